From an optimization exercise on the open Yosys and OpenROAD flow, aimed at small area and a short achievable clock period; shortcuts taken in it are not production practice. In this exercise RTL edits were held to simulation tests only and were not proved equivalent to the original. The runs stand in the order in which they began. Some may have run side by side, so a run need not build on the results above it, and the first need not be the original design. The series may have gaps, and a smaller design here may also do less where the tests do not look. No activity file was given, so power comes from the tool's default toggle rates.

--- flow/design.v ---
module DFlipFlop
(input clk, input rst, input D, output reg Q);
always @ (posedge clk or posedge rst)
if (rst) begin
Q <= 1'b0;
end else begin
Q <= D;
end
endmodule
 module mux2x1( input s, input in1, input in2, output out);
assign out = (s? in2 : in1);
endmodule
module nreg #(parameter n = 8) (input [n-1:0] D, output [n-1:0] Q, input load, input rst, input clk);
wire [n-1:0] out; 
genvar i;
generate
for (i=0; i<n; i=i+1) begin: mygenloop
mux2x1 minst( .s(load),  .in1(Q[i]), .in2(D[i]), .out(out[i]));
DFlipFlop dinst( .clk(clk),  .rst(rst),  .D(out[i]), .Q(Q[i]));
end
endgenerate
endmodule
module nmux2x1#(parameter n=8)(input s, input [n-1:0] in1, input [n-1:0] in2, output [n-1:0] out);
genvar i;
generate
for (i=0; i<n; i=i+1) begin: mygenloop
mux2x1 minst( .s(s),  .in1(in1[i]), .in2(in2[i]), .out(out[i]));
end
endgenerate
endmodule
module mux4x1 #(parameter n = 8) (
    input [1:0] s,                 
    input [n-1:0] in0, in1, in2, in3, 
    output reg [n-1:0] out         
);
    always @(*) begin
        case (s)
            2'b00: out = in0;
            2'b01: out = in1;
            2'b10: out = in2;
            2'b11: out = in3;
            default: out = {n{1'b0}};
        endcase
    end
endmodule
module fulladder(input A, input B, input cin, output cout, output sum );
assign {cout, sum} = A + B + cin;
endmodule
module rca(
    A, B,
    sum,
    overflow
);
    parameter n=32;
    input [n-1:0] A, B;
    output [n:0] sum;
    output overflow; 
    wire [n:0] c;
    wire [31:0] sum_temp;
    genvar i;
    assign c[0] = 0;
    generate
        for (i=0; i<=31; i=i+1) begin: mygenloop
            fulladder fa(.A(A[i]), .B(B[i]), .cin(c[i]), .sum(sum_temp[i]), .cout(c[i+1]));
        end
    endgenerate
    assign overflow = (A[31] == B[31]) && (sum_temp[31] != A[31]);
    assign sum = sum_temp;
endmodule
module alu #(parameter n = 32)(
    input [n-1:0] A,
    input [n-1:0] B,
    input [3:0] sel,
    output reg [n-1:0] result,
    output wire cf, zf, vf, sf,
    input [4:0] shamt,
    input [2:0] funct3,
    output reg branch_taken 
);
    wire [n-1:0] AND = A & B;
    wire [n-1:0] OR = A | B;
    wire [n-1:0] XOR = A ^ B;
    wire [n-1:0] SLL = A << shamt;
    wire [n-1:0] SRL = A >> shamt;
    wire [n-1:0] SRA = A >>> shamt;
    wire [n-1:0] add, sub;
    wire [n-1:0] SLT = ($signed(A) < $signed(B)) ? 32'b1 : 32'b0;     
    wire [n-1:0] SLTU = (A < B) ? 32'b1 : 32'b0;                       
    rca adder( A, B, add, cf);
    wire cf_sub;
    rca subber( A, B, sub, cf_sub);
    assign zf = (result == 0);
    assign sf = result[n-1];
    assign vf = (A[n-1] ^ B[n-1]) ^ result[n-1] ^ cf;
    always @(*) begin
        branch_taken = 1'b0; 
        result = {n{1'b0}};
        case(sel)
            4'b0000: result = AND;
            4'b0001: result = OR;
            4'b0010: result = add;
            4'b0100: result = sub;
            4'b0011: result = XOR;
            4'b0100: result = A - B;
            4'b0101: result = SLL;
            4'b0110: result = SRL;
            4'b0111: result = SRA;
            4'b1000: result = SLT;
            4'b1001: result = SLTU;
            4'b1010: begin  
                case (funct3)
                    3'b000: branch_taken = (A == B);                 
                    3'b001: branch_taken = (A != B);                 
                    3'b100: branch_taken = ($signed(A) < $signed(B));  
                    3'b101: branch_taken = ($signed(A) >= $signed(B));  
                    3'b110: branch_taken = (A < B);                  
                    3'b111: branch_taken = (A >= B);                 
                    default: branch_taken = 1'b0;
                endcase
            end
            default: result = 32'b0;
        endcase
    end
endmodule
module aluctrl(input [1:0] aluop, input [2:0] inst, input in, output reg [3:0] alusel);
    always @(*) begin
        casez ({aluop, inst, in})
            6'b00????: alusel = 4'b0010;  
            6'b01????: alusel = 4'b1010;  
            6'b100000: alusel = 4'b0010;  
            6'b100001: alusel = 4'b0100;  
            6'b10010?: alusel = 4'b1000;  
            6'b10011?: alusel = 4'b1001;  
            6'b10111?: alusel = 4'b0000;  
            6'b10100?: alusel = 4'b0011;  
            6'b101101: alusel = 4'b0001;
            6'b101100: alusel = 4'b0001;  
            6'b101110: alusel = 4'b0000;  
            6'b100010: alusel = 4'b0101;  
            6'b101010: alusel = 4'b0110;  
            6'b101011: alusel = 4'b0111;  
            default: alusel = 4'b0000;    
        endcase
    end
endmodule
module control(input rst, input [4:0] in, output reg branch, mr, mwrite, alusrc, regwr, output reg [1:0] aluop, output reg [1:0] mtoreg, output reg jal, jalr);
    always @ (*) begin
    if (rst) {branch, mr, mtoreg, aluop, mwrite, alusrc, regwr, jal, jalr} = 11'd0;
    else
        case (in)
            5'b01100: begin  
                branch = 0; mr = 0; mtoreg = 2'b01; aluop = 2'b10; mwrite = 0; alusrc = 0; regwr = 1; jal = 0; jalr =0 ;
            end
            5'b00000: begin  
                branch = 0; mr = 1; mtoreg = 2'b10; aluop = 2'b00; mwrite = 0; alusrc = 1; regwr = 1; jal = 0; jalr =0 ;
            end
            5'b01000: begin  
                branch = 0; mr = 0; mtoreg = 2'b00; aluop = 2'b00; mwrite = 1; alusrc = 1; regwr = 0; jal = 0; jalr =0 ;
            end
            5'b11000: begin  
                branch = 1; mr = 0; mtoreg = 2'b00; aluop = 2'b01; mwrite = 0; alusrc = 0;  regwr = 0; jal = 0; jalr =0 ;
            end
            5'b11011: begin  
                branch = 0; mr = 0; mtoreg = 2'b01; aluop = 2'b00; mwrite = 0; alusrc = 1;  regwr = 1; jal = 1; jalr = 0;
            end
            5'b11001: begin  
                branch = 0; mr = 0; mtoreg = 2'b00; aluop = 2'b00; mwrite = 0; alusrc = 1; regwr = 1; jalr = 1; jal = 0;
            end
            5'b00101: begin  
                branch = 0; mr = 0; mtoreg = 2'b11; aluop = 2'b10; mwrite = 0; alusrc = 1; regwr = 1; jal = 0; jalr =0 ;
            end
            5'b01101: begin  
                branch = 0; mr = 0; mtoreg = 2'b11; aluop = 2'b00; mwrite = 0; alusrc = 1;  regwr = 1; jal = 0; jalr =0 ;
            end
            5'b00100: begin  
                branch = 0; mr = 0; mtoreg = 2'b01 ; aluop = 2'b10 ; mwrite = 0; alusrc = 1;  regwr = 1; jal = 0; jalr =0 ;
            end
            5'b00011: begin  
                branch = 0; mr = 0; mtoreg = 2'b00 ; aluop = 2'b00 ; mwrite = 0; alusrc = 0;  regwr = 0; jal = 0; jalr = 0 ;
                end
            5'b11100: begin  
                branch = 0; mr = 0; mtoreg = 2'b00 ; aluop = 2'b00 ; mwrite = 0; alusrc = 0;  regwr = 0; jal = 0; jalr = 0 ;
                end
            default: begin 
                branch = 0; mr = 0; mtoreg = 2'b00; aluop = 2'b00; mwrite = 0; alusrc = 0;  regwr = 0; jal = 0; jalr =0 ;
            end
        endcase
    end
endmodule
module ImmGen (output reg [31:0] gen_out, input [31:0] inst);
always @ (*) begin
gen_out = 32'b0;
if(inst[6] == 1)
 gen_out = {{21{inst[31]}}, inst[7], inst[30:25], inst[11:8]};
else
if(inst[5] == 1) 
gen_out = {{20{inst[31]}}, inst[31:25], inst[11:7]};
if(inst[5] == 0)
     gen_out = (inst[31]? {20'b1 ,inst[31:20]}: {20'b0 ,inst[31:20]});
end
endmodule
module regfile(
input wsig, input clk, input rst, input [4:0] radd1 , input [4:0] radd2, input [4:0] wadd, 
 input [31:0] wdata,  output  [31:0] rdata1 , output  [31:0] rdata2 
    );
    integer i;
    reg [31:0] register [31:0];
  wire wr = wsig == 1 & wadd != 0;
  assign    rdata1 = (wr && wadd == radd1) ? wdata : register[radd1];
  assign  rdata2 = (wr && wadd == radd2) ? wdata : register[radd2];
    always @ (posedge clk) begin
    if(rst == 0) begin
    if(wr) 
    register[wadd] <= wdata;
    end
   else  
   begin
    for(i = 0; i<32; i=i+1) 
    register[i] <= 0;
    end
    end
endmodule
module forward(
input [4:0] ID_EX_rs1, 
input [4:0] ID_EX_rs2, 
input [4:0] EX_MEM_rd, 
input [4:0] MEM_WB_rd,
 input EX_MEM_regwr, 
 input MEM_WB_regwr,
 output reg [1:0] forwardA,
 output reg [1:0] forwardB);
 always @ (*) begin
 if( (EX_MEM_regwr && EX_MEM_rd != 0) && EX_MEM_rd == ID_EX_rs1) begin
 forwardA = 2'b10;
 end
 else 
 if((( MEM_WB_regwr && MEM_WB_rd != 0) && ( MEM_WB_rd == ID_EX_rs1)) 
&& !(EX_MEM_regwr && (EX_MEM_rd != 0) && (EX_MEM_rd == ID_EX_rs1)))
 forwardA = 2'b01;
 else 
 forwardA = 2'b00;
 if( (EX_MEM_regwr && EX_MEM_rd != 0) && EX_MEM_rd == ID_EX_rs2)
 forwardB = 2'b10;
 else 
  if((MEM_WB_regwr && (MEM_WB_rd != 0)
 && (MEM_WB_rd == ID_EX_rs2))
 && !(EX_MEM_regwr && EX_MEM_rd != 0 && EX_MEM_rd == ID_EX_rs2))
    forwardB = 2'b01;
  else 
 forwardB = 2'b00;
 end
endmodule
module StallUnit(input [4:0] IF_ID_rs1_addr, IF_ID_rs2_addr, ID_EX_rd_addr, input ID_EX_MemRead, output reg stall);
always @* begin
    if((IF_ID_rs1_addr == ID_EX_rd_addr | IF_ID_rs2_addr == ID_EX_rd_addr) & ID_EX_MemRead & (ID_EX_rd_addr != 0 ))
        stall = 1;
    else
        stall = 0; 
end
endmodule
module DataMem(
    input MemRead, 
    input [2:0] funct3,
    input [31:0] word,
    output reg [31:0] data_out
);
    always @(*) begin
        if (MemRead) begin
            case (funct3)
                3'b000: data_out = {{24{word[7]}}, word[7:0]};      
                3'b001: data_out = {{16{word[15]}}, word[15:0]};    
                3'b010: data_out = word;                            
                3'b100: data_out = {24'b0, word[7:0]};              
                3'b101: data_out = {16'b0, word[15:0]};             
                default: data_out = word;
            endcase
        end else begin
            data_out = 32'b0;
        end
    end
endmodule
module RISCV_pipeline ( input rst, input clk,
    output [5:0] mem_addr, output mem_we, output [31:0] mem_wdata, input [31:0] mem_rdata );
wire [31:0] instr;
wire [31:0] pc_out;
wire [31:0] imm_out;
wire branch, mr, mwrite, alusrc, regwr, jal, jalr; 
wire [1:0] mtoreg;       
wire [1:0] aluop; 
wire [31:0] rdata1  , rdata2;
reg flusher;
wire [31:0] B;    
wire [3:0] alusel;
wire [31:0] alures; 
wire zero;  
wire [31:0] data_mem_out;    
wire [31:0] data_mux_out; 
wire [31:0] shift_out; 
wire [31:0] temp_pc; 
wire [31:0] temp_pc2;
wire overflow;           
wire pcsrc;               
reg [31:0] result_pc;
wire load = 1;  
wire cf, zf, vf, sf;
wire [4:0] shamt;
wire branch_taken;
wire [31:0] IF_ID_PC, IF_ID_Inst;
wire [31:0] ID_EX_PC, ID_EX_RegR1, ID_EX_RegR2, ID_EX_Imm;
wire [10:0] ID_EX_Ctrl;
wire [3:0] ID_EX_Func;
wire [4:0] ID_EX_Rs1, ID_EX_Rs2, ID_EX_Rd;
wire [31:0] EX_MEM_BranchAddOut, EX_MEM_ALU_out, EX_MEM_RegR2;
wire [7:0] EX_MEM_Ctrl;
wire [4:0] EX_MEM_Rd;
wire EX_MEM_Zero;
wire [31:0] EX_MEM_PC;
wire [31:0] EX_MEM_temp_pc;
wire [31:0] MEM_WB_Mem_out, MEM_WB_ALU_out;
wire [4:0] MEM_WB_Ctrl;
wire [4:0] MEM_WB_Rd;
wire [31:0] MEM_WB_PC;
wire [31:0] MEM_WB_temp_pc; 
wire [1:0] forwardA, forwardB;
wire [31:0] fmux_out, smux_out;
wire [31:0] auipc;
wire [31:0] up_imm;      
wire [31:0] EX_MEM_Jal_tar, EX_MEM_Jalr_tar;         
wire stall;
wire [5:0] choose_mem;
wire [10:0] ctrl_to_ID_EX;
wire ender;
wire [31:0] dummyval;
assign ender = !dummyval[20] && dummyval[6:0] == 7'b1110011;
nreg #(32) PC(result_pc, pc_out, !stall && !EX_MEM_Ctrl[3] && !ender, rst, clk);
assign dummyval = EX_MEM_Ctrl[3] | flusher ? 32'b00000000000000000000000000110011 : data_mem_out[31:0];
nreg #(64) IF_ID (
    .D({pc_out, dummyval}),     
    .Q({IF_ID_PC, IF_ID_Inst}), 
    .load(!stall), 
    .rst(rst), 
    .clk(clk));         
control ctrl(rst,  IF_ID_Inst[6:2], branch, mr, mwrite, alusrc, regwr, aluop, mtoreg, jal, jalr);
 regfile regs( .wsig(MEM_WB_Ctrl[4]) ,  .clk(clk),  .rst(rst), .radd1(IF_ID_Inst[19:15]) , .radd2(IF_ID_Inst[24:20]), .wadd(MEM_WB_Rd), 
  .wdata(data_mux_out),  .rdata1(rdata1) , .rdata2(rdata2));
  ImmGen immgen(.gen_out(imm_out), .inst(IF_ID_Inst));
 nreg #(158) ID_EX(
    .D({ctrl_to_ID_EX, IF_ID_PC, rdata1, rdata2, imm_out, {IF_ID_Inst[14:12], IF_ID_Inst[30]}, IF_ID_Inst[19:15], IF_ID_Inst[24:20], IF_ID_Inst[11:7]}),
    .Q({ID_EX_Ctrl,ID_EX_PC,ID_EX_RegR1,ID_EX_RegR2, ID_EX_Imm, ID_EX_Func,ID_EX_Rs1,ID_EX_Rs2,ID_EX_Rd}),    
    .load(load), 
    .rst(rst), 
    .clk(clk));
  StallUnit staller(.IF_ID_rs1_addr(IF_ID_Inst[19:15]), .IF_ID_rs2_addr(IF_ID_Inst[24:20]), .ID_EX_rd_addr(ID_EX_Rd),  .ID_EX_MemRead(ID_EX_Ctrl[9]), .stall(stall)); 
 nmux2x1#(11) hazard_mux(stall | flusher, {branch, mr, mtoreg, mwrite, alusrc, regwr, aluop, jal, jalr}, 11'd0, ctrl_to_ID_EX);      
rca rca_inst( ID_EX_PC, ID_EX_Imm, temp_pc2, overflow);
  forward forward(
        ID_EX_Rs1, 
        ID_EX_Rs2, 
        EX_MEM_Rd, 
        MEM_WB_Rd,
         EX_MEM_Ctrl[7],         
         MEM_WB_Ctrl[4],         
        forwardA,
        forwardB);
    mux4x1 #(32) first_mux4x1(
    forwardA,                 
   ID_EX_RegR1, data_mux_out, EX_MEM_ALU_out, 32'b0, 
    fmux_out        
);
   mux4x1 #(32) second_mux4x1(
    forwardB,                 
    ID_EX_RegR2, EX_MEM_ALU_out, data_mux_out, 32'b0,              
    smux_out        
);
  nmux2x1#(32) mux_reg(ID_EX_Ctrl[5], smux_out, ID_EX_Imm, B);
  aluctrl aluctrl(ID_EX_Ctrl[3:2], ID_EX_Func[3:1], ID_EX_Func[0] , alusel );
  alu #(32) aluinst(fmux_out,  B, alusel, alures, cf, zf, vf, sf, ID_EX_Rs2, ID_EX_Func[3:1], branch_taken );
   wire [31:0] jal_target = ID_EX_PC + ID_EX_Imm;
   wire [31:0] jalr_target = (ID_EX_RegR1 + ID_EX_Imm) & ~1;
 wire [2:0] EXMEMfunc;
 wire [7:0] ID_EX_Ctrl_In;
 assign ID_EX_Ctrl_In = flusher ? 8'd0 : {ID_EX_Ctrl[4], ID_EX_Ctrl[8:7], ID_EX_Ctrl[10], ID_EX_Ctrl[9], ID_EX_Ctrl[6], ID_EX_Ctrl[1], ID_EX_Ctrl[0]};
  nreg #(209) EX_MEM(
  .D({{ID_EX_Func[3:1], ID_EX_Ctrl_In}, ID_EX_PC, temp_pc2, branch_taken, alures, ID_EX_RegR2, ID_EX_Rd, jal_target, jalr_target}),
  .Q({EXMEMfunc, EX_MEM_Ctrl, EX_MEM_PC, EX_MEM_BranchAddOut, EX_MEM_Zero, EX_MEM_ALU_out, EX_MEM_RegR2, EX_MEM_Rd, EX_MEM_Jal_tar, EX_MEM_Jalr_tar}), 
  .load(load), 
  .rst(rst), 
  .clk(clk));       
 nmux2x1#(6) mem_choose(EX_MEM_Ctrl[3], pc_out[7:2], EX_MEM_ALU_out, choose_mem);
 wire [2:0] funct_in;
 assign funct_in = EX_MEM_Ctrl[3] ? EXMEMfunc : 3'b010;
  DataMem data_mem( .MemRead(1'b1), .funct3(funct_in), .word(mem_rdata), .data_out(data_mem_out));
  assign mem_addr = choose_mem[5:0];
  assign mem_we = EX_MEM_Ctrl[2];
  assign mem_wdata = EX_MEM_RegR2;
  assign pcsrc = (EX_MEM_Ctrl[4] & EX_MEM_Zero);
  nreg #(106) MEM_WB(
  .D({{EX_MEM_Ctrl[7], EX_MEM_Ctrl[6:5], EX_MEM_Ctrl[1], EX_MEM_Ctrl[0]}, EX_MEM_PC, data_mem_out, EX_MEM_ALU_out, EX_MEM_Rd}),
  .Q({MEM_WB_Ctrl, MEM_WB_PC, MEM_WB_Mem_out, MEM_WB_ALU_out, MEM_WB_Rd}),     
  .load(load), 
  .rst(rst), 
  .clk(clk));
   mux4x1 #(32) data_mux ( MEM_WB_Ctrl[3:2], pc_out+4, MEM_WB_ALU_out, MEM_WB_Mem_out,    32'd0,  data_mux_out);
always @* begin
if (EX_MEM_Ctrl[1]) begin flusher = 1; result_pc = jal_target; end
else if (EX_MEM_Ctrl[0]) begin flusher = 1; result_pc = jalr_target; end
else if (EX_MEM_Ctrl[4]) begin flusher = 1; result_pc = EX_MEM_BranchAddOut; end
else begin
flusher = 0;
result_pc = pc_out + 4;
end
end
endmodule
--- flow/run.sh ---
#!/bin/bash
# synth_recipe.tcl (not shown) runs the flow's synth.tcl, then flattens the netlist and writes it again
# the make line also repeats each setting of config.mk as NAME=value (left out here)
make -C /OpenROAD-flow-scripts/flow DESIGN_CONFIG=/design/flow/config.mk WORK_HOME=/design/flow/orfs CLKGATE_MAP_FILE= SYNTH_SCRIPT=/design/flow/synth_recipe.tcl finish
--- flow/config.mk ---
export PLATFORM = sky130hd
export DESIGN_NAME = RISCV_pipeline
export DESIGN_NICKNAME = RISCV_pipeline
export VERILOG_FILES = /design/flow/design.v
export SDC_FILE = /design/flow/constraint.sdc
export NUM_CORES = 4
export LEC_CHECK = 0
export CAP_MARGIN = 20
export CORE_MARGIN = 2
export CORE_UTILIZATION = 40
export SLEW_MARGIN = 20
--- flow/constraint.sdc ---
create_clock -name core_clock -period 16.0 [get_ports {clk}]
set_input_delay 3.2000 -clock core_clock [delete_from_list [all_inputs] [get_ports {clk}]]
set_output_delay 3.2000 -clock core_clock [all_outputs]
set_load 0.01 [all_outputs]
==> impl_metrics.py, run 1 <==
metrics = {
    "critical_path": {
        "startpoint_type": "register",
        "cp-endpoint": "EX_MEM.mygenloop[131].dinst.Q",
        "crit_arrival_ns": 16.08,
        "critPathKind": "register to register",
        "r2r.worst_path.cells": 45,
        "path_common_cell": "fa_1",
        "critPathSlowestCell": "fa_1",
        "endpoint_kind": "register",
        "max_stage_delay_ns": 0.45,
        "rrSetupSlack_ns": 0.61,
        "cp_max_fo": 6,
        "required_ns": 16.69,
        "setup.worst_path.start": "MEM_WB.mygenloop[2].dinst.Q",
        "reg2reg_to": "EX_MEM.mygenloop[131].dinst.Q",
        "r2r-start": "MEM_WB.mygenloop[2].dinst.Q",
    },
    "cts": {
        "cts_buffer_depth": 3,
        "cts.reportedPaths.clkPinSlew_ns": 0.07,
        "ctsRootBufferMaster": "clkbuf_16",
        "clk_latency_ns": 0.85,
        "numCtsBuffers": 164,
        "hold_buffers": 0,
        "htreeDepth": 4,
        "cts.sinks": 1440,
        "cts_tree": "built",
    },
    "yosys": {
        "synth.distinct_cells": 92,
        "ys_seq_elements": 1440,
        "synthArstFlopShare_pct": 28.9,
        "syn_area_um2": 78100,
        "synthCells": 7443,
        "seq_area_frac_synth_pct": 39.6,
        "synth_edf_count": 0,
        "ys.warnings.count": 15,
        "synth.avg_cell_area_um2": 10.5,
        "synth_top_flop_cell": "dfxtp_1",
    },
    "power_and_ir_drop": {
        "ir_drop_mv": 0.122,
        "powerDensity_nw_per_um2": 120,
        "leakage_nw": 29.9,
    },
    "detailed_routing": {
        "num_vias": 62800,
        "wire_per_inst_um": 31.0,
        "routed_via_density": 6.41,
        "dr.pass1.iters": 6,
        "drc": 0,
        "drt-initial-drc-count": 7584,
        "routed_wl_mm": 304,
        "ant_nets": 0,
    },
    "grt": {
        "track_usage_pct": 30.1,
        "grt_pass1_vias": 60900,
        "overflow": 0,
        "grt_pass1_wl_mm": 438,
        "antenna_found_initial": 28,
        "grt_max_degree": 130,
    },
    "place": {
        "place_ws_ns": -0.310,
        "dp_hpwl_mm": 203,
        "port_buffers": 72,
        "gp_congestion": 1.02,
        "place_area_um2": 81200,
    },
    "sta": {
        "fin_skew_ns": 0.0442,
        "rsz0062_at_grt": "no",
        "finalCriticalPeriod_ns": 15.39,
        "fin_ws_ns": 0.609,
        "maxSlewViolCount": 0,
        "tns_ns": 0,
        "clock.fmax_mhz": 65.0,
        "setup_viol": 0,
        "max_slew_margin_pct": 18.6,
        "worst-slew-pin-transition_ns": 1.21,
        "hold_viol": 0,
        "finalCritPeriodShare_pct": 96.2,
    },
    "worst_hold_path": {
        "hp-class": "register to register",
    },
    "floorplanning": {
        "ios": 73,
        "initial_core_util_pct": 40.1,
        "die_w_um": 446,
        "dieArea_um2": 199000,
        "core_area_um2": 195000,
        "die_h_um": 446,
        "fp-row-count": 162,
    },
    "cells_and_area": {
        "final_area_um2": 86900,
        "layout_commonest_cell": "nor2_1",
        "area_growth_pct": 11.3,
        "drive_gt1_share_pct": 19.1,
        "nNetsFinal": 7367,
        "layout_common_cells": "nor2_1, a211oi_1, dfxtp_1",
    },
    "flow_run": {
        "maxCapViolCount": 0,
    },
    "run_status": {
        "outcome": "complete, no violations",
    },
}
==> worst max-delay path: cells and delay by family, from the launching register on <==
family | cells | cell delay, ns
buffers and inverters | 3 | 0.32
adders and majority gates | 31 | 12.38
AOI/OAI and AO/OA | 8 | 1.55
and+or+nand+nor | 3 | 0.62
DFF | 1 | 0.38
==> repair_timing <==
item	4_1_cts	5_1_grt
gates resized for setup	6	11
pin swaps	3	2
endpoints found under the setup margin	1	2
buffers inserted	0	0
==> worst min-delay path by stage <==
stage | startpoint | to | slack (ns) | cells after the start
finish | ID_EX.mygenloop[51].dinst.Q | EX_MEM.mygenloop[69].dinst.Q | 0.35 | 0
global route | IF_ID.mygenloop[61].dinst.Q | ID_EX.mygenloop[144].dinst.Q | 0.37 | 0
CTS | IF_ID.mygenloop[35].dinst.Q | ID_EX.mygenloop[118].dinst.Q | 0.36 | 0
detailed placement | IF_ID.mygenloop[61].dinst.Q | ID_EX.mygenloop[144].dinst.Q | 0.35 | 0
global placement | IF_ID.mygenloop[60].dinst.Q | ID_EX.mygenloop[143].dinst.Q | 0.35 | 0
floorplan | EX_MEM.mygenloop[203].dinst.Q | MEM_WB.mygenloop[103].dinst.Q | 0.33 | 0
==> cell usage after synthesis (20+ instances only) <==
master    count  area [um^2]
o31ai_1      26          195
a21oi_1     226         1130
buf_1        67          251
nand2_1     285         1070
a31oi_1      44          275
and3_1       26          163
mux2_2       71          800
nand3_1      66          330
nand2b_1     28          175
ha_1        158         1980
mux4_2      680        15300
nand4_1      29          181
dfrtp_1     416        10400
o21a_1       26          195
or3_1        22          138
fa_1         61         1220
nor2_1     1195         4490
nor2b_1     119          744
nor3_1       60          300
o221ai_1     40          350
xnor2_1      67          587
and2_1       32          200
o21ai_0     177          886
o211ai_1     32          240
buf_4        38          285
xor2_1       45          394
dfxtp_1    1024        20500
nor4_1       30          188
mux2i_1      85          851
inv_1       118          443
clkbuf_1    690         2590
a21o_1       47          353
a211oi_1   1097         8240
a22oi_1      20          150
==> logic make-up (layout without fill, tap and decap cells) <==
family / Yosys count / after routing / synth area share [%]
mux: 838 / 838 / 21.8
simple gates: 1958 / 1958 / 10.9
buf+inv: 929 / 737 / 4.68
fa+ha+maj: 219 / 219 / 4.09
xor+xnor: 112 / 112 / 1.26
compound gates: 1947 / 1947 / 17.8
flops: 1440 / 1440 / 39.6
other cells: 0 / 11 / 0
==> metal layers <==
metal,part of all wire (%),routed length (um),vias to the layer above,global-route usage [%]
met5,0.020,62,-,0
met3,9.0,27500,820,6.46
met4,6.0,18100,12,15.8
met1,40,122000,31400,39.9
li1,-,-,27400,-
met2,45,137000,3162,46.3
==> registers in the layout, indices dropped and copies added, names as in the netlist <==
name,count
EX_MEM.mygenloop.dinst.Q,112
ID_EX.mygenloop.dinst.Q,138
IF_ID.mygenloop.dinst.Q,62
MEM_WB.mygenloop.dinst.Q,72
PC.mygenloop.dinst.Q,32
regs.register,1024
==> layout make-up <==
class	count	area, um^2
clock inverters	66	922
multi-input cells	5074	44000
fillers	18100	108000
clock buffers	237	4750
repair buffers	311	2590
flip-flops and latches	1440	31000
well taps	2542	3180
diodes	11	27.5
inverters	123	472
==> power breakdown <==
| group | leakage, nW | total, mW | switching [mW] | internal, mW |
|---|---|---|---|---|
| Combinational | 13.6 | 2.40 | 1.65 | 0.744 |
| Sequential | 13.5 | 4.08 | 0.269 | 3.81 |
| Clock | 2.79 | 3.99 | 1.65 | 2.34 |
==> per-stage QoR <==
step	util [%]	total power, mW	cells	hold slack [ns]
final	44.7	10.5	9804	0.353
after global routing	44.7	10.8	9793	0.371
after CTS	44.6	10.5	9792	0.356
after detailed placement	41.7	6.48	9489	0.355
after global placement	41.7	6.45	9489	0.352
after floorplan	-	5.56	7443	0.331
==> run 2, diff against run 1 <==
==> flow/design.v (replaced) <==
module RISCV_pipeline ( input rst, input clk,
    output [5:0] mem_addr, output mem_we, output [31:0] mem_wdata, input [31:0] mem_rdata );
reg  [31:0] pc;
reg  [5:0]  addr_q;
reg  [31:0] d_pc, d_inst;                  
reg         x_br, x_mr, x_mw, x_regwr, x_jal, x_jalr;    
reg  [1:0]  x_mtoreg;
reg         x_useimm, x_op10;
reg  [31:0] x_pc, x_r1, x_r2;
reg  [10:0] x_imm_lo;                      
reg         x_imm_s;                       
reg         x_imm_hi;                      
reg  [2:0]  x_f3;
reg         x_in30;
reg  [4:0]  x_shamt, x_rd;
reg         x_fa_m, x_fa_w, x_fb_m, x_fb_w;
reg         m_br, m_mr, m_mw, m_regwr, m_jal, m_jalr;    
reg  [1:0]  m_mtoreg;
reg  [2:0]  m_f3;
reg  [31:0] m_alu, m_r2;
reg  [4:0]  m_rd;
reg         w_regwr;                       
reg  [4:0]  w_rd;
reg  [31:0] w_val;
reg         rst_q;
wire flush    = m_jal | m_jalr | m_br;
wire bubble_f = m_mr | flush;
wire ecall    = ~bubble_f & ~mem_rdata[20] & (mem_rdata[6:0] == 7'b1110011);
wire stall;
wire pc_en    = ~stall & ~m_mr & ~ecall;
wire [31:0] sum;
wire [31:0] pc_seq = pc + 32'd4;
wire [31:0] pc_tgt = m_jal  ? sum :
                     m_jalr ? {sum[31:1], 1'b0} :
                     m_br   ? m_alu : pc_seq;
wire [31:0] pc_nx  = pc_en ? pc_tgt : pc;
always @(posedge clk or posedge rst)
  if (rst) pc <= 32'd0; else pc <= pc_nx;
always @(posedge clk or posedge rst)
  if (rst) d_inst <= 32'd0;
  else if (!stall) d_inst <= bubble_f ? 32'h00000033 : mem_rdata;
always @(posedge clk)
  if (!stall) d_pc <= pc;
wire [4:0] op  = d_inst[6:2];
wire [4:0] rs1 = d_inst[19:15];
wire [4:0] rs2 = d_inst[24:20];
wire [4:0] rd  = d_inst[11:7];
reg c_br, c_mr, c_mw, c_alusrc, c_regwr, c_jal, c_jalr, c_op10;
reg [1:0] c_mtoreg;
always @* begin
  {c_br, c_mr, c_mw, c_alusrc, c_regwr, c_jal, c_jalr, c_op10} = 8'd0;
  c_mtoreg = 2'b00;
  case (op)
    5'b01100: begin c_mtoreg = 2'b01; c_op10 = 1; c_regwr = 1; end                  
    5'b00000: begin c_mr = 1; c_mtoreg = 2'b10; c_alusrc = 1; c_regwr = 1; end      
    5'b01000: begin c_mw = 1; c_alusrc = 1; end                                     
    5'b11000: begin c_br = 1; end                                                   
    5'b11011: begin c_mtoreg = 2'b01; c_alusrc = 1; c_regwr = 1; c_jal = 1; end     
    5'b11001: begin c_alusrc = 1; c_regwr = 1; c_jalr = 1; end                      
    5'b00101: begin c_mtoreg = 2'b11; c_op10 = 1; c_alusrc = 1; c_regwr = 1; end    
    5'b01101: begin c_mtoreg = 2'b11; c_alusrc = 1; c_regwr = 1; end                
    5'b00100: begin c_mtoreg = 2'b01; c_op10 = 1; c_alusrc = 1; c_regwr = 1; end    
    default: ;
  endcase
end
assign stall = x_mr & (x_rd != 5'd0) & ((rs1 == x_rd) | (rs2 == x_rd));
wire kill = stall | flush;
wire        w_we = w_regwr & (w_rd != 5'd0);
reg  [31:0] rf [1:31];
integer i;
always @(posedge clk)
  if (rst_q) begin
    for (i = 1; i < 32; i = i + 1) rf[i] <= 32'd0;
  end else if (w_we)
    rf[w_rd] <= w_val;
always @(posedge clk) rst_q <= rst;
wire [31:0] rf1 = (rs1 == 5'd0) ? 32'd0 : rf[rs1];
wire [31:0] rf2 = (rs2 == 5'd0) ? 32'd0 : rf[rs2];
wire [31:0] r1  = (w_we && w_rd == rs1) ? w_val : rf1;
wire [31:0] r2  = (w_we && w_rd == rs2) ? w_val : rf2;
wire ex_regwr_nx = x_regwr & ~flush;
wire fa_m = ex_regwr_nx & (x_rd != 5'd0) & (x_rd == rs1);
wire fa_w = ~fa_m & m_regwr & (m_rd != 5'd0) & (m_rd == rs1);
wire fb_m = ex_regwr_nx & (x_rd != 5'd0) & (x_rd == rs2);
wire fb_w = ~fb_m & m_regwr & (m_rd != 5'd0) & (m_rd == rs2);
always @(posedge clk or posedge rst)
  if (rst) begin
    {x_br, x_mr, x_mw, x_regwr, x_jal, x_jalr, x_useimm, x_op10} <= 8'd0;
    x_mtoreg <= 2'b00;
  end else if (kill) begin
    {x_br, x_mr, x_mw, x_regwr, x_jal, x_jalr, x_useimm, x_op10} <= 8'd0;
    x_mtoreg <= 2'b00;
  end else begin
    {x_br, x_mr, x_mw, x_regwr, x_jal, x_jalr, x_useimm, x_op10} <=
      {c_br, c_mr, c_mw, c_regwr, c_jal, c_jalr, c_alusrc | c_br, c_op10};
    x_mtoreg <= c_mtoreg;
  end
always @(posedge clk) begin
  x_pc     <= d_pc;
  x_r1     <= r1;
  x_r2     <= r2;
  x_imm_lo <= ~d_inst[5] ? d_inst[30:20] :                            
              d_inst[6] ? {d_inst[7], d_inst[30:25], d_inst[11:8]} :    
                          {d_inst[30:25], d_inst[11:7]};                
  x_imm_s  <= d_inst[31];
  x_imm_hi <= d_inst[5] & d_inst[31];
  x_f3     <= d_inst[14:12];
  x_in30   <= d_inst[30];
  x_shamt  <= rs2;
  x_rd     <= rd;
  x_fa_m   <= fa_m;
  x_fa_w   <= fa_w;
  x_fb_m   <= fb_m;
  x_fb_w   <= fb_w;
end
wire [31:0] imm = {{19{x_imm_hi}}, x_imm_s, x_imm_s, x_imm_lo};
wire a_pc = ~m_jalr & (m_jal | x_br);
wire a_m  = ~m_jalr & ~a_pc & x_fa_m;
wire a_w  = ~m_jalr & ~a_pc & ~x_fa_m & x_fa_w;
wire a_r  = ~a_pc & ~a_m & ~a_w;
wire [31:0] A = ({32{a_pc}} & x_pc) | ({32{a_m}} & m_alu) |
                ({32{a_w}} & w_val) | ({32{a_r}} & x_r1);
wire b_i  = x_useimm | m_jal | m_jalr;
wire b_w  = ~b_i & x_fb_m;                 
wire b_m  = ~b_i & ~x_fb_m & x_fb_w;
wire b_r  = ~b_i & ~x_fb_m & ~x_fb_w;
wire [31:0] B = ({32{b_i}} & imm) | ({32{b_w}} & w_val) |
                ({32{b_m}} & m_alu) | ({32{b_r}} & x_r2);
assign sum = A + B;
wire        slt  = $signed(A) < $signed(B);
wire        sltu = A < B;
wire [31:0] sll  = A << x_shamt;
wire [31:0] srl  = A >> x_shamt;
reg [31:0] res;
always @* begin
  res = sum;
  if (x_op10)
    case (x_f3)
      3'b000: res = sum;
      3'b001: res = x_in30 ? (A & B) : sll;
      3'b010: res = {31'd0, slt};
      3'b011: res = {31'd0, sltu};
      3'b100: res = A ^ B;
      3'b101: res = srl;
      3'b110: res = A | B;
      3'b111: res = A & B;
    endcase
end
always @(posedge clk or posedge rst)
  if (rst) begin
    {m_br, m_mr, m_mw, m_regwr, m_jal, m_jalr} <= 6'd0;
    m_mtoreg <= 2'b00;
    addr_q   <= 6'd0;
  end else begin
    if (flush) begin
      {m_br, m_mr, m_mw, m_regwr, m_jal, m_jalr} <= 6'd0;
      m_mtoreg <= 2'b00;
    end else begin
      {m_br, m_mr, m_mw, m_regwr, m_jal, m_jalr} <= {x_br, x_mr, x_mw, x_regwr, x_jal, x_jalr};
      m_mtoreg <= x_mtoreg;
    end
    addr_q <= (x_mr & ~flush) ? sum[5:0] : pc_nx[7:2];
  end
always @(posedge clk) begin
  m_f3  <= x_f3;
  m_alu <= res;
  m_r2  <= x_r2;
  m_rd  <= x_rd;
end
reg [31:0] ld;
always @* begin
  case (m_f3)
    3'b000: ld = {{24{mem_rdata[7]}}, mem_rdata[7:0]};
    3'b001: ld = {{16{mem_rdata[15]}}, mem_rdata[15:0]};
    3'b100: ld = {24'd0, mem_rdata[7:0]};
    3'b101: ld = {16'd0, mem_rdata[15:0]};
    default: ld = mem_rdata;
  endcase
end
wire [31:0] tgt4 = {pc_tgt[31:2] + 30'd1, pc_tgt[1:0]};
wire [31:0] link = pc_en ? tgt4 : pc_seq;
reg [31:0] wb_nx;
always @* begin
  case (m_mtoreg)
    2'b00: wb_nx = link;
    2'b01: wb_nx = m_alu;
    2'b10: wb_nx = ld;
    default: wb_nx = 32'd0;
  endcase
end
always @(posedge clk or posedge rst)
  if (rst) w_regwr <= 1'b0; else w_regwr <= m_regwr;
always @(posedge clk) begin
  w_rd  <= m_rd;
  w_val <= wb_nx;
end
assign mem_addr  = addr_q;
assign mem_we    = m_mw;
assign mem_wdata = m_r2;
endmodule
==> impl_metrics.py, run 2 <==
metrics = {
    "cts": {
        "cts.reportedPaths.clkPinSlew_ns": 0.06,
        "post_cts_resized": 0,
        "htreeDepth": 4,
        "cts_buffer_depth": 3,
        "post-cts-setup-buffers": 0,
        "ctsRootBufferMaster": "clkbuf_16",
        "cts.sinks": 1380,
        "cts_tree": "built",
        "numCtsBuffers": 153,
        "clk_latency_ns": 0.82,
        "hold_buffers": 0,
    },
    "floorplanning": {
        "die_h_um": 441,
        "initial_core_util_pct": 40.3,
        "die_w_um": 441,
        "dieArea_um2": 195000,
        "core_area_um2": 190000,
        "ios": 73,
        "fp-row-count": 160,
    },
    "place": {
        "port_buffers": 72,
        "dp.cells": 8329,
        "gp_congestion": 0.994,
        "place_ws_ns": 9.31,
        "dp_hpwl_mm": 191,
    },
    "detailed_routing": {
        "routed_wl_mm": 296,
        "dr.pass1.iters": 6,
        "drt-initial-drc-count": 7410,
        "drc": 0,
        "wire_per_inst_um": 34.4,
        "ant_nets": 0,
        "num_vias": 54800,
        "routed_via_density": 6.36,
    },
    "power_and_ir_drop": {
        "powerDensity_nw_per_um2": 145,
        "combinationalPowerShare_pct": 31.0,
        "ir_drop_mv": 0.113,
        "switching_share_pct": 37.8,
        "leakage_nw": 31.2,
        "total_power_mw": 12.4,
        "power_frac_seq_pct": 40.0,
        "p_clk_share_pct": 29.1,
        "intPower_mw": 7.68,
        "p_sw_mw": 4.67,
    },
    "critical_path": {
        "r2r.worst_path.cells": 17,
        "crit_arrival_ns": 7.47,
        "critPathKind": "register to register",
        "required_ns": 16.67,
        "r2r-start": "m_jal",
        "reg2reg_to": "w_val[31]",
        "cp_max_fo": 64,
        "endpoint_kind": "register",
        "startpoint_type": "register",
        "rrSetupSlack_ns": 9.20,
    },
    "sta": {
        "worst-slew-pin-transition_ns": 1.30,
        "finalCriticalPeriod_ns": 6.80,
        "max_slew_margin_pct": 13.4,
        "tns_ns": 0,
        "hold_viol": 0,
        "maxSlewViolCount": 0,
        "fin_skew_ns": 0.0351,
        "finalCritPeriodShare_pct": 42.5,
        "setup_viol": 0,
        "rsz0062_at_grt": "no",
        "fin_ws_ns": 9.20,
        "clock.fmax_mhz": 147,
    },
    "yosys": {
        "syn_area_um2": 76500,
        "synth.distinct_cells": 94,
        "synthTopCellsByArea": "edfxtp_1, mux4_2, and2_1",
        "synth_top_family_by_area": "multiplexers",
        "ys_seq_elements": 1380,
        "synth_common_cells": "edfxtp_1, and2_1, mux4_2, clkbuf_1, nand2_1",
        "yosysMostFrequentCell": "edfxtp_1",
        "synthMuxAreaShare_pct": 19.9,
        "synthAdderAreaFrac_pct": 1.63,
        "synth_edf_count": 1056,
        "synthXorXnorAreaFrac_pct": 1.10,
        "synth-compound-area-share_pct": 9.28,
        "synthArstFlopShare_pct": 6.30,
        "synthCells": 6110,
        "synth_top_flop_cell": "edfxtp_1",
        "seq_area_frac_synth_pct": 50.5,
        "synth_simple_gate_area_share_pct": 14.2,
        "ys.warnings.count": 1,
        "synth_top_area_share_pct": 41.4,
        "synth_top_cell_by_area": "edfxtp_1",
        "synth.avg_cell_area_um2": 12.5,
    },
    "cells_and_area": {
        "drive_gt1_share_pct": 19.0,
        "largest_register_ffs": 1024,
        "layout_commonest_cell": "edfxtp_1",
        "area_growth_pct": 11.2,
        "largest_register": "rf",
        "fin_util_pct": 44.8,
        "finalNonFillerCells": 8620,
        "nFillCells": 17000,
        "layout_common_cells": "edfxtp_1, and2_1, mux4_2",
        "nNetsFinal": 6109,
    },
    "worst_hold_path": {
        "hp-class": "register to register",
        "hold_end": "x_pc[18]",
        "hold_depth": 0,
        "hold_start": "d_pc[18]",
    },
    "run_status": {
        "outcome": "complete, no violations",
    },
    "grt": {
        "grt_max_degree": 95,
        "track_usage_pct": 30.2,
        "overflow": 0,
        "grt_pass1_vias": 53500,
        "antenna_found_initial": 32,
        "grt_pass1_wl_mm": 413,
    },
    "flow_run": {
        "maxCapViolCount": 0,
    },
}
[run 2: cell types whose count changed after synthesis, sizes merged, moves of 162 or more]
cell    change
a211oi   -1056
edfxtp   +1056
and2      +973
nor2      -955
dfxtp     -787
dfrtp     -329
clkbuf    -234
mux4      -162
[run 2: worst max path at each step]
stage                     cells past startpoint   from         to  slack [ns]
after floorplan                              21  m_jal  w_val[24]       10.44
after global placement                       17  m_jal  w_val[31]        9.36
after CTS                                    17  m_jal  w_val[31]        9.27
after global routing                         17  m_jal  w_val[31]        8.90
final                                        17  m_jal  w_val[31]        9.20
after detailed placement                     17  m_jal  w_val[31]        9.31
[run 2: power by group through the flow]
stage	combinational [mW]	clock, mW	sequential (mW)
floorplan	2.35	0	4.61
global placement	3.70	0	4.96
detailed placement	3.70	0	4.97
CTS	3.72	3.62	4.90
global route	3.99	3.75	4.95
finish	3.82	3.59	4.94
[run 2: kinds of logic (layout without fill, tap and decap cells)]
| kind of cell | after synthesis | after routing |
|---|---|---|
| AOI/OAI and AO/OA | 1029 | 1029 |
| xor gates and xnor gates | 96 | 96 |
| adders and majority gates | 99 | 99 |
| buffers and inverters | 682 | 642 |
| DFF | 1380 | 1380 |
| muxes | 859 | 859 |
| other | 1 | 40 |
| and+or+nand+nor | 1964 | 1964 |
[run 2: cell type report]
class	instances	area [um^2]	share of cell area, %
Antenna cell	8	20.0	0.0235
Clock buffer	199	4250	4.99
Clock inverter	81	774	0.910
Inverter	104	393	0.461
Multi-Input combinational cell	4079	35700	42.0
Sequential cell	1380	38700	45.4
Tap cell	2511	3140	3.69
Timing Repair Buffer	258	2160	2.54
[run 2: worst max-delay path, stage by stage (launching register included)]
cell      delay (ns)
dfrtp_1         0.32
buf_4           0.49
or3_1           0.84
nor3_2          0.05
buf_4           0.26
a221o_1         0.38
ha_1            0.30
fa_1            0.49
a21o_1          0.19
a221oi_1        0.55
o21ai_0         0.22
xor2_1          0.35
a22oi_1         0.24
or4_4           0.62
nor4_1          0.63
and3_1          0.41
and4_1          0.22
o31ai_1         0.07
[run 2: metal layers]
layer	global-route usage, %	part of all wire (%)	vias to the layer above
met4	16.9	6.4	4
li1	-	-	22800
met3	6.90	10	693
met5	0	0.010	-
met1	39.9	38	28100
met2	45.8	45	3279
[run 2: through the flow]
| step | cell area (um^2) | hold WS [ns] |
|---|---|---|
| after floorplan | 76700 | 0.323 |
| after global placement | 80100 | 0.324 |
| after detailed placement | 80100 | 0.327 |
| after CTS | 85100 | 0.326 |
| after global routing | 85100 | 0.340 |
| final | 85100 | 0.322 |
==> run 3, diff against run 2 <==
==> flow/design.v (replaced) <==
module RISCV_pipeline ( input rst, input clk,
    output [5:0] mem_addr, output mem_we, output [31:0] mem_wdata, input [31:0] mem_rdata );
reg  [31:0] pc;
reg  [5:0]  addr_q;
reg  [31:0] d_pc, d_inst;                  
reg         x_br, x_mr, x_mw, x_regwr, x_jal, x_jalr;    
reg  [1:0]  x_mtoreg;
reg         x_op10;
reg         x_a_pc, x_a_m, x_a_wv, x_a_wp, x_a_r;        
reg         x_b_i, x_b_wv, x_b_wp, x_b_m, x_b_r;         
reg  [31:0] x_pc, x_r1, x_r2;
reg  [10:0] x_imm_lo;                      
reg         x_imm_s;                       
reg         x_imm_hi;                      
reg  [2:0]  x_f3;
reg         x_in30;
reg  [4:0]  x_shamt, x_rd;
reg         m_br, m_mr, m_mw, m_regwr, m_jal, m_jalr;    
reg  [1:0]  m_mtoreg;
reg  [2:0]  m_f3;
reg  [31:0] m_alu, m_r2;
reg  [4:0]  m_rd;
reg         w_regwr, w_00;                 
reg  [4:0]  w_rd;
reg  [31:0] w_val;
reg         rst_q;
wire flush    = m_jal | m_jalr | m_br;
wire bubble_f = m_mr | flush;
wire ecall    = ~bubble_f & ~mem_rdata[20] & (mem_rdata[6:0] == 7'b1110011);
wire stall;
wire pc_en    = ~stall & ~m_mr & ~ecall;
wire [31:0] sum;
wire [31:0] pc_seq = pc + 32'd4;
wire [31:0] pc_tgt = m_jal  ? sum :
                     m_jalr ? {sum[31:1], 1'b0} :
                     m_br   ? m_alu : pc_seq;
wire [31:0] pc_nx  = pc_en ? pc_tgt : pc;
always @(posedge clk or posedge rst)
  if (rst) pc <= 32'd0; else pc <= pc_nx;
always @(posedge clk or posedge rst)
  if (rst) d_inst <= 32'd0;
  else if (!stall) d_inst <= bubble_f ? 32'h00000033 : mem_rdata;
always @(posedge clk)
  if (!stall) d_pc <= pc;
wire [31:0] wb = w_00 ? pc_seq : w_val;
reg  [31:2] s_q;
always @(posedge clk) s_q <= pc_en ? pc[31:2] + 30'd2 : pc_seq[31:2];
wire [31:0] pc4_f = {s_q, pc[1:0]};
wire [4:0] op  = d_inst[6:2];
wire [4:0] rs1 = d_inst[19:15];
wire [4:0] rs2 = d_inst[24:20];
wire [4:0] rd  = d_inst[11:7];
reg c_br, c_mr, c_mw, c_alusrc, c_regwr, c_jal, c_jalr, c_op10;
reg [1:0] c_mtoreg;
always @* begin
  {c_br, c_mr, c_mw, c_alusrc, c_regwr, c_jal, c_jalr, c_op10} = 8'd0;
  c_mtoreg = 2'b00;
  case (op)
    5'b01100: begin c_mtoreg = 2'b01; c_op10 = 1; c_regwr = 1; end                  
    5'b00000: begin c_mr = 1; c_mtoreg = 2'b10; c_alusrc = 1; c_regwr = 1; end      
    5'b01000: begin c_mw = 1; c_alusrc = 1; end                                     
    5'b11000: begin c_br = 1; end                                                   
    5'b11011: begin c_mtoreg = 2'b01; c_alusrc = 1; c_regwr = 1; c_jal = 1; end     
    5'b11001: begin c_alusrc = 1; c_regwr = 1; c_jalr = 1; end                      
    5'b00101: begin c_mtoreg = 2'b11; c_op10 = 1; c_alusrc = 1; c_regwr = 1; end    
    5'b01101: begin c_mtoreg = 2'b11; c_alusrc = 1; c_regwr = 1; end                
    5'b00100: begin c_mtoreg = 2'b01; c_op10 = 1; c_alusrc = 1; c_regwr = 1; end    
    default: ;
  endcase
end
assign stall = x_mr & (x_rd != 5'd0) & ((rs1 == x_rd) | (rs2 == x_rd));
wire kill = stall | flush;
wire        w_we = w_regwr & (w_rd != 5'd0);
wire [31:0] w_d  = rst_q ? 32'd0 : wb;
reg  [31:0] rf [1:31];
genvar g;
generate
  for (g = 1; g < 32; g = g + 1) begin : regs
    wire we_g = rst_q | (w_we & (w_rd == g));
    always @(posedge clk)
      if (we_g) rf[g] <= w_d;
  end
endgenerate
always @(posedge clk) rst_q <= rst;
wire byp1 = w_we & (w_rd == rs1);
wire byp2 = w_we & (w_rd == rs2);
reg [31:0] r1, r2;
integer k;
always @* begin
  r1 = {32{byp1}} & wb;
  r2 = {32{byp2}} & wb;
  for (k = 1; k < 32; k = k + 1) begin
    r1 = r1 | ({32{~byp1 & (rs1 == k)}} & rf[k]);
    r2 = r2 | ({32{~byp2 & (rs2 == k)}} & rf[k]);
  end
end
wire n_jal    = x_jal & ~flush;              
wire n_jalr   = x_jalr & ~flush;             
wire n_br     = c_br & ~kill;                
wire n_00     = (m_mtoreg == 2'b00);         
wire fa_m = x_regwr & ~flush & (x_rd != 5'd0) & (x_rd == rs1);
wire fa_w = m_regwr & (m_rd != 5'd0) & (m_rd == rs1);
wire fb_m = x_regwr & ~flush & (x_rd != 5'd0) & (x_rd == rs2);
wire fb_w = m_regwr & (m_rd != 5'd0) & (m_rd == rs2);
wire na_pc = ~n_jalr & (n_jal | n_br);
wire na_m  = ~n_jalr & ~na_pc & fa_m;
wire na_w  = ~n_jalr & ~na_pc & ~fa_m & fa_w;
wire nb_i  = ((c_alusrc | c_br) & ~kill) | n_jal | n_jalr;
wire nb_w  = ~nb_i & fb_m;                   
wire nb_m  = ~nb_i & ~fb_m & fb_w;
always @(posedge clk or posedge rst)
  if (rst) begin
    {x_br, x_mr, x_mw, x_regwr, x_jal, x_jalr, x_op10} <= 7'd0;
    x_mtoreg <= 2'b00;
    {x_a_pc, x_a_m, x_a_wv, x_a_wp, x_a_r} <= 5'd0;
    {x_b_i, x_b_wv, x_b_wp, x_b_m, x_b_r} <= 5'd0;
  end else begin
    if (kill) begin
      {x_br, x_mr, x_mw, x_regwr, x_jal, x_jalr, x_op10} <= 7'd0;
      x_mtoreg <= 2'b00;
    end else begin
      {x_br, x_mr, x_mw, x_regwr, x_jal, x_jalr, x_op10} <=
        {c_br, c_mr, c_mw, c_regwr, c_jal, c_jalr, c_op10};
      x_mtoreg <= c_mtoreg;
    end
    x_a_pc <= na_pc;
    x_a_m  <= na_m;
    x_a_wv <= na_w & ~n_00;
    x_a_wp <= na_w & n_00;
    x_a_r  <= ~na_pc & ~na_m & ~na_w;
    x_b_i  <= nb_i;
    x_b_wv <= nb_w & ~n_00;
    x_b_wp <= nb_w & n_00;
    x_b_m  <= nb_m;
    x_b_r  <= ~nb_i & ~nb_w & ~nb_m;
  end
always @(posedge clk) begin
  x_pc     <= d_pc;
  x_r1     <= r1;
  x_r2     <= r2;
  x_imm_lo <= ~d_inst[5] ? d_inst[30:20] :                            
              d_inst[6] ? {d_inst[7], d_inst[30:25], d_inst[11:8]} :    
                          {d_inst[30:25], d_inst[11:7]};                
  x_imm_s  <= d_inst[31];
  x_imm_hi <= d_inst[5] & d_inst[31];
  x_f3     <= d_inst[14:12];
  x_in30   <= d_inst[30];
  x_shamt  <= rs2;
  x_rd     <= rd;
end
wire [31:0] imm = {{19{x_imm_hi}}, x_imm_s, x_imm_s, x_imm_lo};
wire [31:0] A = ({32{x_a_pc}} & x_pc)  | ({32{x_a_m}}  & m_alu) |
                ({32{x_a_wv}} & w_val) | ({32{x_a_wp}} & pc4_f) |
                ({32{x_a_r}}  & x_r1);
wire [31:0] B = ({32{x_b_i}}  & imm)   | ({32{x_b_wv}} & w_val) |
                ({32{x_b_wp}} & pc4_f) | ({32{x_b_m}} & m_alu) |
                ({32{x_b_r}}  & x_r2);
assign sum = A + B;
wire [32:0] dif  = {1'b0, A} - {1'b0, B};
wire        sltu = dif[32];
wire        slt  = (A[31] ^ B[31]) ? A[31] : sltu;
wire        s_f001 = (x_f3 == 3'b001);
wire        left   = s_f001 & ~x_in30;
reg  [31:0] a_rev, sh_rev;
integer j;
always @* for (j = 0; j < 32; j = j + 1) a_rev[j] = A[31 - j];
wire [31:0] sh_in = left ? a_rev : A;
wire [31:0] sh    = sh_in >> x_shamt;
always @* for (j = 0; j < 32; j = j + 1) sh_rev[j] = sh[31 - j];
wire o_sum  = ~x_op10 | (x_f3 == 3'b000);
wire o_and  = x_op10 & ((x_f3 == 3'b111) | (s_f001 & x_in30));
wire o_or   = x_op10 & (x_f3 == 3'b110);
wire o_xor  = x_op10 & (x_f3 == 3'b100);
wire o_sll  = x_op10 & left;
wire o_srl  = x_op10 & (x_f3 == 3'b101);
wire o_slt  = x_op10 & (x_f3 == 3'b010);
wire o_sltu = x_op10 & (x_f3 == 3'b011);
wire [31:0] res = ({32{o_sum}} & sum)    | ({32{o_and}} & (A & B)) |
                  ({32{o_or}}  & (A | B)) | ({32{o_xor}} & (A ^ B)) |
                  ({32{o_sll}} & sh_rev) | ({32{o_srl}} & sh) |
                  {31'd0, (o_slt & slt) | (o_sltu & sltu)};
always @(posedge clk or posedge rst)
  if (rst) begin
    {m_br, m_mr, m_mw, m_regwr, m_jal, m_jalr} <= 6'd0;
    m_mtoreg <= 2'b00;
    addr_q   <= 6'd0;
  end else begin
    if (flush) begin
      {m_br, m_mr, m_mw, m_regwr, m_jal, m_jalr} <= 6'd0;
      m_mtoreg <= 2'b00;
    end else begin
      {m_br, m_mr, m_mw, m_regwr, m_jal, m_jalr} <= {x_br, x_mr, x_mw, x_regwr, x_jal, x_jalr};
      m_mtoreg <= x_mtoreg;
    end
    addr_q <= (x_mr & ~flush) ? sum[5:0] : pc_nx[7:2];
  end
always @(posedge clk) begin
  m_f3  <= x_f3;
  m_alu <= res;
  m_r2  <= x_r2;
  m_rd  <= x_rd;
end
reg [31:0] ld;
always @* begin
  case (m_f3)
    3'b000: ld = {{24{mem_rdata[7]}}, mem_rdata[7:0]};
    3'b001: ld = {{16{mem_rdata[15]}}, mem_rdata[15:0]};
    3'b100: ld = {24'd0, mem_rdata[7:0]};
    3'b101: ld = {16'd0, mem_rdata[15:0]};
    default: ld = mem_rdata;
  endcase
end
always @(posedge clk or posedge rst)
  if (rst) begin
    w_regwr <= 1'b0;
    w_00    <= 1'b1;
  end else begin
    w_regwr <= m_regwr;
    w_00    <= (m_mtoreg == 2'b00);
  end
always @(posedge clk) begin
  w_rd  <= m_rd;
  w_val <= m_mtoreg[1] ? (m_mtoreg[0] ? 32'd0 : ld) : m_alu;
end
assign mem_addr  = addr_q;
assign mem_we    = m_mw;
assign mem_wdata = m_r2;
endmodule
==> impl_metrics.py, run 3 <==
metrics = {
    "place": {
        "port_buffers": 72,
        "gp_congestion": 1.02,
        "place_area_um2": 66500,
        "place_ws_ns": 9.68,
        "dp_hpwl_mm": 171,
    },
    "detailed_routing": {
        "dr.pass1.iters": 14,
        "ant_nets": 0,
        "routed_wl_mm": 307,
        "num_vias": 53900,
        "routed_via_density": 7.45,
        "wire_per_inst_um": 42.4,
        "drc": 0,
        "drt-initial-drc-count": 12200,
    },
    "power_and_ir_drop": {
        "combinationalPowerShare_pct": 26.2,
        "switching_share_pct": 36.6,
        "intPower_mw": 8.04,
        "total_power_mw": 12.7,
        "leakage_nw": 25.4,
        "p_sw_mw": 4.65,
        "p_clk_share_pct": 27.1,
        "powerDensity_nw_per_um2": 178,
        "power_frac_seq_pct": 46.7,
        "ir_drop_mv": 0.0998,
    },
    "sta": {
        "hold_viol": 0,
        "max_slew_margin_pct": 16.9,
        "maxSlewViolCount": 0,
        "setup_viol": 0,
        "clock.fmax_mhz": 180,
        "tns_ns": 0,
        "worst-slew-pin-transition_ns": 1.25,
        "rsz0062_at_grt": "no",
        "fin_skew_ns": 0.0500,
        "finalCriticalPeriod_ns": 5.57,
        "finalCritPeriodShare_pct": 34.8,
        "fin_ws_ns": 10.43,
    },
    "cts": {
        "hold_buffers": 0,
        "ctsRootBufferMaster": "clkbuf_16",
        "numCtsBuffers": 144,
        "post_cts_resized": 0,
        "clk_latency_ns": 0.81,
        "htreeDepth": 4,
        "post-cts-setup-buffers": 0,
        "cts.sinks": 1384,
        "cts.reportedPaths.clkPinSlew_ns": 0.06,
        "cts_tree": "built",
        "cts_buffer_depth": 3,
    },
    "yosys": {
        "synth_top_cell_by_area": "edfxtp_1",
        "synthCells": 5010,
        "synth.distinct_cells": 94,
        "synthArstFlopShare_pct": 7.01,
        "syn_area_um2": 62700,
        "synth_common_cells": "edfxtp_1, a22oi_1, nand2_1, dfxtp_1, a221oi_1",
        "synth_edf_count": 1024,
        "synth_top_area_share_pct": 49.0,
        "yosysMostFrequentCell": "edfxtp_1",
        "seq_area_frac_synth_pct": 61.3,
        "synth_top_flop_cell": "edfxtp_1",
        "ys.warnings.count": 2,
        "ys_seq_elements": 1384,
        "synth.avg_cell_area_um2": 12.5,
        "synthTopCellsByArea": "edfxtp_1, dfxtp_1, a22oi_1",
    },
    "floorplanning": {
        "initial_core_util_pct": 40.2,
        "dieArea_um2": 160000,
        "ios": 73,
        "core_area_um2": 156000,
        "fp-row-count": 145,
        "die_w_um": 400,
        "die_h_um": 400,
    },
    "grt": {
        "track_usage_pct": 37.4,
        "grt_max_degree": 65,
        "antenna_found_initial": 10,
        "overflow": 0,
        "grt_pass1_vias": 49900,
        "grt_pass1_wl_mm": 411,
    },
    "critical_path": {
        "cp-endpoint": "s_q[22]",
        "endpoint_kind": "register",
        "setup.worst_path.start": "mem_rdata[20]",
        "startpoint_type": "primary input",
        "crit_arrival_ns": 6.25,
        "critPathTopFamily": "simple AND/OR/NAND/NOR gates",
        "worst-path-buf-inv": 2,
        "max_stage_delay_ns": 0.74,
        "r2r-start": "x_a_wv",
        "cp_max_fo": 28,
        "critPathKind": "primary input to register",
        "rrSetupSlack_ns": 10.97,
        "path_cells": "clkdlybuf4s50_1 -> nor2_1 -> nand3_1 -> nor4_1 -> a31oi_1 -> and2_1 -> buf_4 -> mux2i_1 -> nor2b_1 -> nand4_1 -> xnor2_1",
        "r2r.worst_path.cells": 13,
        "reg2reg_to": "pc[23]",
        "cp_num_cells": 11,
        "required_ns": 16.69,
        "critPathSlowestCell": "nor2b_1",
    },
    "cells_and_area": {
        "layout_commonest_cell": "edfxtp_1",
        "largest_register_ffs": 992,
        "largest_register": "rf",
        "regArea_um2": 38400,
        "nNetsFinal": 5178,
        "multi_input_area_um2": 22800,
        "final_area_um2": 71300,
        "layout_common_cells": "edfxtp_1, a22oi_1, nand2_1",
        "drive_gt1_share_pct": 11.4,
        "nFillCells": 14000,
        "fin_util_pct": 45.7,
        "area_growth_pct": 13.6,
    },
    "worst_hold_path": {
        "hp-class": "register to register",
    },
    "run_status": {
        "outcome": "complete, no violations",
    },
    "flow_run": {
        "maxCapViolCount": 0,
    },
}
[run 3: changes by cell type after synthesis, moves of 187 or more]
cell      change
clkbuf_1    -259
and2_1      -991
mux4_2      -491
mux2i_1     -188
a22oi_1     +516
a221oi_1    +187
[run 3: area by class of cell]
cell class              count  share of cell area [%]
diodes                     13                  0.0457
clock buffers             200                    5.70
clock inverters            64                   0.982
inverters                 136                   0.720
multi-input cells        3119                    32.0
flip-flops and latches   1384                    54.0
well taps                2058                    3.61
repair buffers            260                    2.99
[run 3: how the worst min path moves through the flow]
stage / startpoint / endpoint / slack (ns) / cells after the start
finish: d_pc[13] / x_pc[13] / 0.34 / 0
global route: d_pc[20] / x_pc[20] / 0.34 / 0
CTS: d_pc[13] / x_pc[13] / 0.34 / 0
detailed placement: d_pc[13] / x_pc[13] / 0.33 / 0
global placement: d_pc[3] / x_pc[3] / 0.32 / 0
floorplan: d_pc[0] / x_pc[0] / 0.32 / 0
[run 3: cell families (layout without fill, tap and decap cells)]
| group | after synthesis | after routing | synth area share, % |
|---|---|---|---|
| AND/OR/NAND/NOR | 1219 | 1219 | 9.83 |
| AO/OA/AOI/OAI | 1577 | 1577 | 19.3 |
| other | 0 | 13 | 0 |
| XOR/XNOR | 114 | 114 | 1.59 |
| buffers and inverters | 507 | 660 | 3.50 |
| flip-flops | 1384 | 1384 | 61.3 |
| adder cells (fa/ha/maj) | 99 | 99 | 1.99 |
| multiplexers | 110 | 110 | 2.49 |
[run 3: through the flow]
stage               std cells  hold slack (ns)
global route             7223            0.344
detailed placement       6957            0.327
global placement         6957            0.325
CTS                      7221            0.340
finish                   7234            0.337
floorplan                5010            0.323
[run 3: worst reg2reg max path, delay by kind of cell, from the launching register on]
kind | cells | cell delay (ns)
DFF | 1 | 0.35
AOI/OAI and AO/OA | 8 | 3.22
buffers and inverters | 1 | 0.28
and+or+nand+nor | 2 | 0.28
adders and majority gates | 1 | 0.28
xor gates and xnor gates | 1 | 0.55
[run 3: power by group through the flow]
| stage | clock, mW | sequential, mW | combinational (mW) |
|---|---|---|---|
| after floorplan | 0 | 5.45 | 1.85 |
| final | 3.44 | 5.93 | 3.32 |
| after global routing | 3.57 | 5.95 | 3.43 |
| after global placement | 0 | 5.89 | 3.13 |
| after CTS | 3.44 | 5.83 | 3.16 |
| after detailed placement | 0 | 5.90 | 3.14 |
[run 3: layer usage]
metal / global-route usage [%] / wire, um / part of all wire [%] / up-vias
met1: 44.9 / 101000 / 33 / 26100
met5: 1.63 / 373 / 0.12 / -
met2: 53.0 / 125000 / 41 / 5878
met3: 14.3 / 49100 / 16 / 1720
met4: 30.4 / 31700 / 10 / 16
li1: - / - / - / 20200
==> run 4, diff against run 3 <==
--- a/flow/design.v
+++ b/flow/design.v
@@ -183,7 +183,6 @@
   if (rst) begin
     {m_br, m_mr, m_mw, m_regwr, m_jal, m_jalr} <= 6'd0;
     m_mtoreg <= 2'b00;
-    addr_q   <= 6'd0;
   end else begin
     if (flush) begin
       {m_br, m_mr, m_mw, m_regwr, m_jal, m_jalr} <= 6'd0;
@@ -192,8 +191,9 @@
       {m_br, m_mr, m_mw, m_regwr, m_jal, m_jalr} <= {x_br, x_mr, x_mw, x_regwr, x_jal, x_jalr};
       m_mtoreg <= x_mtoreg;
     end
-    addr_q <= (x_mr & ~flush) ? sum[5:0] : pc_nx[7:2];
-  end
+  end
+always @(posedge clk)
+  addr_q <= rst ? 6'd0 : (x_mr & ~flush) ? sum[5:0] : pc_nx[7:2];
 always @(posedge clk) begin
   m_f3  <= x_f3;
   m_alu <= res;
==> flow/flow/run.sh (new file) <==
#!/bin/bash
# The standard layout (standard.sh), with three changes to how it is made:
#  - the port buffers are buf_4 (buffer_ports otherwise picks a slow delay cell);
#  - timing repair may change a cell's footprint when it upsizes;
#  - timing repair aims for more setup slack than the clock period needs.
# The design, its synthesis, the clock and the constraints are the standard flow's own.
# make's full output goes to standard.log in this folder.
set -euo pipefail
bash standard.sh \
  MATCH_CELL_FOOTPRINT=0 \
  SETUP_SLACK_MARGIN=11.5 \
  "BUFFER_PORTS_ARGS=-buffer_cell sky130_fd_sc_hd__buf_4" \
  finish > standard.log 2>&1
==> flow/standard.sh (new file) <==
#!/bin/bash
# synth_recipe.tcl (not shown) runs the flow's synth.tcl, then flattens the netlist and writes it again
# the make line also repeats each setting of config.mk as NAME=value (left out here)
make -C /OpenROAD-flow-scripts/flow DESIGN_CONFIG=/design/flow/config.mk WORK_HOME=/design/flow/orfs CLKGATE_MAP_FILE= SYNTH_SCRIPT=/design/flow/synth_recipe.tcl "${@:-finish}"
--- a/flow/config.mk
+++ b/flow/config.mk
@@ -7,5 +7,7 @@
 export LEC_CHECK = 0
 export CAP_MARGIN = 20
 export CORE_MARGIN = 2
-export CORE_UTILIZATION = 40
+export CORE_UTILIZATION = 55
+export CTS_CLUSTER_DIAMETER = 70
+export CTS_CLUSTER_SIZE = 30
 export SLEW_MARGIN = 20
removed: flow/run.sh
==> impl_metrics.py, run 4 <==
metrics = {
    "detailed_routing": {
        "num_vias": 55700,
        "drt-initial-drc-count": 13600,
        "dr.pass1.iters": 15,
        "wire_per_inst_um": 45.5,
        "routed_wl_mm": 309,
        "drt-met1-wl_mm": 96.9,
        "routed_via_density": 8.20,
        "drc": 0,
        "ant_nets": 0,
        "wl_met2_mm": 126,
        "highest_layer": "met5",
        "routed-wl-met3_mm": 55.1,
    },
    "sta": {
        "max_slew_margin_pct": 12.8,
        "holdWs_ns": 0.331,
        "finalCriticalPeriod_ns": 4.57,
        "setup_viol": 0,
        "worst-slew-pin-transition_ns": 1.31,
        "clock.fmax_mhz": 219,
        "maxSlewViolCount": 0,
        "finalCritPeriodShare_pct": 28.6,
        "tns_ns": 0,
        "fin_ws_ns": 11.43,
        "hold_viol": 0,
        "rsz0062_at_grt": "yes",
        "fin_skew_ns": 0.0594,
    },
    "yosys": {
        "synth_top_flop_cell": "edfxtp_1",
        "ys_seq_elements": 1384,
        "synth.avg_cell_area_um2": 12.1,
        "synth_edf_count": 1024,
        "synthArstFlopShare_pct": 6.58,
        "synth_top_area_share_pct": 48.8,
        "seq_area_frac_synth_pct": 61.0,
        "synth.distinct_cells": 81,
        "syn_area_um2": 63000,
        "synth_common_cells": "edfxtp_1, a22oi_1, nand2_1, clkbuf_1, dfxtp_1",
        "ys.warnings.count": 2,
        "synth_top_cell_by_area": "edfxtp_1",
        "synthTopCellsByArea": "edfxtp_1, dfxtp_1, a22oi_1",
        "synthCells": 5209,
        "yosysMostFrequentCell": "edfxtp_1",
    },
    "cells_and_area": {
        "final_area_um2": 70300,
        "nNetsFinal": 5323,
        "largest_register": "rf",
        "area_growth_pct": 11.6,
        "drive_gt1_share_pct": 13.1,
        "largest_register_ffs": 992,
        "layout_commonest_cell": "edfxtp_1",
        "finalNonFillerCells": 6790,
        "layout_common_cells": "edfxtp_1, a22oi_1, nand2_1",
        "fin_util_pct": 61.7,
    },
    "power_and_ir_drop": {
        "leakage_nw": 25.3,
        "switching_share_pct": 39.8,
        "p_sw_mw": 4.80,
        "intPower_mw": 7.28,
        "p_clk_share_pct": 22.8,
        "total_power_mw": 12.1,
        "ir_drop_mv": 0.148,
        "power_frac_seq_pct": 48.4,
        "combinationalPowerShare_pct": 28.9,
        "powerDensity_nw_per_um2": 172,
    },
    "run_status": {
        "outcome": "complete, no violations",
    },
    "floorplanning": {
        "ios": 73,
        "die_h_um": 342,
        "initial_core_util_pct": 55.3,
        "die_w_um": 342,
        "dieArea_um2": 117000,
        "fp-row-count": 124,
        "core_area_um2": 114000,
    },
    "cts": {
        "cts.reportedPaths.clkPinSlew_ns": 0.11,
        "cts.sinks": 1384,
        "numCtsBuffers": 89,
        "cts_buffer_depth": 3,
        "ctsRootBufferMaster": "clkbuf_16",
        "cts_tree": "built",
        "clk_latency_ns": 0.75,
        "htreeDepth": 3,
    },
    "place": {
        "place_area_um2": 66400,
        "port_buffers": 72,
        "place_ws_ns": 10.32,
        "gp_congestion": 1.04,
        "dp.cells": 6597,
        "dp_hpwl_mm": 180,
    },
    "grt": {
        "grt_max_degree": 66,
        "track_usage_pct": 51.6,
        "grt_pass1_vias": 50300,
        "antenna_found_initial": 14,
        "grt_pass1_wl_mm": 415,
        "overflow": 0,
    },
    "worst_hold_path": {
        "hp-class": "register to register",
    },
    "critical_path": {
        "crit_arrival_ns": 5.11,
        "endpoint_kind": "register",
        "required_ns": 16.53,
        "critPathKind": "register to register",
        "cp_max_fo": 20,
        "startpoint_type": "register",
    },
    "flow_run": {
        "maxCapViolCount": 0,
    },
}
==> run 4: kinds of logic after synthesis <==
kind of cell / after synthesis / synth area share [%]
AOI/OAI and AO/OA: 1594 / 19.4
adders and majority gates: 99 / 1.98
and+or+nand+nor: 1386 / 10.6
buffers and inverters: 533 / 3.28
DFF: 1384 / 61.0
muxes: 97 / 2.14
xor gates and xnor gates: 116 / 1.61
==> run 4: timing repair <==
item                                   CTS  global route
resized for setup                       16            27
cloned                                   0             2
endpoints found under the hold margin    0             0
pin swaps                                5             5
hold buffers                             0             0
buffers inserted                         4             7
setup endpoints to repair               44            45
==> run 4: cell type report <==
type,instances,area (um^2)
Clock inverter,75,1200
Antenna cell,12,30.0
Clock buffer,92,2280
Tap cell,1512,1890
Multi-Input combinational cell,3292,23600
Timing Repair Buffer,291,2340
Inverter,132,499
Sequential cell,1384,38400
Fill cell,8888,43600
==> run 4: worst max-delay path, cell delays in order, from the launching register on <==
cell	delay, ns
dfrtp_2	0.54
xor2_1	0.22
a2111oi_2	0.40
clkbuf_8	0.41
and2_1	0.22
buf_6	0.33
nor3_2	0.09
buf_4	0.30
buf_4	0.38
a221oi_1	0.32
nand3_1	0.13
nor4_1	0.67
o21ai_0	0.29
==> run 4: worst paths after layout <==
check,slack (ns),endpoint,cells after the start,from
max,11.43,x_r2[17],12,d_inst[23]
min,0.33,x_pc[3],0,d_pc[3]
max reg2reg,11.43,x_r2[17],12,d_inst[23]
min reg2reg,0.33,x_pc[3],0,d_pc[3]
max in group asynchronous,11.92,m_br,3,rst
min in group asynchronous,2.68,pc[4],2,rst
==> run 4: power groups by stage <==
stage               registers [mW]  logic, mW  clock network (mW)
finish                        5.84       3.49                2.75
global placement              5.83       3.22                   0
detailed placement            5.83       3.22                   0
global route                  5.87       3.58                2.86
floorplan                     5.45       1.89                   0
CTS                           5.76       3.25                2.73
==> run 4: metal layers <==
metal	up-vias	GRT usage, %
met5	-	1.63
met4	20	36.9
met3	1881	22.6
met2	6579	73.5
met1	26500	62.3
li1	20700	-
==> run 5, diff against run 4 <==
--- a/flow/design.v
+++ b/flow/design.v
@@ -6,8 +6,8 @@
 reg         x_br, x_mr, x_mw, x_regwr, x_jal, x_jalr;    
 reg  [1:0]  x_mtoreg;
 reg         x_op10;
-reg         x_a_pc, x_a_m, x_a_wv, x_a_wp, x_a_r;        
-reg         x_b_i, x_b_wv, x_b_wp, x_b_m, x_b_r;         
+reg         x_a_pc, x_a_m, x_a_w, x_a_r;        
+reg         x_b_i, x_b_w, x_b_m, x_b_r;         
 reg  [31:0] x_pc, x_r1, x_r2;
 reg  [10:0] x_imm_lo;                      
 reg         x_imm_s;                       
@@ -43,9 +43,7 @@
 always @(posedge clk)
   if (!stall) d_pc <= pc;
 wire [31:0] wb = w_00 ? pc_seq : w_val;
-reg  [31:2] s_q;
-always @(posedge clk) s_q <= pc_en ? pc[31:2] + 30'd2 : pc_seq[31:2];
-wire [31:0] pc4_f = {s_q, pc[1:0]};
+wire [31:0] pc4_nx = pc_en ? {pc[31:2] + 30'd2, pc[1:0]} : pc_seq;
 wire [4:0] op  = d_inst[6:2];
 wire [4:0] rs1 = d_inst[19:15];
 wire [4:0] rs2 = d_inst[24:20];
@@ -97,7 +95,6 @@
 wire n_jal    = x_jal & ~flush;              
 wire n_jalr   = x_jalr & ~flush;             
 wire n_br     = c_br & ~kill;                
-wire n_00     = (m_mtoreg == 2'b00);         
 wire fa_m = x_regwr & ~flush & (x_rd != 5'd0) & (x_rd == rs1);
 wire fa_w = m_regwr & (m_rd != 5'd0) & (m_rd == rs1);
 wire fb_m = x_regwr & ~flush & (x_rd != 5'd0) & (x_rd == rs2);
@@ -112,8 +109,8 @@
   if (rst) begin
     {x_br, x_mr, x_mw, x_regwr, x_jal, x_jalr, x_op10} <= 7'd0;
     x_mtoreg <= 2'b00;
-    {x_a_pc, x_a_m, x_a_wv, x_a_wp, x_a_r} <= 5'd0;
-    {x_b_i, x_b_wv, x_b_wp, x_b_m, x_b_r} <= 5'd0;
+    {x_a_pc, x_a_m, x_a_w, x_a_r} <= 4'd0;
+    {x_b_i, x_b_w, x_b_m, x_b_r} <= 4'd0;
   end else begin
     if (kill) begin
       {x_br, x_mr, x_mw, x_regwr, x_jal, x_jalr, x_op10} <= 7'd0;
@@ -125,12 +122,10 @@
     end
     x_a_pc <= na_pc;
     x_a_m  <= na_m;
-    x_a_wv <= na_w & ~n_00;
-    x_a_wp <= na_w & n_00;
+    x_a_w  <= na_w;
     x_a_r  <= ~na_pc & ~na_m & ~na_w;
     x_b_i  <= nb_i;
-    x_b_wv <= nb_w & ~n_00;
-    x_b_wp <= nb_w & n_00;
+    x_b_w  <= nb_w;
     x_b_m  <= nb_m;
     x_b_r  <= ~nb_i & ~nb_w & ~nb_m;
   end
@@ -149,12 +144,10 @@
   x_rd     <= rd;
 end
 wire [31:0] imm = {{19{x_imm_hi}}, x_imm_s, x_imm_s, x_imm_lo};
-wire [31:0] A = ({32{x_a_pc}} & x_pc)  | ({32{x_a_m}}  & m_alu) |
-                ({32{x_a_wv}} & w_val) | ({32{x_a_wp}} & pc4_f) |
-                ({32{x_a_r}}  & x_r1);
-wire [31:0] B = ({32{x_b_i}}  & imm)   | ({32{x_b_wv}} & w_val) |
-                ({32{x_b_wp}} & pc4_f) | ({32{x_b_m}} & m_alu) |
-                ({32{x_b_r}}  & x_r2);
+wire [31:0] A = ({32{x_a_pc}} & x_pc) | ({32{x_a_m}} & m_alu) |
+                ({32{x_a_w}}  & w_val) | ({32{x_a_r}} & x_r1);
+wire [31:0] B = ({32{x_b_i}}  & imm)   | ({32{x_b_w}} & w_val) |
+                ({32{x_b_m}}  & m_alu) | ({32{x_b_r}} & x_r2);
 assign sum = A + B;
 wire [32:0] dif  = {1'b0, A} - {1'b0, B};
 wire        sltu = dif[32];
@@ -220,7 +213,7 @@
   end
 always @(posedge clk) begin
   w_rd  <= m_rd;
-  w_val <= m_mtoreg[1] ? (m_mtoreg[0] ? 32'd0 : ld) : m_alu;
+  w_val <= m_mtoreg[1] ? (m_mtoreg[0] ? 32'd0 : ld) : (m_mtoreg[0] ? m_alu : pc4_nx);
 end
 assign mem_addr  = addr_q;
 assign mem_we    = m_mw;
==> impl_metrics.py, run 5 <==
metrics = {
    "cts": {
        "htreeDepth": 3,
        "numCtsBuffers": 87,
        "cts_buffer_depth": 3,
        "hold_buffers": 0,
        "cts.sinks": 1352,
        "cts.reportedPaths.clkPinSlew_ns": 0.10,
        "cts_tree": "built",
        "post-cts-setup-buffers": 0,
        "clk_latency_ns": 0.76,
        "ctsRootBufferMaster": "clkbuf_16",
    },
    "grt": {
        "grt_pass1_wl_mm": 412,
        "grt_pass1_vias": 50400,
        "track_usage_pct": 51.5,
        "antenna_found_initial": 16,
        "overflow": 0,
        "grt_max_degree": 68,
    },
    "power_and_ir_drop": {
        "leakage_nw": 24.7,
        "powerDensity_nw_per_um2": 174,
        "total_power_mw": 12.0,
        "ir_drop_mv": 0.136,
    },
    "floorplanning": {
        "ios": 73,
        "die_h_um": 341,
        "dieArea_um2": 116000,
        "die_w_um": 341,
        "initial_core_util_pct": 55.5,
        "core_area_um2": 113000,
        "fp-row-count": 123,
    },
    "cells_and_area": {
        "area_growth_pct": 10.6,
        "multi_input_area_um2": 23600,
        "nFillCells": 8906,
        "layout_commonest_cell": "edfxtp_1",
        "nNetsFinal": 5163,
        "fin_util_pct": 61.4,
        "largest_register": "rf",
        "layout_common_cells": "edfxtp_1, a22oi_1, nand2_1",
        "drive_gt1_share_pct": 12.7,
        "largest_register_ffs": 992,
        "regArea_um2": 37800,
    },
    "detailed_routing": {
        "wire_per_inst_um": 46.2,
        "routed_wl_mm": 306,
        "drc": 0,
        "ant_nets": 0,
        "dr.pass1.iters": 12,
        "drt-initial-drc-count": 12300,
        "routed_via_density": 8.33,
        "num_vias": 55200,
    },
    "sta": {
        "fin_skew_ns": 0.0514,
        "fin_ws_ns": 11.25,
        "max_slew_margin_pct": 4.61,
        "worst-slew-pin-transition_ns": 1.42,
        "finalCriticalPeriod_ns": 4.75,
        "maxSlewViolCount": 0,
        "setup_viol": 0,
        "tns_ns": 0,
        "finalCritPeriodShare_pct": 29.7,
        "hold_viol": 0,
        "rsz0062_at_grt": "yes",
        "clock.fmax_mhz": 211,
    },
    "critical_path": {
        "rrSetupSlack_ns": 11.25,
        "endpoint_kind": "register",
        "critPathSlowestCell": "nor3_4",
        "path_cells": "or2_4 -> o41a_1 -> buf_4 -> and3_2 -> buf_6 -> nor3_4 -> buf_4 -> a22oi_1 -> nand4_1 -> nor2_1 -> o211ai_1",
        "max_stage_delay_ns": 1.11,
        "critPathKind": "register to register",
        "path_common_cell": "buf_4",
        "cp_max_fo": 25,
        "startpoint_type": "register",
        "required_ns": 16.59,
        "crit_arrival_ns": 5.34,
    },
    "yosys": {
        "synthTopCellsByArea": "edfxtp_1, dfxtp_1, a22oi_1",
        "synth.avg_cell_area_um2": 12.3,
        "synthCells": 5069,
        "syn_area_um2": 62600,
        "seq_area_frac_synth_pct": 60.4,
        "synth.distinct_cells": 86,
        "yosysMostFrequentCell": "edfxtp_1",
        "ys.warnings.count": 2,
        "synth_top_flop_cell": "edfxtp_1",
        "synthArstFlopShare_pct": 6.58,
        "ys_seq_elements": 1352,
        "synth_edf_count": 1024,
        "synth_top_area_share_pct": 49.1,
        "synth_top_cell_by_area": "edfxtp_1",
        "synth_common_cells": "edfxtp_1, a22oi_1, nand2_1, dfxtp_1, clkbuf_1",
    },
    "run_status": {
        "outcome": "complete, no violations",
    },
    "place": {
        "port_buffers": 72,
        "gp_congestion": 1.00,
        "dp_hpwl_mm": 180,
        "place_ws_ns": 10.88,
    },
    "flow_run": {
        "maxCapViolCount": 0,
    },
    "worst_hold_path": {
        "hp-class": "register to register",
    },
}
==> run 5: cell types whose count changed in the layout (fill, tap and decap cells not counted), moves of 17 or more <==
cell | previous run | this run
nand2_1 | 488 | 393
a211oi_4 | 18 | 0
a21oi_1 | 94 | 130
a22o_1 | 145 | 180
mux4_2 | 28 | 52
a222oi_1 | 136 | 63
nor2_1 | 232 | 201
a221oi_1 | 167 | 219
dfxtp_1 | 264 | 237
nand3_1 | 161 | 120
a22oi_1 | 568 | 602
buf_4 | 278 | 261
==> run 5: routing by layer <==
layer | track usage, % | wire (um)
met1 | 61.4 | 95500
met2 | 72.4 | 124000
met3 | 23.1 | 54100
met4 | 39.8 | 32300
met5 | 2.17 | 267
==> run 5: power by group <==
group	switching, mW	leakage, nW	total [mW]	internal, mW
clock network	1.47	1.62	2.69	1.22
registers	0.889	13.6	5.80	4.91
logic	2.48	9.46	3.55	1.08
total	4.84	24.7	12.0	7.21
==> run 5: kinds of logic after synthesis <==
group	after synthesis	share of synthesized area, %
adders and majority gates	99	1.99
AOI/OAI and AO/OA	1670	20.3
buffers and inverters	521	3.40
and+or+nand+nor	1192	9.37
xor gates and xnor gates	106	1.48
DFF	1352	60.4
muxes	129	3.14
==> run 5: repair_timing <==
action,4_1_cts,5_1_grt
endpoints found under the hold margin,0,0
setup endpoints to repair,63,53
pin swaps,0,2
resized for setup,9,15
==> run 5: final timing paths <==
kind                          start        to  depth (start not counted)
setup / recovery            w_rd[3]  x_r1[31]                         11
hold / removal             d_pc[27]  x_pc[27]                          0
setup reg to reg            w_rd[3]  x_r1[31]                         11
hold reg to reg            d_pc[27]  x_pc[27]                          0
max in group asynchronous       rst   w_regwr                          4
min in group asynchronous       rst     pc[3]                          3
==> run 5: through the flow <==
step	instances	hold WS, ns	area (um^2)
3_3_place_gp	6440	0.324	65600
2_1_floorplan	5069	0.323	62700
5_1_grt	6608	0.334	69100
3_5_place_dp	6440	0.327	65600
6_report	6622	0.337	69200
4_1_cts	6603	0.337	69000
==> run 5: worst max-delay path, delay by kind of cell (launching register included) <==
kind | cells | cell delay (ns)
DFF | 1 | 0.48
and+or+nand+nor | 5 | 1.95
buffers and inverters | 3 | 1.20
AOI/OAI and AO/OA | 3 | 0.89
==> run 5: final cells by class <==
cell class | instances | share of cell area (%)
clock inverter | 66 | 1.48
antenna | 18 | 0.0651
clock buffer | 97 | 3.36
multi-input combinational | 3196 | 34.1
inverter | 126 | 0.707
tap | 1500 | 2.71
timing repair buffer | 267 | 2.95
sequential | 1352 | 54.6
==> run 6, diff against run 5 <==
--- a/flow/design.v
+++ b/flow/design.v
@@ -80,8 +80,18 @@
   end
 endgenerate
 always @(posedge clk) rst_q <= rst;
-wire byp1 = w_we & (w_rd == rs1);
-wire byp2 = w_we & (w_rd == rs2);
+reg  byp1, byp2;
+wire [4:0] rs1_nx = stall ? rs1 : bubble_f ? 5'd0 : mem_rdata[19:15];
+wire [4:0] rs2_nx = stall ? rs2 : bubble_f ? 5'd0 : mem_rdata[24:20];
+wire       wwe_nx = m_regwr & (m_rd != 5'd0);
+always @(posedge clk or posedge rst)
+  if (rst) begin
+    byp1 <= 1'b0;
+    byp2 <= 1'b0;
+  end else begin
+    byp1 <= wwe_nx & (m_rd == rs1_nx);
+    byp2 <= wwe_nx & (m_rd == rs2_nx);
+  end
 reg [31:0] r1, r2;
 integer k;
 always @* begin
--- a/flow/flow/run.sh
+++ b/flow/flow/run.sh
@@ -8,6 +8,6 @@
 set -euo pipefail
 bash standard.sh \
   MATCH_CELL_FOOTPRINT=0 \
-  SETUP_SLACK_MARGIN=11.5 \
+  SETUP_SLACK_MARGIN=11.6 \
   "BUFFER_PORTS_ARGS=-buffer_cell sky130_fd_sc_hd__buf_4" \
   finish > standard.log 2>&1
--- a/flow/config.mk
+++ b/flow/config.mk
@@ -8,6 +8,6 @@
 export CAP_MARGIN = 20
 export CORE_MARGIN = 2
 export CORE_UTILIZATION = 55
-export CTS_CLUSTER_DIAMETER = 70
+export CTS_CLUSTER_DIAMETER = 60
 export CTS_CLUSTER_SIZE = 30
 export SLEW_MARGIN = 20
==> impl_metrics.py, run 6 <==
metrics = {
    "detailed_routing": {
        "routed_wl_mm": 300,
        "drc": 0,
        "drt-initial-drc-count": 13000,
        "wire_per_inst_um": 46.0,
        "routed_via_density": 8.26,
        "dr.pass1.iters": 13,
        "ant_nets": 0,
        "num_vias": 53900,
    },
    "power_and_ir_drop": {
        "total_power_mw": 12.4,
        "leakage_nw": 25.0,
        "ir_drop_mv": 0.136,
        "powerDensity_nw_per_um2": 178,
    },
    "sta": {
        "finalCritPeriodShare_pct": 28.3,
        "hold_viol": 0,
        "fin_skew_ns": 0.101,
        "setup_viol": 0,
        "worst-slew-pin-transition_ns": 1.33,
        "rsz0062_at_grt": "yes",
        "clock.fmax_mhz": 221,
        "max_slew_margin_pct": 10.8,
        "tns_ns": 0,
        "maxSlewViolCount": 0,
        "finalCriticalPeriod_ns": 4.53,
    },
    "yosys": {
        "synth.distinct_cells": 79,
        "synthMuxAreaShare_pct": 2.21,
        "synth_top_area_share_pct": 50.2,
        "ys.warnings.count": 2,
        "synth_edf_count": 1024,
        "seq_area_frac_synth_pct": 61.7,
        "synthAdderAreaFrac_pct": 2.03,
        "synthXorXnorAreaFrac_pct": 1.60,
        "synth-compound-area-share_pct": 20.9,
        "synthCells": 4909,
        "synth_top_cell_by_area": "edfxtp_1",
        "synthTopCellsByArea": "edfxtp_1, dfxtp_1, a221oi_1",
        "synth_simple_gate_area_share_pct": 8.50,
        "yosysMostFrequentCell": "edfxtp_1",
        "synth.avg_cell_area_um2": 12.5,
        "ys_seq_elements": 1354,
        "synth_common_cells": "edfxtp_1, a221oi_1, nand2_1, a22o_1, clkbuf_1",
        "synth_top_flop_cell": "edfxtp_1",
        "synth_top_family_by_area": "compound AO/OA/AOI/OAI gates",
        "synthArstFlopShare_pct": 6.72,
        "syn_area_um2": 61300,
    },
    "critical_path": {
        "critPathKind": "register to register",
        "endpoint_kind": "register",
        "cp_max_fo": 29,
        "crit_arrival_ns": 5.11,
        "startpoint_type": "register",
        "r2r.worst_path.cells": 9,
        "required_ns": 16.59,
    },
    "run_status": {
        "outcome": "complete, no violations",
    },
    "cells_and_area": {
        "largest_register_ffs": 992,
        "nNetsFinal": 5048,
        "layout_common_cells": "edfxtp_1, a221oi_1, nand2_1",
        "area_growth_pct": 13.0,
        "layout_commonest_cell": "edfxtp_1",
        "largest_register": "rf",
        "drive_gt1_share_pct": 14.5,
    },
    "floorplanning": {
        "fp-row-count": 122,
        "dieArea_um2": 114000,
        "die_h_um": 338,
        "die_w_um": 338,
        "ios": 73,
        "core_area_um2": 111000,
        "initial_core_util_pct": 55.4,
    },
    "place": {
        "gp_congestion": 1.04,
        "dp_hpwl_mm": 172,
        "port_buffers": 72,
    },
    "cts": {
        "cts.reportedPaths.clkPinSlew_ns": 0.08,
        "cts_buffer_depth": 3,
        "numCtsBuffers": 114,
        "hold_buffers": 0,
        "clk_latency_ns": 0.79,
        "htreeDepth": 3,
        "ctsRootBufferMaster": "clkbuf_16",
        "cts_tree": "built",
        "cts.sinks": 1354,
    },
    "worst_hold_path": {
        "hold_depth": 0,
        "hp-class": "register to register",
    },
    "grt": {
        "grt_pass1_vias": 49100,
        "track_usage_pct": 51.7,
        "grt_pass1_wl_mm": 402,
        "overflow": 0,
        "grt_max_degree": 71,
        "antenna_found_initial": 22,
    },
    "flow_run": {
        "maxCapViolCount": 0,
    },
}
## run 6: cell types whose count changed after synthesis, sizes merged, moves of 23 or more
cell and change:
a22oi -285, a22o +166, a221oi +161, buf -103
clkbuf +81, nor2 +62, nor3 -43, a21oi +42
nand2 -41, a211o +36, o211ai -29, mux4 -24
nor2b +23
## run 6: critical path, stage by stage (launching register included)
cell	delay (ns)
dfrtp_2	0.37
buf_4	0.71
nor2_1	0.20
nand2_1	0.59
nor2_4	0.20
buf_4	0.44
a221oi_1	0.42
nand4_1	0.19
nor3_1	0.90
o21ai_0	0.25
## run 6: path summary, 6_finish.rpt
check | from | endpoint | slack [ns]
max | byp2 | x_r2[29] | 11.47
min | d_pc[5] | x_pc[5] | 0.33
max reg2reg | byp2 | x_r2[29] | 11.47
min reg2reg | d_pc[5] | x_pc[5] | 0.33
max in group asynchronous | rst | byp1 | 11.98
min in group asynchronous | rst | pc[7] | 2.65
## run 6: layer usage
metal	up-vias	part of all wire [%]	track usage [%]
met1	25800	32	61.5
met2	6274	41	74.2
li1	19800	-	-
met5	-	0.098	0.468
met3	1971	17	22.6
met4	26	10	38.6
## run 6: what timing repair did
| action | in CTS | in global routing |
|---|---|---|
| setup buffers | 2 | 8 |
| hold endpoints to repair | 0 | 0 |
| resized for setup | 72 | 49 |
| setup endpoints to repair | 61 | 71 |
| pin swaps | 2 | 4 |
## run 6: logic make-up (layout without fill, tap and decap cells)
family	Yosys count	after routing
adder cells (fa/ha/maj)	99	99
AND/OR/NAND/NOR	1106	1106
XOR/XNOR	112	112
buffers and inverters	488	595
other	0	18
AO/OA/AOI/OAI	1652	1652
flip-flops	1354	1354
multiplexers	98	98
## run 6: power by group
part	switching [mW]	internal (mW)
Combinational	2.47	1.05
Clock	1.57	1.54
Sequential	0.813	4.91
Total	4.85	7.50
## run 6: cell type report
class	instances	area (um^2)
diodes	18	45.0
clock buffers	120	2940
clock inverters	97	1280
fillers	8649	41300
inverters	115	440
multi-input cells	3067	22600
flip-flops and latches	1354	37900
well taps	1488	1860
repair buffers	263	2160
## run 6: through the flow
step	cell area (um^2)	hold WS, ns	utilization [%]	instances	setup WS (ns)
final	69200	0.330	62.6	6522	11.47
after global routing	69200	0.342	62.6	6505	11.52
after CTS	68900	0.334	62.3	6495	11.53
after detailed placement	64400	0.327	58.3	6276	10.21
after global placement	64400	0.324	58.3	6275	10.29
after floorplan	61400	0.323	-	4909	11.24
==> run 7, diff against run 6 <==
--- a/flow/design.v
+++ b/flow/design.v
@@ -92,16 +92,18 @@
     byp1 <= wwe_nx & (m_rd == rs1_nx);
     byp2 <= wwe_nx & (m_rd == rs2_nx);
   end
-reg [31:0] r1, r2;
+reg [31:0] q1, q2;
 integer k;
 always @* begin
-  r1 = {32{byp1}} & wb;
-  r2 = {32{byp2}} & wb;
+  q1 = 32'd0;
+  q2 = 32'd0;
   for (k = 1; k < 32; k = k + 1) begin
-    r1 = r1 | ({32{~byp1 & (rs1 == k)}} & rf[k]);
-    r2 = r2 | ({32{~byp2 & (rs2 == k)}} & rf[k]);
-  end
-end
+    q1 = q1 | ({32{rs1 == k}} & rf[k]);
+    q2 = q2 | ({32{rs2 == k}} & rf[k]);
+  end
+end
+wire [31:0] r1 = byp1 ? wb : q1;
+wire [31:0] r2 = byp2 ? wb : q2;
 wire n_jal    = x_jal & ~flush;              
 wire n_jalr   = x_jalr & ~flush;             
 wire n_br     = c_br & ~kill;                
==> impl_metrics.py, run 7 <==
metrics = {
    "place": {
        "dp_hpwl_mm": 170,
        "place_area_um2": 64700,
        "port_buffers": 72,
        "gp_congestion": 1.04,
    },
    "critical_path": {
        "crit_arrival_ns": 1.24,
        "critPathKind": "register to primary output",
        "required_ns": 12.80,
        "critPathSlowestCell": "dfxtp_4",
        "worst-path-buf-inv": 1,
        "path_cells": "buf_6",
        "startpoint_type": "register",
        "critPathTopFamily": "flip-flops",
        "endpoint_kind": "primary output",
        "cp_max_fo": 1,
        "max_stage_delay_ns": 0.37,
    },
    "cts": {
        "cts_tree": "built",
        "cts.sinks": 1354,
        "cts_buffer_depth": 3,
        "cts.reportedPaths.clkPinSlew_ns": 0.09,
        "ctsRootBufferMaster": "clkbuf_16",
        "htreeDepth": 3,
        "numCtsBuffers": 105,
        "hold_buffers": 0,
        "clk_latency_ns": 0.77,
    },
    "detailed_routing": {
        "ant_nets": 0,
        "wire_per_inst_um": 44.8,
        "routed_wl_mm": 294,
        "drc": 0,
        "drt-initial-drc-count": 12300,
        "num_vias": 53500,
        "routed_via_density": 8.14,
        "dr.pass1.iters": 10,
    },
    "grt": {
        "track_usage_pct": 49.9,
        "grt_pass1_vias": 48500,
        "overflow": 0,
        "antenna_found_initial": 15,
        "grt_max_degree": 66,
        "grt_pass1_wl_mm": 397,
    },
    "sta": {
        "max_slew_margin_pct": 7.90,
        "hold_viol": 0,
        "holdWs_ns": 0.339,
        "fin_skew_ns": 0.0654,
        "finalCriticalPeriod_ns": 4.44,
        "maxSlewViolCount": 0,
        "rsz0062_at_grt": "yes",
        "clock.fmax_mhz": 225,
        "worst-slew-pin-transition_ns": 1.37,
        "finalCritPeriodShare_pct": 27.7,
        "tns_ns": 0,
        "setup_viol": 0,
    },
    "cells_and_area": {
        "nFillCells": 8701,
        "layout_commonest_cell": "edfxtp_1",
        "final_area_um2": 69000,
        "largest_register_ffs": 992,
        "area_growth_pct": 12.0,
        "drive_gt1_share_pct": 13.3,
        "nNetsFinal": 5124,
        "fin_util_pct": 62.2,
        "layout_common_cells": "edfxtp_1, a22oi_1, nand2_1",
        "largest_register": "rf",
    },
    "yosys": {
        "syn_area_um2": 61600,
        "yosysMostFrequentCell": "edfxtp_1",
        "synthTopCellsByArea": "edfxtp_1, dfxtp_1, a22oi_1",
        "ys_seq_elements": 1354,
        "synthCells": 5019,
        "seq_area_frac_synth_pct": 61.4,
        "synth_top_flop_cell": "edfxtp_1",
        "synth_edf_count": 1024,
        "synth_top_area_share_pct": 49.9,
        "synth_common_cells": "edfxtp_1, a22oi_1, nand2_1, a221oi_1, clkbuf_1",
        "synth.avg_cell_area_um2": 12.3,
        "synth_top_cell_by_area": "edfxtp_1",
        "synth.distinct_cells": 81,
        "ys.warnings.count": 2,
        "synthArstFlopShare_pct": 6.72,
    },
    "floorplanning": {
        "die_w_um": 339,
        "fp-row-count": 122,
        "initial_core_util_pct": 55.5,
        "die_h_um": 339,
        "core_area_um2": 111000,
        "dieArea_um2": 115000,
        "ios": 73,
    },
    "run_status": {
        "outcome": "complete, no violations",
    },
    "power_and_ir_drop": {
        "leakage_nw": 24.9,
        "ir_drop_mv": 0.133,
        "powerDensity_nw_per_um2": 177,
    },
    "worst_hold_path": {
        "hp-class": "register to register",
    },
    "flow_run": {
        "maxCapViolCount": 0,
    },
}
==> run 7: cell types whose count changed after synthesis, moves of 14 or more <==
cell      previous run  this run
o221ai_1            21         7
a21oi_1            173       242
clkbuf_1           319       337
nand3_1            115       134
nor3_1              43        96
nor2_1             282       257
a222oi_1            53         1
a211o_1             41         5
a22oi_1            317       417
a22o_1             346       324
nand2_1            353       370
a221oi_1           381       346
nor2b_1             48        18
o21ai_0            138       155
==> run 7: worst paths after layout <==
path                           from            end  slack, ns  cells past startpoint
setup / recovery           m_r2[25]  mem_wdata[25]      11.56                      1
max in group asynchronous       rst           byp1      12.01                      3
min in group asynchronous       rst          pc[7]       2.60                      2
setup reg to reg            x_f3[0]      m_alu[19]      11.65                      9
hold reg to reg            d_pc[14]       x_pc[14]       0.34                      0
hold / removal             d_pc[14]       x_pc[14]       0.34                      0
==> run 7: metal layers <==
layer,global-route usage (%),up-vias,wire (um)
met4,36.1,36,30000
met5,0.750,-,480
met2,71.4,5963,121000
li1,-,20000,-
met1,60.3,25700,93400
met3,21.5,1809,49900
==> run 7: final cells by class <==
class,count,area [um^2],share of cell area (%)
Antenna cell,10,25.0,0.0363
Clock buffer,109,2680,3.89
Clock inverter,87,1370,1.98
Inverter,110,429,0.622
Multi-Input combinational cell,3171,22800,33.1
Sequential cell,1354,37900,54.8
Tap cell,1488,1860,2.70
Timing Repair Buffer,249,1980,2.87
==> run 7: cell families (layout without fill, tap and decap cells) <==
| kind of cell | Yosys count | in the layout | synth area share [%] |
|---|---|---|---|
| mux | 112 | 112 | 2.57 |
| other cells | 0 | 10 | 0 |
| flops | 1354 | 1354 | 61.4 |
| xor+xnor | 110 | 110 | 1.56 |
| fa+ha+maj | 99 | 99 | 2.02 |
| simple gates | 1160 | 1160 | 8.91 |
| buf+inv | 494 | 555 | 3.07 |
| compound gates | 1690 | 1690 | 20.5 |
==> run 7: metrics by stage <==
| stage | std cells | power (mW) | worst slack, ns |
|---|---|---|---|
| 6_report | 6578 | 12.2 | 11.56 |
| 5_1_grt | 6568 | 12.5 | 11.54 |
| 4_1_cts | 6566 | 11.9 | 11.56 |
| 3_5_place_dp | 6369 | 8.93 | 10.55 |
| 3_3_place_gp | 6369 | 8.93 | 10.55 |
| 2_1_floorplan | 5019 | 7.23 | 11.05 |
==> run 7: timing repair <==
item / 4_1_cts / 5_1_grt
pin swaps: 1 / 1
setup buffers: 1 / 0
endpoints found under the setup margin: 26 / 70
resized for setup: 31 / 35
==> run 7: power breakdown <==
part	switching [mW]	internal, mW	total (mW)
Clock	1.60	1.42	3.02
Sequential	0.841	4.94	5.78
Combinational	2.39	1.01	3.41
Total	4.83	7.38	12.2
==> run 8, diff against run 7 <==
--- a/flow/config.mk
+++ b/flow/config.mk
@@ -7,7 +7,7 @@
 export LEC_CHECK = 0
 export CAP_MARGIN = 20
 export CORE_MARGIN = 2
-export CORE_UTILIZATION = 55
+export CORE_UTILIZATION = 58
 export CTS_CLUSTER_DIAMETER = 60
 export CTS_CLUSTER_SIZE = 30
 export SLEW_MARGIN = 20
==> impl_metrics.py, run 8 <==
metrics = {
    "place": {
        "place_area_um2": 64500,
        "dp_hpwl_mm": 167,
        "port_buffers": 72,
        "place_ws_ns": 10.83,
        "gp_congestion": 1.04,
    },
    "cts": {
        "cts.sinks": 1354,
        "cts.reportedPaths.clkPinSlew_ns": 0.08,
        "post-cts-setup-buffers": 0,
        "clk_latency_ns": 0.77,
        "numCtsBuffers": 101,
        "htreeDepth": 3,
        "ctsRootBufferMaster": "clkbuf_16",
        "cts_buffer_depth": 3,
        "cts_tree": "built",
    },
    "detailed_routing": {
        "drc": 0,
        "routed_via_density": 8.26,
        "wire_per_inst_um": 44.9,
        "ant_nets": 0,
        "num_vias": 53400,
        "dr.pass1.iters": 11,
        "drt-initial-drc-count": 12200,
        "routed_wl_mm": 290,
    },
    "power_and_ir_drop": {
        "power_frac_seq_pct": 47.7,
        "switching_share_pct": 39.4,
        "leakage_nw": 24.7,
        "combinationalPowerShare_pct": 28.4,
        "ir_drop_mv": 0.149,
        "total_power_mw": 12.1,
        "intPower_mw": 7.33,
        "powerDensity_nw_per_um2": 176,
        "p_sw_mw": 4.76,
        "p_clk_share_pct": 23.8,
    },
    "critical_path": {
        "required_ns": 12.80,
        "max_stage_delay_ns": 0.38,
        "endpoint_kind": "primary output",
        "critPathKind": "register to primary output",
        "r2r-start": "x_b_i",
        "reg2reg_to": "pc[20]",
        "startpoint_type": "register",
        "critPathTopFamily": "flip-flops",
        "rrSetupSlack_ns": 11.66,
        "crit_arrival_ns": 1.22,
        "cp_max_fo": 1,
        "worst-path-buf-inv": 1,
        "path_cells": "buf_6",
        "r2r.worst_path.cells": 12,
        "critPathSlowestCell": "dfrtp_1",
    },
    "grt": {
        "overflow": 0,
        "met1_usage_pct": 61.9,
        "grtUsageMet2_pct": 74.5,
        "grt_max_degree": 64,
        "top_usage_layer": "met2",
        "grt_pass1_vias": 49600,
        "grt_pass1_wl_mm": 394,
        "track_usage_pct": 52.6,
        "antenna_found_initial": 7,
        "grtUsageMet3_pct": 23.7,
    },
    "cells_and_area": {
        "layout_commonest_cell": "edfxtp_1",
        "nNetsFinal": 5111,
        "largest_register_ffs": 992,
        "largest_register": "rf",
        "final_area_um2": 68500,
        "layout_common_cells": "edfxtp_1, a22oi_1, nand2_1",
        "fin_util_pct": 65.1,
        "drive_gt1_share_pct": 12.9,
        "area_growth_pct": 11.2,
        "nFillCells": 7910,
    },
    "yosys": {
        "synth_edf_count": 1024,
        "synth_top_cell_by_area": "edfxtp_1",
        "synth.distinct_cells": 81,
        "synth_top_area_share_pct": 49.9,
        "synth_top_flop_cell": "edfxtp_1",
        "yosysMostFrequentCell": "edfxtp_1",
        "seq_area_frac_synth_pct": 61.4,
        "ys_seq_elements": 1354,
        "syn_area_um2": 61600,
        "synthArstFlopShare_pct": 6.72,
        "ys.warnings.count": 2,
        "synth.avg_cell_area_um2": 12.3,
        "synth_common_cells": "edfxtp_1, a22oi_1, nand2_1, a221oi_1, clkbuf_1",
        "synthCells": 5019,
        "synthTopCellsByArea": "edfxtp_1, dfxtp_1, a22oi_1",
    },
    "sta": {
        "finalCriticalPeriod_ns": 4.42,
        "rsz0062_at_grt": "yes",
        "setup_viol": 0,
        "max_slew_margin_pct": -7.70,
        "clock.fmax_mhz": 226,
        "fin_skew_ns": 0.0859,
        "tns_ns": 0,
        "hold_viol": 0,
        "finalCritPeriodShare_pct": 27.6,
        "maxSlewViolCount": 3,
        "worst-slew-pin-transition_ns": 1.60,
        "fin_ws_ns": 11.58,
    },
    "run_status": {
        "violatedChecks": "max-capacitance violations, max-slew violations",
        "outcome": "complete, but fails checks",
    },
    "worst_hold_path": {
        "hold_start": "d_pc[22]",
        "hold_end": "x_pc[22]",
        "hp-class": "register to register",
        "hold_depth": 0,
    },
    "flow_run": {
        "maxCapViolCount": 1,
    },
    "floorplanning": {
        "ios": 73,
        "core_area_um2": 105000,
        "die_h_um": 330,
        "initial_core_util_pct": 58.5,
        "dieArea_um2": 109000,
        "die_w_um": 330,
        "fp-row-count": 119,
    },
}
run 8: cell counts after synthesis:
Identical to the previous run, type by type.
run 8: area by class of cell:
cell class / count / area (um^2) / area share [%]
sequential: 1354 / 37800 / 55.2
multi-input combinational: 3172 / 22900 / 33.4
clock buffer: 106 / 2580 / 3.76
timing repair buffer: 239 / 1860 / 2.71
tap: 1391 / 1740 / 2.54
clock inverter: 85 / 1190 / 1.73
inverter: 110 / 429 / 0.626
antenna: 10 / 25.0 / 0.0365
run 8: through the flow:
step | std cells | hold WS, ns
floorplan | 5019 | 0.323
global placement | 6264 | 0.324
detailed placement | 6264 | 0.327
CTS | 6455 | 0.345
global route | 6458 | 0.347
finish | 6467 | 0.344
run 8: worst max path at each step:
| stage | start | to | slack, ns | cells after the start |
|---|---|---|---|---|
| 5_1_grt | m_mw | mem_we | 11.56 | 1 |
| 4_1_cts | m_mw | mem_we | 11.55 | 1 |
| 6_report | m_mw | mem_we | 11.58 | 1 |
| 3_3_place_gp | mem_rdata[20] | pc[31] | 10.84 | 9 |
| 3_5_place_dp | mem_rdata[20] | pc[31] | 10.83 | 9 |
| 2_1_floorplan | rst | addr_q[5] | 11.05 | 3 |
run 8: power by group through the flow:
stage	combinational, mW	clock, mW	sequential, mW
detailed placement	3.18	0	5.76
floorplan	1.88	0	5.35
finish	3.44	2.88	5.77
global route	3.53	2.99	5.80
CTS	3.20	2.86	5.69
global placement	3.17	0	5.75
run 8: repair_timing:
| action | in CTS | in global routing |
|---|---|---|
| hold buffers | 0 | 0 |
| gates cloned | 0 | 1 |
| resized for setup | 19 | 31 |
| endpoints found under the setup margin | 15 | 25 |
run 8: metal layers:
metal  routed length, um  part of all wire [%]
met4               31700                    11
met5                 470                  0.16
met2              118000                    41
met1               89200                    31
met3               50800                    17
run 8: cell families after synthesis:
| logic type | after synthesis | synth area share [%] |
|---|---|---|
| buf+inv | 494 | 3.07 |
| compound gates | 1690 | 20.5 |
| simple gates | 1160 | 8.91 |
| xor+xnor | 110 | 1.56 |
| fa+ha+maj | 99 | 2.02 |
| flops | 1354 | 61.4 |
| mux | 112 | 2.57 |

==> separate check: timing with driven ports <==
The results above use ideal ports. As a check the final layouts listed here were re-extracted and re-timed, cells and wires unchanged. Step 1: set_driving_cell puts a clkbuf_16 on clk and a buf_2 on each other input, an assumption about the parent block. Step 2 adds t to the input delays and takes it off the output delays; t is the mean of the earliest and latest rising clock arrival at the registers after step 1. Input paths then give back, and output paths get back, about the clock's delay inside the block. Three values: ideal, step 1, step 2; two values: the first two.
| run | t (ns) | setup WS [ns] | latest minus earliest clock arrival (ns) | worst slew at a driven data input, ns |
|---|---|---|---|---|
| run 1 | 0.919 | 0.609 / 0.609 / 0.609 | 0.046 / 0.046 | 0.05 |
| run 2 | 0.885 | 9.202 / 9.202 / 9.202 | 0.037 / 0.037 | 0.10 |
| run 3 | 0.869 | 10.433 / 10.488 / 9.619 | 0.051 / 0.052 | 0.07 |
| run 4 | 0.794 | 11.425 / 11.425 / 10.830 | 0.060 / 0.060 | 0.04 |
| run 5 | 0.811 | 11.250 / 11.250 / 10.850 | 0.052 / 0.052 | 0.04 |
| run 6 | 0.816 | 11.473 / 11.473 / 10.899 | 0.106 / 0.106 | 0.04 |
| run 7 | 0.812 | 11.565 / 11.490 / 10.903 | 0.066 / 0.067 | 0.04 |
| run 8 | 0.801 | 11.577 / 11.502 / 10.851 | 0.086 / 0.086 | 0.05 |
The setup slack of run 3, which loses most, moves by +0.055 ns with the drivers and by -0.814 ns with both steps.
